This design comes from an exercise in tuning for small area on the open sky130 flow, not from production work. In this exercise RTL edits were held to simulation tests only and were not proved equivalent to the original. Runs are listed by start time; runs that overlapped did not see each other's results, and the first one shown may already differ from the original design. Not every run is shown, and edits may drop behaviour that the tests do not exercise. The clock cells of runs 5 to 9 come from the design's own scripts or RTL, not from TritonCTS. No driver is modelled on the clock port, so clock power and skew are understated where the tree is cut down; a real chip needs a root buffer or a tree. Power and IR drop assume default switching activity.

==> design.v <==
module detect_module (
	input CLK,
	input rst,
	input Pin_In,
	output H2L_Sig,
	output L2H_Sig
);
parameter T100US = 13'd4_999;
reg [12:0]Count1;
reg isEn;
always @ ( posedge CLK )
	if( rst )
		isEn <= 1'b0;
	else
		isEn <= 1'b1;
reg H2L_F1;
reg H2L_F2;
reg L2H_F1;
reg L2H_F2;
always @ ( posedge CLK )
	if( rst ) begin
		H2L_F1 <= 1'b0;
		H2L_F2 <= 1'b0;
		L2H_F1 <= 1'b0;
		L2H_F2 <= 1'b0;
	end
	else begin
		H2L_F1 <= Pin_In;
		H2L_F2 <= H2L_F1;
		L2H_F1 <= Pin_In;
		L2H_F2 <= L2H_F1;
	end
assign H2L_Sig = isEn ? ( H2L_F2 & !H2L_F1 ) : 1'b0;
assign L2H_Sig = isEn ? ( !L2H_F2 & L2H_F1 ) : 1'b0;
endmodule
module delay_module(
	input CLK,
	input rst,
	input H2L_Sig,
	input L2H_Sig,
	output Pin_Out
);
parameter T1MS = 3'd5;
reg isCount;
reg [2:0]Count1;
always @ ( posedge CLK )
	if( rst )
		Count1 <= 3'd0;
	else if( isCount && Count1 == T1MS )
		Count1 <= 3'd0;
	else if( isCount )
		Count1 <= Count1 + 1'b1;
	else if( !isCount )
		Count1 <= 3'd0;
reg [3:0]Count_MS;
always @ ( posedge CLK )
	if( rst )
		Count_MS <= 4'd0;
	else if( isCount && Count1 == T1MS )
		Count_MS <= Count_MS + 1'b1;
	else if( !isCount )
		Count_MS <= 4'd0;
reg rPin_Out;
reg [1:0]i;
always @ ( posedge CLK )
	if( rst ) begin
		isCount <= 1'b0;
		rPin_Out <= 1'b0;
		i <= 2'd0;
	end
	else
	case ( i )
		2'd0 :
			if( H2L_Sig ) i <= 2'd1;
		else if( L2H_Sig ) i <= 2'd2;
		2'd1 :
			if( Count_MS == 4'd10 ) begin isCount <= 1'b0; rPin_Out <= 1'b1; i <= 2'd0; end
			else	isCount <= 1'b1;
		2'd2 :
			if( Count_MS == 4'd10 ) begin isCount <= 1'b0; rPin_Out <= 1'b0; i <= 2'd0; end
			else	isCount <= 1'b1;
		default: ;
	endcase
assign Pin_Out = rPin_Out;
endmodule
module debounce_module(
	input CLK,
	input rst,
	input Pin_In,
	output Pin_Out
);
wire H2L_Sig;
wire L2H_Sig;
detect_module U1
(
	.CLK( CLK ),
	.rst( rst ),
	.Pin_In( Pin_In ),    
	.H2L_Sig( H2L_Sig ),  
	.L2H_Sig( L2H_Sig )   
);
delay_module U2
(
	.CLK( CLK ),
	.rst( rst ),
	.H2L_Sig( H2L_Sig ),  
	.L2H_Sig( L2H_Sig ),  
	.Pin_Out( Pin_Out )   
);
endmodule
module debounce_module2(
	input clk_32_768K,
	input rst,
	input key,
	output reg key_out
);
reg state;
reg state_q;
reg[14:0] cnt;
always@(*)
begin
	if(key == 0)
		state = 1;  
	else if(cnt==15'd1_7000)
		state = 0;
	else
		state = state_q;
end
always@(posedge clk_32_768K)
begin
	if(rst)
		state_q <= 1'b0;
	else
		state_q <= state;
end
always@(posedge clk_32_768K)
begin
	if(rst)
		cnt<=15'd0;
	else if(state == 1)
		cnt<=cnt+1'b1;
	else
		cnt<=0;
end
always@(posedge clk_32_768K)
begin
	if(rst)
		key_out <=1'b0;
	else if(state == 1)
		key_out <=1'b1;
	else
		key_out <=1'b0;
end
endmodule
module Week (
	input wire [5:0] Day_Date,
	input wire [3:0] Mon_Date,
	input wire [6:0] Year_Date,
	output reg [2:0] Week,
	output reg [31:0] rDay_Date,
	output reg [31:0] rMon_Date,
	output reg [31:0] rYear_Date
);
always @(*) begin
	rDay_Date = Day_Date;
	rMon_Date = Mon_Date;
	rYear_Date = Year_Date+11'd2000;
	if((rMon_Date==4'd1)||(rMon_Date==4'd2)) begin
		rMon_Date = rMon_Date + 4'd12;
		rYear_Date = rYear_Date - 1'b1;
	end
	Week = (rDay_Date + rMon_Date*2 + (rMon_Date+1)*3/5 + rYear_Date 
		+ rYear_Date/4 - rYear_Date/100 + rYear_Date/400) % 7 + 1;
end	
endmodule
module TimeandDate (
	input wire clk_32_768K,  
	input wire rst,
	input wire Mode,
	input wire Button0,
	input wire Button1,
	input wire Button2,
	input wire Button3_Rise,
	output reg [1:0] Blink,
	output reg [5:0] Sec_Time,
	output reg [5:0] Min_Time,
	output reg [4:0] Hr_Time,
	output reg [5:0] Day_Date,
	output reg [3:0] Mon_Date,
	output reg [6:0] Year_Date,
	output reg Display
);
reg [12:0] Count_clk_8192Hz;
reg clk_8192HZ;
reg [2:0] Edit;
reg [1:0] Counter_T;
wire tick_2Hz = (Count_clk_8192Hz == 13'd8191) && !clk_8192HZ;
always @(posedge clk_32_768K) begin
	if (rst) begin
		Count_clk_8192Hz <= 13'd0;
		clk_8192HZ <= 1'b0;
	end
	else if (Count_clk_8192Hz ==  13'd8191) begin
		Count_clk_8192Hz <= 13'd0;
		clk_8192HZ <= ~ clk_8192HZ;
	end
	else begin
		Count_clk_8192Hz <= Count_clk_8192Hz + 1'b1;
	end
end
reg [1:0] ct;
reg [5:0] s;
reg [5:0] m;
reg [4:0] h;
reg [5:0] d;
reg [3:0] mo;
reg [6:0] y;
reg [5:0] ml;
always @(*) begin
	ct = Counter_T;
	s  = Sec_Time;
	m  = Min_Time;
	h  = Hr_Time;
	d  = Day_Date;
	mo = Mon_Date;
	y  = Year_Date;
	ml = 6'd31;
	ct = ct + 1'b1;
	if(ct == 2'd2) begin
		ct = 2'd0;
		s = s + 1'b1;
		if(s == 6'd60) begin
			s = 6'd0;
			m = m + 1'b1;
			if(m == 6'd60) begin
				m = 6'd0;
				h = h + 1'b1;
				if(h == 5'd24) begin
					h = 5'd0;
					d = d + 1'b1;
					case (mo)
						4'd2: ml = (y[1:0] == 2'd0) ? 6'd29 : 6'd28;
						4'd4, 4'd6, 4'd9, 4'd11: ml = 6'd30;
						default: ml = 6'd31;
					endcase
					if(d > ml) begin
						d = 6'd1;
						mo = mo + 1'b1;
						if(mo == 4'd13) begin
							mo = 4'd1;
							y = y + 1'b1;
							if(y == 7'd100) begin
								y = 7'd0;
							end
						end
					end
				end
			end
		end
	end
	if(Mode == 1'd1) begin
		case (Edit)
			3'd0: begin
				if(Button1 || Button2) 
					s = 6'd0; 
			end
			3'd1: begin 
				if(Button1) 
					m = m + 1'b1;
				if(Button2)
					m = 6'd0;
				if(m == 6'd60)
					m = 6'd0;
			end
			3'd2 : begin
				if(Button1) 
					h  = h + 1'b1;
				if(Button2)
					h  = 5'd0;
				if(h == 5'd24)
					h = 5'd0;
			end
			3'd3: begin
				if(Button1) begin
					d  = d + 1'b1;
					case (mo)
						4'd2: ml = (y[1:0] == 2'd0) ? 6'd29 : 6'd28;
						4'd4, 4'd6, 4'd9, 4'd11: ml = 6'd30;
						default: ml = 6'd31;
					endcase
					if(d > ml)
						d = 6'd1;
				end
				if(Button2)
					d = 6'd1;
			end
			3'd4: begin
				if(Button1) 
					mo  = mo + 1'b1;
				if(Button2)
					mo  = 4'd1;
				if(mo == 4'd13)
					mo = 4'd1;
			end
			3'd5: begin
				if(Button1) 
					y = y + 1'b1;
				if(Button2)
					y = y - 1'b1;
				if(y == 7'd100)
					y = 7'd0;
				if(y == 7'b111_1111)
					y = 7'd0;
			end
			default: ;
		endcase
	end
end
always @(posedge clk_32_768K) begin
	if (rst) begin
		Counter_T <= 2'd0;
		Sec_Time  <= 6'd0;
		Min_Time  <= 6'd0;
		Hr_Time   <= 5'd0;
		Day_Date  <= 6'd1;
		Mon_Date  <= 4'd1;
		Year_Date <= 7'd0;
	end
	else if (tick_2Hz) begin
		Counter_T <= ct;
		Sec_Time  <= s;
		Min_Time  <= m;
		Hr_Time   <= h;
		Day_Date  <= d;
		Mon_Date  <= mo;
		Year_Date <= y;
	end
end
always@(*)begin
	if(Mode == 1'd0) begin
		Blink = 2'b00;
		Display = 1'b0;
	end
	else begin
		case (Edit)
			3'd0: begin Blink = 2'b01; Display = 1'b0; end
			3'd1: begin Blink = 2'b10; Display = 1'b0; end
			3'd2 : begin Blink = 2'b11; Display = 1'b0; end
			3'd3: begin Blink = 2'b01; Display = 1'b1; end
			3'd4: begin Blink = 2'b10; Display = 1'b1; end
			3'd5:begin Blink = 2'b11; Display = 1'b1; end
			default : begin Blink = 2'b00; Display = 1'b0; end
		endcase
	end
end
always @(posedge clk_32_768K) begin
	if (rst)
		Edit <= 3'd0;
	else if(Button0) begin
		Edit <= 3'd0;
	end
	else if (Button3_Rise) begin
		if (Edit == 3'd5)
			Edit <=3'd0;
		else
			Edit <= Edit +1'b1;
	end
end
endmodule
module Watch_Control (
 	input wire clk_32_768K,     
	input wire rst,
	input wire Button0_IN,
	input wire Button1_IN,
	input wire Button2_IN,
	input wire Button3_IN,
	output wire [1:0] Blink,
	output wire [7:0] SecBuffer,
	output wire [7:0] MinBuffer,
	output wire [7:0] HrBuffer,
	output wire [3:0] Week
);
wire Button0;
wire Button1;
wire Button2;
wire Button3;
wire Button_SetTaD0;
wire Button_SetTaD1;
wire Button_SetTaD2;
wire Button_SetTaD3;
wire Button_DisplayDate;
wire [5:0] Sec_Time;
wire [5:0] Min_Time;
wire [4:0] Hr_Time;
wire [5:0] Day_Date;
wire [3:0] Mon_Date;
wire [6:0] Year_Date;
wire Display;
reg Mode;
reg StateTime;
reg StateSetTime;
reg BlinkSec;
reg BlinkMin;
reg BlinkHr;
reg Button0_d;
reg Button_SetTaD3_d;
debounce_module   debounce0 (clk_32_768K,rst,Button0_IN,Button0);
debounce_module2  debounce1 (clk_32_768K,rst,Button1_IN,Button1);
debounce_module2  debounce2 (clk_32_768K,rst,Button2_IN,Button2);
debounce_module   debounce3 (clk_32_768K,rst,Button3_IN,Button3);
always @(posedge clk_32_768K) begin
	if (rst) begin
		Button0_d <= 1'b0;
		Mode <= 1'd0;
	end
	else begin
		Button0_d <= Button0;
		if (Button0 && !Button0_d)
			Mode <= ~Mode;
	end
end
always @(*) begin
	case(Mode)
		1'd0: begin
			StateTime     = 1'b1;
			StateSetTime   = 1'b0;
		end
		default: begin
			StateTime     = 1'b0;
			StateSetTime   = 1'b1;
		end
	endcase
end
assign Button_SetTaD0 = StateSetTime & Button0;
assign Button_SetTaD1 = StateSetTime & Button1;
assign Button_SetTaD2 = StateSetTime & Button2;
assign Button_SetTaD3 = StateSetTime & Button3;
always @(posedge clk_32_768K) begin
	if (rst)
		Button_SetTaD3_d <= 1'b0;
	else
		Button_SetTaD3_d <= Button_SetTaD3;
end
assign Button_DisplayDate = StateTime & Button3;
assign SecBuffer=~Button_DisplayDate?(Display?Day_Date:Sec_Time):Day_Date;
assign MinBuffer=~Button_DisplayDate?(Display?Mon_Date:Min_Time):Mon_Date;
assign HrBuffer =~Button_DisplayDate?(Display?Year_Date:Hr_Time):Year_Date;
TimeandDate TaD0 (
	.clk_32_768K(clk_32_768K),
	.rst        (rst),
	.Mode       (Mode),
	.Button0    (Button_SetTaD0),
	.Button1    (Button_SetTaD1),
	.Button2    (Button_SetTaD2),
	.Button3_Rise (Button_SetTaD3 & ~Button_SetTaD3_d),
	.Blink      (Blink),
	.Sec_Time   (Sec_Time),
	.Min_Time   (Min_Time),
	.Hr_Time    (Hr_Time),
	.Day_Date   (Day_Date),
	.Mon_Date   (Mon_Date),
	.Year_Date  (Year_Date),
	.Display    (Display)
);
wire [2:0] Week3;
wire [31:0] rDay_unused;
wire [31:0] rMon_unused;
wire [31:0] rYear_unused;
Week wk0 (
	.Day_Date  (Day_Date),
	.Mon_Date  (Mon_Date),
	.Year_Date (Year_Date),
	.Week      (Week3),
	.rDay_Date (rDay_unused),
	.rMon_Date (rMon_unused),
	.rYear_Date(rYear_unused)
);
assign Week = {1'b0, Week3};
endmodule 
module number_mod_module (
	input CLK,
	input [23:0]Number_Data,
	output [3:0]Ten_Data0,
	output [3:0]One_Data0,
	output [3:0]Ten_Data1,
	output [3:0]One_Data1,
	output [3:0]Ten_Data2,
	output [3:0]One_Data2
);
reg [31:0]rTen0;
reg [31:0]rOne0;
reg [31:0]rTen1;
reg [31:0]rOne1;
reg [31:0]rTen2;
reg [31:0]rOne2;
always @ ( posedge CLK ) begin
	rTen0 <= Number_Data[7:0]   / 10;
	rOne0 <= Number_Data[7:0]   % 10;
	rTen1 <= Number_Data[15:8]  / 10;
	rOne1 <= Number_Data[15:8]  % 10;
	rTen2 <= Number_Data[23:16] / 10;
	rOne2 <= Number_Data[23:16] % 10;
end
assign Ten_Data0 = rTen0[3:0];
assign One_Data0 = rOne0[3:0];
assign Ten_Data1 = rTen1[3:0];
assign One_Data1 = rOne1[3:0];
assign Ten_Data2 = rTen2[3:0];
assign One_Data2 = rOne2[3:0];
endmodule
module smg_encoder_module (
	input CLK,
	input [3:0]Ten_Data,
	input [3:0]One_Data,
	output [7:0]Ten_SMG_Data,
	output [7:0]One_SMG_Data
);
parameter _0 = 8'b1100_0000, _1 = 8'b1111_1001, _2 = 8'b1010_0100,
	_3 = 8'b1011_0000, _4 = 8'b1001_1001, _5 = 8'b1001_0010,
		_6 = 8'b1000_0010, _7 = 8'b1111_1000, _8 = 8'b1000_0000,
			_9 = 8'b1001_0000;
reg [7:0]rTen_SMG_Data;
always @ ( posedge CLK )
	case( Ten_Data )
		4'd0 : rTen_SMG_Data <= _0;
		4'd1 : rTen_SMG_Data <= _1;
		4'd2 : rTen_SMG_Data <= _2;
		4'd3 : rTen_SMG_Data <= _3;
		4'd4 : rTen_SMG_Data <= _4;
		4'd5 : rTen_SMG_Data <= _5;
		4'd6 : rTen_SMG_Data <= _6;
		4'd7 : rTen_SMG_Data <= _7;
		4'd8 : rTen_SMG_Data <= _8;
		4'd9 : rTen_SMG_Data <= _9;
	endcase
	reg [7:0]rOne_SMG_Data;
always @ ( posedge CLK )
	case( One_Data )
		4'd0 : rOne_SMG_Data <= _0;
		4'd1 : rOne_SMG_Data <= _1;
		4'd2 : rOne_SMG_Data <= _2;
		4'd3 : rOne_SMG_Data <= _3;
		4'd4 : rOne_SMG_Data <= _4;
		4'd5 : rOne_SMG_Data <= _5;
		4'd6 : rOne_SMG_Data <= _6;
		4'd7 : rOne_SMG_Data <= _7;
		4'd8 : rOne_SMG_Data <= _8;
		4'd9 : rOne_SMG_Data <= _9;
	endcase
assign Ten_SMG_Data = rTen_SMG_Data;
assign One_SMG_Data = rOne_SMG_Data;
endmodule
module row_scan_module (
	input CLK,
	input rst,
	input [7:0]Ten_SMG_Data0,
	input [7:0]One_SMG_Data0,
	input [7:0]Ten_SMG_Data1,
	input [7:0]One_SMG_Data1,
	input [7:0]Ten_SMG_Data2,
	input [7:0]One_SMG_Data2,
	output [7:0]Row_Scan_Sig
);
parameter T10MS = 6'd54; 
reg [5:0]Count1;
always @ ( posedge CLK )
	if( rst )
		Count1 <= 6'd0;
	else if( Count1 == T10MS )
		Count1 <= 6'd0;
	else
		Count1 <= Count1 + 1'b1;
reg [2:0]t;
always @ ( posedge CLK )
	if( rst )
		t <= 3'd0;
	else if( t == 3'd6 )
		t <= 3'd0;
	else if( Count1 == T10MS )
		t <= t + 1'b1;
reg [7:0]rData;
always @ ( posedge CLK )
	if( rst )
		rData <= 8'b1111_1111;
	else if( Count1 == T10MS )
		case( t )
			3'd0 : rData <= Ten_SMG_Data0;
			3'd1 : rData <= One_SMG_Data0;
			3'd2 : rData <= Ten_SMG_Data1;
			3'd3 : rData <= One_SMG_Data1;
			3'd4 : rData <= Ten_SMG_Data2;
			3'd5 : rData <= One_SMG_Data2;
			default: ;
		endcase
assign Row_Scan_Sig = rData;
endmodule
module column_scan_module (
	input CLK,
	input rst,
	output [5:0]Column_Scan_Sig
);
parameter T10MS = 6'd54;
reg [5:0]Count1;
always @ ( posedge CLK )
	if( rst )
		Count1 <= 6'd0;
	else if( Count1 == T10MS )
		Count1 <= 6'd0;
	else
		Count1 <= Count1 + 1'b1;
reg [2:0]t;
always @ ( posedge CLK )
	if( rst )
		t <= 3'd0;
	else if( t == 3'd6 )
		t <= 3'd0;
	else if( Count1 == T10MS )
		t <= t + 1'b1;
reg [5:0]rColumn_Scan;
always @ ( posedge CLK )
	if( rst )
		rColumn_Scan <= 6'b111111;
	else if( Count1 == T10MS )
		case( t )
			3'd0 : rColumn_Scan <= 6'b111110;
			3'd1 : rColumn_Scan <= 6'b111101;
			3'd2 : rColumn_Scan <= 6'b111011;
			3'd3 : rColumn_Scan <= 6'b110111;
			3'd4 : rColumn_Scan <= 6'b101111;
			3'd5 : rColumn_Scan <= 6'b011111;
			default: ;
		endcase
assign Column_Scan_Sig = rColumn_Scan;
endmodule
module smg_scan_module (
	input CLK,
	input rst,
	input [7:0]Ten_SMG_Data0,
	input [7:0]One_SMG_Data0,
	input [7:0]Ten_SMG_Data1,
	input [7:0]One_SMG_Data1,
	input [7:0]Ten_SMG_Data2,
	input [7:0]One_SMG_Data2,
	output [7:0]Row_Scan_Sig,
	output [5:0]Column_Scan_Sig
);
row_scan_module U1
(
	.CLK( CLK ),
	.rst( rst ),
	.Ten_SMG_Data0( Ten_SMG_Data0),  
	.One_SMG_Data0( One_SMG_Data0),  
	.Ten_SMG_Data1( Ten_SMG_Data1),  
	.One_SMG_Data1( One_SMG_Data1),  
	.Ten_SMG_Data2( Ten_SMG_Data2),  
	.One_SMG_Data2( One_SMG_Data2),  
	.Row_Scan_Sig ( Row_Scan_Sig )   
);
column_scan_module U2
(
	.CLK( CLK ),
	.rst( rst ),
	.Column_Scan_Sig( Column_Scan_Sig )  
);
endmodule
module smg
(
	input CLK,
	input rst,
	input [1:0] Blink,
	input [23:0]Number_Data,
	output [7:0]Row_Scan_Sig,
	output [5:0]Column_Scan_Sig
);
wire [3:0]Ten_Data0;
wire [3:0]One_Data0;
wire [3:0]Ten_Data1;
wire [3:0]One_Data1;
wire [3:0]Ten_Data2;
wire [3:0]One_Data2;
wire [7:0] cRow_Scan_Sig;
number_mod_module U1
(
	.CLK( CLK ),
	.Number_Data(Number_Data),  
	.Ten_Data0(Ten_Data0),  
	.One_Data0(One_Data0),  
	.Ten_Data1(Ten_Data1),  
	.One_Data1(One_Data1),  
	.Ten_Data2(Ten_Data2),  
	.One_Data2(One_Data2)   
);
wire [7:0]Ten_SMG_Data0;
wire [7:0]One_SMG_Data0;
wire [7:0]Ten_SMG_Data1;
wire [7:0]One_SMG_Data1;
wire [7:0]Ten_SMG_Data2;
wire [7:0]One_SMG_Data2;
smg_encoder_module e0
(
	.CLK( CLK ),
	.Ten_Data( Ten_Data0),  
	.One_Data( One_Data0),  
	.Ten_SMG_Data( Ten_SMG_Data0),  
	.One_SMG_Data( One_SMG_Data0)   
);
smg_encoder_module e1
(
	.CLK( CLK ),
	.Ten_Data( Ten_Data1),  
	.One_Data( One_Data1),  
	.Ten_SMG_Data( Ten_SMG_Data1),  
	.One_SMG_Data( One_SMG_Data1)   
);
smg_encoder_module e2
(
	.CLK( CLK ),
	.Ten_Data( Ten_Data2),  
	.One_Data( One_Data2),  
	.Ten_SMG_Data( Ten_SMG_Data2),  
	.One_SMG_Data( One_SMG_Data2)   
);
smg_scan_module U3
(
	.CLK( CLK ),
	.rst( rst ),
	.Ten_SMG_Data0( Ten_SMG_Data0),  
	.One_SMG_Data0( One_SMG_Data0),  
	.Ten_SMG_Data1( Ten_SMG_Data1),  
	.One_SMG_Data1( One_SMG_Data1),  
	.Ten_SMG_Data2( Ten_SMG_Data2),  
	.One_SMG_Data2( One_SMG_Data2),  
	.Row_Scan_Sig( cRow_Scan_Sig),  
	.Column_Scan_Sig(Column_Scan_Sig)  
);
parameter T500MS = 14'd10800; 
reg [13:0]Count1;
reg rblink;
always @(posedge CLK) begin
	if(rst) begin
		Count1 <= 14'd0;
		rblink <= 1'b0;
	end
	else if(Blink) begin
		if( Count1 == T500MS ) begin
			Count1 <= 14'd0;
			rblink <= ~rblink;
		end
		else
			Count1 <= Count1 + 1'b1;
	end
end
reg [7:0] rRow_Scan_Sig;
always @(*) begin
	case (Blink)
		2'b01 : rRow_Scan_Sig = (rblink&&(~(Column_Scan_Sig[1]
	&&Column_Scan_Sig[0])))?8'b1111_1111:cRow_Scan_Sig;
		2'b10 : rRow_Scan_Sig = (rblink&&(~(Column_Scan_Sig[3]
	&&Column_Scan_Sig[2])))?8'b1111_1111:cRow_Scan_Sig;
		2'b11 : rRow_Scan_Sig = (rblink&&(~(Column_Scan_Sig[5]
	&&Column_Scan_Sig[4])))?8'b1111_1111:cRow_Scan_Sig;
		2'b00 : rRow_Scan_Sig = cRow_Scan_Sig;
	endcase
end
assign Row_Scan_Sig = rRow_Scan_Sig;
endmodule
module DigitalWatch (
	input clk,     
	input wire rst,  
	input wire Button0_IN,
	input wire Button1_IN,
	input wire Button2_IN,
	input wire Button3_IN,
	output wire [7:0]Row_Scan_Sig,
	output wire [5:0]Column_Scan_Sig,
	output [3:0] Week
);
	wire [7:0] SecBuffer;
	wire [7:0] MinBuffer;
	wire [7:0] HrBuffer;
	wire [1:0] Blink;
	wire clk_32_768K;
assign clk_32_768K = clk;
Watch_Control W0 (
	.clk_32_768K(clk_32_768K),
	.rst        (rst),
	.Button0_IN (Button0_IN),
	.Button1_IN (Button1_IN),
	.Button2_IN (Button2_IN),
	.Button3_IN (Button3_IN),
	.Blink      (Blink),
	.SecBuffer  (SecBuffer),
	.MinBuffer  (MinBuffer),
	.HrBuffer   (HrBuffer),
	.Week       (Week)
);
smg smg0 (
	.CLK            (clk_32_768K),
	.rst            (rst),
	.Blink          (Blink),
	.Number_Data    ({HrBuffer,MinBuffer,SecBuffer}),
	.Row_Scan_Sig   (Row_Scan_Sig),
	.Column_Scan_Sig(Column_Scan_Sig)
);
endmodule
==> run.sh <==
#!/bin/bash
# synth_recipe.tcl (not shown) runs the flow's synth.tcl, then flattens the netlist and writes it again
# the make line also repeats each setting of config.mk as NAME=value (left out here)
make -C /OpenROAD-flow-scripts/flow DESIGN_CONFIG=/design/flow/config.mk WORK_HOME=/design/flow/orfs CLKGATE_MAP_FILE= SYNTH_SCRIPT=/design/flow/synth_recipe.tcl finish
==> config.mk <==
export PLATFORM = sky130hd
export DESIGN_NAME = DigitalWatch
export DESIGN_NICKNAME = DigitalWatch
export VERILOG_FILES = /design/flow/design.v
export SDC_FILE = /design/flow/constraint.sdc
export NUM_CORES = 4
export LEC_CHECK = 0
export ABC_AREA = 1
export CAP_MARGIN = 20
export CORE_MARGIN = 2
export CORE_UTILIZATION = 40
export SLEW_MARGIN = 20
==> constraint.sdc <==
create_clock -name core_clock -period 40.0 [get_ports {clk}]
set_input_delay 8.0000 -clock core_clock [delete_from_list [all_inputs] [get_ports {clk}]]
set_output_delay 8.0000 -clock core_clock [all_outputs]
set_load 0.01 [all_outputs]
==> summary.md, run 1 <==
| Metric | Value |
|---|---|
| Status | no timing/DRC/antenna violations |
| Yosys cell types | 68 |
| Initial Util | 0.403 |
| Reg2reg end | W0.TaD0.Year_Date[6] |
| Post-layout util | 0.440 |
| # rows | 85 |
| CP Capture Type | output port |
| Vias | 19,100 |
| Number of routed nets with antenna violations | 0 |
| Clk sinks | 225 |
| Die height | 236 um |
| Number of vias per cell | between 4 and 5 |
| Starting DRT DRC Count | 920 |
| Wire length per cell | about 12 um |
| Worst Path Arrival | 23.67 ns |
| Hold/Removal Path Class | reg2reg |
| Total of max-cap violations | 0 |
| Worst Path Class, Setup | reg2out |
| Hold-fix buffer count after cts | 0 |
| Post-route design area | 0.0236 sq mm |
| Total CTS buffers | 24 |
| Area after DPL | 0.0227 sq mm |
| Reg2reg setup slack | 33.68 ns |
| Clk slew on worst S/H paths | 0.07 ns |
| Post-CTS sizing | 0 |
| Worst-Skew Late Latency | 0.55 ns |
| Most frequent CP cell | nand2_1 |
| Drt pass-1 iters | 6 |
| Port Buffer Count | 21 |
| Gpl congestion | 0.867 |
| Final wirelength | 47,800 um |
| Setup violations, final | 0 |
| Slew Limit Fails | 0 |
| Top FF cell, synth | dfxtp_1 |
| Max H-tree Level | 1 |
| Core Box Area | 0.0535 sq mm |
| Io pins | 24 |
| Syn_area_per_cell | 6.75 sq um |
| Total grt overflow | 0 |
| Final nets | roughly 3,500 |
| YS warnings | 11 |
| Crit-path slowest cell | o21ai_1 |
| Clock Skews | around 0.032 ns |
| Worst path required time | ~32 ns |
| Diode count | 0 |
| CTS tree | built |
| RSZ-0062 raised after global routing | no |
| Min-Delay Endpoint | W0.TaD0.Counter_T[1] |
| CP peak stage delay | approximately 0.55 ns |
| Slew @ Worst Pin | ~0.96 ns |
| Mapped Area | 0.0215 sq mm |
| Reg-to-Reg Start | W0.TaD0.Sec_Time[0] |
| Number of synthesized flops with an enable pin | 42 |
| R2R depth | 36 |
| Crit path launch type | flip-flop |
| Yosys reg bits | roughly 230 |
| Met2 WL post-DR | 21,400 um |
| Final-layout fill cell count | around 5,500 |
| Max FO, Critical Path | 10 |
| Die area | 0.0557 sq mm |
| Largest net degree at the start of global routing | 46 |
| Initial antenna violation count | 0 |
| WL met3 | 1530 um |
| FFs w/ async S/R, synth | 0 |
| Vias in the first global route | 17,700 |
| Highest clock rate | 31.6 MHz |
| Hold depth | 2 |
| Metal-1 WL | 24,300 um |
| Hpwl dp | 38,500 um |
| GRT Total Usage | 0.172 |
| Slew headroom | 0.359 |
| Die extent in x | 236 um |
| Max Buffers Root-to-Sink | 3 |
| Final hold vios | 0 |
| Final TNS setup | 0 ns |
| Share of cells above drive strength 1 | 0.0487 |
| Area growth syn-to-layout | 9.35% |
| Hold path startpoint | W0.TaD0.Counter_T[1] |
| Post-CTS Setup Inserts | 0 |
| Mapped Cells | 3,189 |
| Register area share after synthesis | 0.229 |
| DR top layer | met4 |
| Final period utilization | 0.792 |
| Final min period | approximately 32 ns |
| DR DRC count | 0 |
| First-pass GRT wire length | between 80,000 and 90,000 um |
| Root Driver | clkbuf_16 |
## cells in the mapped netlist, drive strengths merged, types with 2 or more instances
cell type / count / area [sq um]
conb: 2 / 7.51
nor3: 76 / 385
a221oi: 5 / 43.8
nand2: 728 / 2860
a21boi: 2 / 15.0
and2: 4 / 25.0
a31o: 3 / 26.3
ha: 197 / 2460
dfxtp: 183 / 3660
fa: 71 / 1420
xor2: 97 / 857
a22oi: 4 / 30.0
clkinv: 6 / 22.5
o21bai: 15 / 135
nor4: 19 / 119
a2111oi: 3 / 26.3
o221ai: 8 / 70.1
a21o: 6 / 45.0
o22ai: 4 / 25.0
edfxtp: 42 / 1260
and3: 3 / 18.8
o21a: 9 / 67.6
o21ai: 174 / 886
nand3b: 4 / 30.0
clkbuf: 23 / 86.3
inv: 640 / 2400
o211ai: 33 / 248
nor2: 333 / 1290
buf: 5 / 26.3
a31oi: 15 / 93.8
a21oi: 171 / 890
o311ai: 2 / 17.5
a211oi: 11 / 82.6
or2: 12 / 75.1
nand4: 60 / 419
nand3: 151 / 821
nor3b: 22 / 170
o2111ai: 2 / 17.5
xnor2: 34 / 298
## how the worst max path moves through the flow
| stage | start | to | slack, ns | cells after the start |
|---|---|---|---|---|
| finish | W0.TaD0.Mon_Date[0] | Week[2] | 8.33 | 171 |
| global route | W0.TaD0.Mon_Date[0] | Week[2] | 5.40 | 176 |
| CTS | W0.TaD0.Mon_Date[0] | Week[2] | 8.33 | 172 |
| detailed placement | W0.TaD0.Mon_Date[0] | Week[2] | 9.01 | 172 |
| global placement | W0.TaD0.Year_Date[5] | Week[2] | 9.24 | 177 |
| floorplan | W0.TaD0.Year_Date[5] | Week[2] | 12.74 | 170 |
## per-layer routing
layer,track usage,vias up
li1,-,10300
met1,0.246,8490
met2,0.286,257
met3,0.0172,38
met4,0.0237,0
met5,0,-
## registers in the layout, indices dropped and copies added, names as in the netlist, 5 cells and up
name                      cells
smg0.e2.rTen_SMG_Data         7
smg0.U3.U2.Count1             6
smg0.U3.U2.rColumn_Scan       6
W0.TaD0.Sec_Time              6
smg0.e2.rOne_SMG_Data         7
smg0.Count1                  14
W0.TaD0.Count_clk_8192Hz     13
smg0.e0.rTen_SMG_Data         7
W0.TaD0.Year_Date             7
smg0.U3.U1.rData              7
W0.TaD0.Day_Date              6
smg0.U3.U1.Count1             6
smg0.e1.rOne_SMG_Data         7
W0.TaD0.Hr_Time               5
smg0.e0.rOne_SMG_Data         7
smg0.e1.rTen_SMG_Data         7
W0.debounce2.cnt             15
W0.TaD0.Min_Time              6
W0.debounce1.cnt             15
## per-stage QoR
step / instances / hold slack, ns / setup slack (ns)
floorplan: 3244 / 0.409 / 12.74
global placement: 3937 / 0.424 / 9.24
detailed placement: 3937 / 0.427 / 9.01
CTS: 3981 / 0.437 / 8.33
global route: 3983 / 0.456 / 5.40
finish: 3983 / 0.431 / 8.33
## critical path, delay by kind of cell (launching register included)
family / cells / cell delay [ns]
flip-flops: 1 / 0.53
buffers and inverters: 26 / 3.33
adder cells (fa/ha/maj): 10 / 3.03
XOR/XNOR: 6 / 0.90
AND/OR/NAND/NOR: 105 / 11.13
AO/OA/AOI/OAI: 24 / 4.19
## cell usage in the layout (no fill, tap or decap), types with 9 or more instances in the layout
cell,count
a211oi_1,11
a21oi_1,164
a31oi_1,15
clkbuf_16,25
clkdlybuf4s50_1,20
conb_1,57
dfxtp_1,183
edfxtp_1,42
fa_1,71
ha_1,197
inv_1,629
inv_2,10
nand2_1,684
nand2_2,41
nand3_1,138
nand3_2,13
nand4_1,53
nor2_1,323
nor3_1,75
nor3b_1,21
nor4_1,17
o211ai_1,33
o21a_1,9
o21ai_0,153
o21ai_1,17
o21bai_1,11
or2_2,9
xnor2_1,34
xor2_1,96
## cell families after synthesis
group,count (synthesis),share of synthesized area
buffers and inverters,674,0.118
xor gates and xnor gates,131,0.0536
adders and majority gates,268,0.180
other,2,0.000349
and+or+nand+nor,1415,0.290
AOI/OAI and AO/OA,474,0.129
DFF,225,0.229
## layout make-up
cell class	instances	area, sq um	area share
flip-flops and latches	225	4920	0.209
clock buffers	34	679	0.0288
clock inverters	10	106	0.00452
repair buffers	27	251	0.0107
well taps	696	871	0.0370
multi-input cells	2345	14300	0.607
inverters	646	2430	0.103
Power of run 1 is left out: the tool's default activity adds up to more than one toggle a clock period on the data nets, which glitch-free logic cannot reach.
==> inputs of run 2 (changes only) <==
==> design.v (replaced) <==
module debounce_module (
	input clk,
	input rst,
	input pin,
	output reg out
);
reg f1, f2;
reg [5:0] k;
reg dir;
wire h2l = f2 & ~f1;
wire l2h = ~f2 & f1;
wire idle = (k == 6'd0);
wire fin = (k == 6'b110000);
always @(posedge clk) begin
	if (rst) begin
		f1 <= 1'b0;
		f2 <= 1'b0;
		out <= 1'b0;
	end
	else begin
		f1 <= pin;
		f2 <= f1;
		if (fin)
			out <= dir;
	end
	if (rst | fin)
		k <= 6'd0;
	else
		k <= {k[4:0], (k[5] ^ k[4]) | (idle & (h2l | l2h))};
	if (idle)
		dir <= h2l;
end
endmodule
module debounce_module2 (
	input clk,
	input rst,
	input key,
	output reg key_out
);
reg [14:0] cnt;
wire state = ~key | (key_out & (cnt != 15'b100000111111101));
always @(posedge clk) begin
	if (rst) begin
		key_out <= 1'b0;
		cnt <= 15'd0;
	end
	else begin
		key_out <= state;
		cnt <= state ? {cnt[13:0], cnt[14] ^ cnt[13] ^ (cnt[13:0] == 14'd0)} : 15'd0;
	end
end
endmodule
module week_calc (
	input [4:0] Day,
	input [3:0] Mon,
	input [6:0] Year,
	output [2:0] Week
);
reg [2:0] t2;
always @(*)
	case ({Mon, Year[1:0]})
		6'd0: t2 = 3'd0;
		6'd1: t2 = 3'd0;
		6'd2: t2 = 3'd0;
		6'd3: t2 = 3'd0;
		6'd4: t2 = 3'd5;
		6'd5: t2 = 3'd6;
		6'd6: t2 = 3'd6;
		6'd7: t2 = 3'd6;
		6'd8: t2 = 3'd1;
		6'd9: t2 = 3'd2;
		6'd10: t2 = 3'd2;
		6'd11: t2 = 3'd2;
		6'd12: t2 = 3'd2;
		6'd13: t2 = 3'd2;
		6'd14: t2 = 3'd2;
		6'd15: t2 = 3'd2;
		6'd16: t2 = 3'd5;
		6'd17: t2 = 3'd5;
		6'd18: t2 = 3'd5;
		6'd19: t2 = 3'd5;
		6'd20: t2 = 3'd0;
		6'd21: t2 = 3'd0;
		6'd22: t2 = 3'd0;
		6'd23: t2 = 3'd0;
		6'd24: t2 = 3'd3;
		6'd25: t2 = 3'd3;
		6'd26: t2 = 3'd3;
		6'd27: t2 = 3'd3;
		6'd28: t2 = 3'd5;
		6'd29: t2 = 3'd5;
		6'd30: t2 = 3'd5;
		6'd31: t2 = 3'd5;
		6'd32: t2 = 3'd1;
		6'd33: t2 = 3'd1;
		6'd34: t2 = 3'd1;
		6'd35: t2 = 3'd1;
		6'd36: t2 = 3'd4;
		6'd37: t2 = 3'd4;
		6'd38: t2 = 3'd4;
		6'd39: t2 = 3'd4;
		6'd40: t2 = 3'd6;
		6'd41: t2 = 3'd6;
		6'd42: t2 = 3'd6;
		6'd43: t2 = 3'd6;
		6'd44: t2 = 3'd2;
		6'd45: t2 = 3'd2;
		6'd46: t2 = 3'd2;
		6'd47: t2 = 3'd2;
		6'd48: t2 = 3'd4;
		6'd49: t2 = 3'd4;
		6'd50: t2 = 3'd4;
		6'd51: t2 = 3'd4;
		6'd52: t2 = 3'd0;
		6'd53: t2 = 3'd0;
		6'd54: t2 = 3'd0;
		6'd55: t2 = 3'd0;
		6'd56: t2 = 3'd0;
		6'd57: t2 = 3'd0;
		6'd58: t2 = 3'd0;
		6'd59: t2 = 3'd0;
		6'd60: t2 = 3'd0;
		6'd61: t2 = 3'd0;
		6'd62: t2 = 3'd0;
		6'd63: t2 = 3'd0;
		default: t2 = 3'd0;
	endcase
wire s0, k0;
assign {k0, s0} = Day[0] + Day[3] + Year[0];
wire s1, k1;
assign {k1, s1} = Year[2] + Year[3] + Year[5];
wire s2, k2;
assign {k2, s2} = Day[1] + Day[4] + Year[1];
wire s3, k3;
assign {k3, s3} = Year[3] + Year[4] + Year[6];
wire s4, k4;
assign {k4, s4} = Day[2] + Year[2] + Year[4];
wire s5, k5;
assign {k5, s5} = s0 + s1 + Year[6];
wire s6, k6;
assign {k6, s6} = k0 + k1 + s2;
wire s7, k7;
assign {k7, s7} = k2 + k3 + s4;
wire s8, k8;
assign {k8, s8} = s5 + t2[0] + k4;
wire s9, k9;
assign {k9, s9} = k5 + s6 + s3;
wire s10, k10;
assign {k10, s10} = k6 + s7 + Year[5];
wire s11, k11;
assign {k11, s11} = s8 + k7 + k10;
wire s12, k12;
assign {k12, s12} = k8 + s9 + t2[1];
wire s13, k13;
assign {k13, s13} = k9 + s10 + t2[2];
wire [3:0] u = {k12,k11,s11} + {s13,s12,k13};
wire [2:0] r = u[2:0] + u[3];
assign Week = (r == 3'd0) ? 3'd7 : r;
endmodule
module time_next (
	input tick,             
	input adv,              
	input Mode,
	input [2:0] Edit,
	input Button1,
	input Button2,
	input [5:0] Sec,
	input [5:0] Min,
	input [4:0] Hr,
	input [4:0] Day,
	input [3:0] Mon,
	input [6:0] Year,
	output [5:0] sec_n,
	output [5:0] min_n,
	output [4:0] hr_n,
	output [4:0] day_n,
	output [3:0] mon_n,
	output [6:0] year_n
);
wire setm = tick & Mode;
wire sel0 = setm & (Edit == 3'd0);
wire sel1 = setm & (Edit == 3'd1);
wire sel2 = setm & (Edit == 3'd2);
wire sel3 = setm & (Edit == 3'd3);
wire sel4 = setm & (Edit == 3'd4);
wire sel5 = setm & (Edit == 3'd5);
wire s59 = (Sec == 6'd59);
wire c_m = adv & s59;
assign sec_n = (sel0 & (Button1 | Button2)) ? 6'd0 :
                   adv ? (s59 ? 6'd0 : Sec + 1'b1) : Sec;
wire m59 = (Min == 6'd59);
wire c_h = c_m & m59;
wire [6:0] m_sum = Min + c_m + (sel1 & Button1);
assign min_n = (sel1 & Button2) ? 6'd0 :
                   (m_sum >= 7'd60) ? {5'd0, m_sum[0]} : m_sum[5:0];
wire h23 = (Hr == 5'd23);
wire c_d = c_h & h23;
wire [5:0] h_sum = Hr + c_h + (sel2 & Button1);
assign hr_n = (sel2 & Button2) ? 5'd0 :
                  (h_sum >= 6'd24) ? {4'd0, h_sum[0]} : h_sum[4:0];
reg [4:0] ml1;  
always @(*)
	case (Mon)
		4'd2: ml1 = (Year[1:0] == 2'd0) ? 5'd28 : 5'd27;
		4'd4, 4'd6, 4'd9, 4'd11: ml1 = 5'd29;
		default: ml1 = 5'd30;
	endcase
wire d_end  = (Day > ml1);        
wire d_end1 = (Day >= ml1);       
wire d_inc  = sel3 & Button1;
wire [1:0] d_n = c_d + d_inc;
wire [5:0] d_sum = Day + d_n;
wire c_mo = c_d & d_end;
assign day_n = (sel3 & Button2) ? 5'd1 :
                   (d_n != 2'd0 && d_end) ? {3'd0, d_n} :
                   (d_n == 2'd2 && d_end1) ? 5'd1 : d_sum[4:0];
wire mo12 = (Mon == 4'd12);
wire c_y = c_mo & mo12;
wire [4:0] mo_sum = Mon + c_mo + (sel4 & Button1);
assign mon_n = (sel4 & Button2) ? 4'd1 :
                   (mo_sum > 5'd12) ? mo_sum[3:0] - 4'd12 : mo_sum[3:0];
wire y99 = (Year == 7'd99);
wire y_up = sel5 & Button1 & ~Button2;
wire y_dn = sel5 & Button2 & ~Button1;
wire [6:0] y_delta = y_dn ? ((c_y & ~y99) ? 7'd0 : (c_y ? 7'd1 : 7'h7f)) : {5'd0, c_y & y_up, c_y ^ y_up};
wire [6:0] y_sum = Year + y_delta;
assign year_n = (y_sum == 7'h7f) ? 7'd0 :
                    (y_sum >= 7'd100) ? {6'd0, y_sum[0]} : y_sum;
endmodule
module DigitalWatch (
	input clk,     
	input wire rst,  
	input wire Button0_IN,
	input wire Button1_IN,
	input wire Button2_IN,
	input wire Button3_IN,
	output wire [7:0]Row_Scan_Sig,
	output wire [5:0]Column_Scan_Sig,
	output [3:0] Week
);
wire Button0, Button1, Button2, Button3;
debounce_module  db0 (.clk(clk), .rst(rst), .pin(Button0_IN), .out(Button0));
debounce_module  db3 (.clk(clk), .rst(rst), .pin(Button3_IN), .out(Button3));
debounce_module2 db1 (.clk(clk), .rst(rst), .key(Button1_IN), .key_out(Button1));
debounce_module2 db2 (.clk(clk), .rst(rst), .key(Button2_IN), .key_out(Button2));
reg Mode;
reg Button0_d;
reg SetB3_d;
reg [2:0] Edit;
wire SetB3 = Mode & Button3;
always @(posedge clk) begin
	if (rst) begin
		Button0_d <= 1'b0;
		Mode <= 1'b0;
		SetB3_d <= 1'b0;
		Edit <= 3'd0;
	end
	else begin
		Button0_d <= Button0;
		if (Button0 && !Button0_d)
			Mode <= ~Mode;
		SetB3_d <= SetB3;
		if (Mode & Button0)
			Edit <= 3'd0;
		else if (SetB3 & ~SetB3_d)
			Edit <= (Edit == 3'd5) ? 3'd0 : Edit + 1'b1;
	end
end
reg [14:0] Div;
wire tick = (Div[13:0] == 14'b11111110000000);
wire adv  = tick & Div[14];
always @(posedge clk) begin
	if (rst)
		Div <= 15'b000011100000001;
	else
		Div <= {Div[13:0], Div[14] ^ Div[13] ^ (Div[13:0] == 14'd0)};
end
reg [5:0] Sec;
reg [5:0] Min;
reg [4:0] Hr;
reg [4:0] Day;
reg [3:0] Mon;
reg [6:0] Year;
wire [5:0] sec_n;
wire [5:0] min_n;
wire [4:0] hr_n;
wire [4:0] day_n;
wire [3:0] mon_n;
wire [6:0] year_n;
time_next tn0 (
	.tick(tick), .adv(adv), .Mode(Mode), .Edit(Edit),
	.Button1(Button1), .Button2(Button2),
	.Sec(Sec), .Min(Min), .Hr(Hr), .Day(Day), .Mon(Mon), .Year(Year),
	.sec_n(sec_n), .min_n(min_n), .hr_n(hr_n), .day_n(day_n), .mon_n(mon_n), .year_n(year_n)
);
always @(posedge clk) begin
	if (rst) begin
		Sec  <= 6'd0;
		Min  <= 6'd0;
		Hr   <= 5'd0;
		Day  <= 5'd1;
		Mon  <= 4'd1;
		Year <= 7'd0;
	end
	else begin
		Sec  <= sec_n;
		Min  <= min_n;
		Hr   <= hr_n;
		Day  <= day_n;
		Mon  <= mon_n;
		Year <= year_n;
	end
end
wire [2:0] wd;
week_calc wk0 (.Day(Day), .Mon(Mon), .Year(Year), .Week(wd));
assign Week = {1'b0, wd};
wire ShowDate = Mode ? (Edit >= 3'd3) : Button3;
wire [1:0] Field = (Edit >= 3'd3) ? Edit - 3'd3 : Edit[1:0];
reg [13:0] BlinkCnt;
reg rblink;
wire bwrap = (BlinkCnt == 14'd10800);
always @(posedge clk) begin
	if (rst | (Mode & bwrap))
		BlinkCnt <= 14'd0;
	else
		BlinkCnt <= BlinkCnt + Mode;
	if (rst)
		rblink <= 1'b0;
	else if (Mode & bwrap)
		rblink <= ~rblink;
end
reg [5:0] Scan;
wire scan_take = (Scan == 6'b101001);
wire scan_show = (Scan == 6'b100111);
always @(posedge clk) begin
	if (rst)
		Scan <= 6'b000111;
	else
		Scan <= {Scan[4:3], Scan[2] & ~scan_show, Scan[1:0], Scan[5] ^ Scan[4]};
end
reg [2:0] Digit;     
reg [3:0] NextBCD;   
reg [3:0] ShowBCD;   
wire [2:0] NextDigit = (Digit[2] & Digit[0]) ? 3'd0 : Digit + 1'b1;
always @(posedge clk) begin
	if (rst)
		Digit <= 3'd7;
	else if (scan_show)
		Digit <= NextDigit;
end
reg [6:0] val;
always @(*) begin
	case ({ShowDate, NextDigit[2:1]})
		3'b000: val = {1'b0, Sec};
		3'b001: val = {1'b0, Min};
		3'b010: val = {2'b0, Hr};
		3'b100: val = {2'b0, Day};
		3'b101: val = {3'b0, Mon};
		3'b110: val = Year;
		default: val = 7'd0;
	endcase
end
wire [3:0] tens = val / 10;
wire [3:0] ones = val % 10;
always @(posedge clk) begin
	if (scan_take)
		NextBCD <= NextDigit[0] ? ones : tens;
	if (scan_show)
		ShowBCD <= NextBCD;
end
reg [6:0] seg;
always @(*) begin
	case (ShowBCD)
		4'd0: seg = 7'b100_0000;
		4'd1: seg = 7'b111_1001;
		4'd2: seg = 7'b010_0100;
		4'd3: seg = 7'b011_0000;
		4'd4: seg = 7'b001_1001;
		4'd5: seg = 7'b001_0010;
		4'd6: seg = 7'b000_0010;
		4'd7: seg = 7'b111_1000;
		4'd8: seg = 7'b000_0000;
		4'd9: seg = 7'b001_0000;
		default: seg = 7'b111_1111;
	endcase
end
wire blank = (Digit == 3'd7) | (rblink & Mode & (Digit[2:1] == Field));
assign Row_Scan_Sig = {1'b1, blank ? 7'h7f : seg};
assign Column_Scan_Sig = ~(6'b1 << Digit);
endmodule
==> run 2 against run 1 <==
Against the previous run:
- flip-flop and latch count down 80
- synthesized area down 62%
- synthesized cell count down 66%
- worst hold slack worse by 0.0081 ns
- sequential share of layout area up 11 points
- critical path type unchanged
- clock-buffer cell count down 13
- clock skew down 0.022 ns
- highest routed layer unchanged
- critical endpoint is now Week[0]
- wire length down 67%
- via count down 66%
- critical path depth down 156
- non-clock buffer count down 4
==> summary.md, run 2 <==
| Metric | Value |
|---|---|
| Crit path launch type | flip-flop (unchanged) |
| Post-CTS Setup Inserts | 0 (unchanged) |
| Clk pwr share | 0.485 |
| FFs w/ async S/R, synth | 0 (unchanged) |
| Clk sinks | 145 (was 225) |
| Final TNS setup | 0 ns (unchanged) |
| Most frequent cells in the layout | 209 x inv_1, 147 x nand2_1, 143 x nor2_1 (was 684 x nand2_1, 629 x inv_1, 323 x nor2_1) |
| Final min period | 12.74 ns (was 31.67 ns) |
| Syn_area_per_cell | 7.71 sq um (was 6.75 sq um) |
| Setup violations, final | 0 (unchanged) |
| Initial antenna violation count | 0 (unchanged) |
| Total CTS buffers | 17 (was 24) |
| Die extent in x | 148 um (was 236 um) |
| Int Pwr | 0.000242 W |
| Max IR drop VDD | around 0.028 mV |
| Worst Path Class, Setup | reg2out (unchanged) |
| # rows | 52 (was 85) |
| Share of cells above drive strength 1 | 0.0835 (was 0.0487) |
| Yosys reg bits | 145 (was 225) |
| Max Buffers Root-to-Sink | 2 (was 3) |
| Total grt overflow | 0 (unchanged) |
| RSZ-0062 raised after global routing | no (unchanged) |
| Total of max-cap violations | 0 (unchanged) |
| Most frequent cell after synthesis | inv_1 (was nand2_1) |
| Max FO, Critical Path | 7 (was 10) |
| Core Box Area | 0.0202 sq mm (was 0.0535 sq mm) |
| Gpl congestion | 0.843 (was 0.867) |
| CTS tree | built (unchanged) |
| Slew Limit Fails | 0 (unchanged) |
| Final wirelength | 15,500 um (was 47,800 um) |
| Flop pwr share | 0.482 |
| Starting DRT DRC Count | 293 (was 920) |
| Yosys cell types | 54 (was 68) |
| YS warnings | 5 (was 11) |
| Largest net degree at the start of global routing | 31 (was 46) |
| Max H-tree Level | 4 (was 1) |
| Clk slew on worst S/H paths | 0.06 ns (was 0.07 ns) |
| Hold/Removal Path Class | reg2reg (unchanged) |
| Diode count | 0 (unchanged) |
| Worst path required time | 32.00 ns (about the same) |
| PD cells | 33.5 mW/mm^2 |
| Root Driver | clkbuf_16 (unchanged) |
| Hold-fix buffer count after cts | 0 (unchanged) |
| Mapped Area | 0.00826 sq mm (was 0.0215 sq mm) |
| Vias in the first global route | 6,215 (was 17,700) |
| Initial Util | 0.408 (was 0.403) |
| Top FF cell, synth | dfxtp_1 (unchanged) |
| R2R depth | 31 (was 36) |
| Leakage | 4.16 nW |
| Hold depth | 2 (unchanged) |
| Slew @ Worst Pin | 0.966 ns (was 0.958 ns) |
| DR DRC count | 0 (unchanged) |
| Highest clock rate | 78.5 MHz (was 31.6 MHz) |
| First-pass GRT wire length | 27,600 um (was 82,300 um) |
| Synth area leader | dfxtp_1 (unchanged) |
| Combinational power share | 0.033 |
| Ranking of synthesized cells by area | dfxtp_1 33%, inv_1 9.5%, ha_1 8.8% (was dfxtp_1 17%, nand2_1 12%, ha_1 11%) |
| Final hold vios | 0 (unchanged) |
| Biggest regs | Div: 15 flops, db1.cnt: 15 flops, db2.cnt: 15 flops (was W0.debounce1.cnt: 15 flops, W0.debounce2.cnt: 15 flops, smg0.Count1: 14 flops) |
| Number of routed nets with antenna violations | 0 (unchanged) |
| Port Buffer Count | 21 (unchanged) |
| Final nets | 1,185 (was 3,543) |
| Die area | 0.0218 sq mm (was 0.0557 sq mm) |
| Area of the multi-input gates | 0.00437 sq mm (was 0.0143 sq mm) |
| Net Switching | 0.0000698 W |
| Vias | 6,477 (was 19,100) |
| Drt pass-1 iters | 5 (was 6) |
| Register area share after synthesis | 0.364 (was 0.229) |
| Top post-synthesis cells by count | 209 x inv_1, 147 x nand2_1, 143 x nor2_1 (was 684 x nand2_1, 629 x inv_1, 323 x nor2_1) |
| Switching Share | 0.224 |
| Io pins | 24 (unchanged) |
| Worst-Skew Late Latency | 0.42 ns (was 0.55 ns) |
| GRT Total Usage | 0.151 (was 0.172) |
| Number of synthesized flops with an enable pin | 10 (was 42) |
| Wire length per cell | 11.2 um (was 12.0 um) |
| Final period utilization | 0.318 (was 0.792) |
| Mapped Cells | 1,071 (was 3,189) |
| Slew headroom | 0.354 (was 0.359) |
| Status | no timing/DRC/antenna violations (unchanged) |
| Most common cell after layout, fill and taps aside | inv_1 (was nand2_1) |
| Clock Skews | 0.00963 ns (was 0.0319 ns) |
| Post-CTS sizing | 0 (unchanged) |
| CP Capture Type | output port (unchanged) |
| Die height | 148 um (was 236 um) |
| Post-synth top area share | 0.327 (was 0.170) |
| Worst Path Arrival | 4.74 ns (was 23.67 ns) |
| Number of vias per cell | 4.68 (was 4.80) |
| Post-layout util | 0.460 (was 0.440) |
| Hpwl dp | 11,900 um (was 38,500 um) |
| Final-layout fill cell count | 1,984 (was 5,535) |
| Register area | 0.00300 sq mm (was 0.00492 sq mm) |
| Area growth syn-to-layout | 12.8% (was 9.35%) |
==> run 2: changes by cell type after synthesis, moves of 74 or more <==
cell     before  now
ha_1        197   58
inv_1       629  209
a21oi_1     164   35
nor2_1      323  143
o21ai_0     154   42
nand2_1     684  147
nand3_1     138   64
==> run 2: worst max-delay path, cell delays in order (launching register included) <==
cell	delay [ns]
dfxtp_1	0.40
fa_1	0.56
inv_1	0.05
fa_1	0.53
inv_1	0.05
fa_1	0.49
fa_1	0.41
ha_1	0.35
a21oi_1	0.15
nand2_1	0.06
ha_1	0.19
ha_1	0.18
xor2_1	0.19
nand3_1	0.11
nand2_1	0.07
clkdlybuf4s50_1	0.52
==> run 2: power by group through the flow <==
stage | Sequential [W] | Combinational (W) | Clock [W]
floorplan | 0.000153 | 0.00000755 | 0
global placement | 0.000153 | 0.0000103 | 0
detailed placement | 0.000153 | 0.0000103 | 0
CTS | 0.000150 | 0.0000104 | 0.000155
global route | 0.000150 | 0.0000119 | 0.000161
finish | 0.000150 | 0.0000103 | 0.000151
==> run 2: kinds of logic (layout without fill, tap and decap cells) <==
family                   Yosys count  after routing  share of synthesized area
XOR/XNOR                          28             28                     0.0297
adder cells (fa/ha/maj)           78             78                      0.136
AO/OA/AOI/OAI                    111            111                     0.0818
AND/OR/NAND/NOR                  478            478                      0.280
other                              2              2                   0.000910
flip-flops                       145            145                      0.364
buffers and inverters            229            272                      0.107
==> run 2: area by class of cell <==
type | instances | area share
multi-input cells | 697 | 0.469
clock inverters | 11 | 0.0109
clock buffers | 21 | 0.0496
flip-flops and latches | 145 | 0.322
well taps | 270 | 0.0363
inverters | 217 | 0.0880
repair buffers | 23 | 0.0242
==> run 2: per-stage QoR <==
stage	area, sq um	setup WS, ns	hold slack [ns]	std cells	power (W)
2_1_floorplan	8260	28.30	0.403	1071	0.000160
3_5_place_dp	8750	27.68	0.415	1352	0.000164
3_3_place_gp	8750	27.72	0.414	1352	0.000164
5_1_grt	9310	26.97	0.450	1384	0.000323
6_report	9310	27.26	0.423	1384	0.000312
4_1_cts	9310	27.23	0.426	1384	0.000316
==> run 2: worst paths after layout <==
check              start  endpoint  slack, ns
setup / recovery  Day[2]   Week[0]      27.26
hold / removal    Div[5]    Div[6]       0.42
hold reg to reg   Div[5]    Div[6]       0.42
setup reg to reg  Div[1]   Year[1]      34.72
==> run 2: per-layer routing <==
metal  vias to the layer above  wire length [um]  global-route usage
met5                         -                 0                   0
met4                         0               172              0.0471
met3                        15               334              0.0259
met2                        54              7190               0.253
met1                      2942              7840               0.201
li1                       3466                 -                   -
==> inputs of run 3 (changes only) <==
==> flow/run.sh (new file) <==
#!/bin/bash
# Layout flow: the standard flow (standard.sh) with
#  - synth_area.tcl: the standard synthesis, but ABC maps for area (area.abc)
#    and adders are not extracted into adder cells;
#  - a clock tree of clkbuf_8 buffers without dummy loads;
#  - buf_1 cells as the port buffers.
# The make run's full output goes to standard.log in the work folder; the
# tools' own logs stay under orfs/logs.
set -euo pipefail
W=$PWD
CTS="-sink_clustering_enable -sink_clustering_size 50 -sink_clustering_max_diameter 500 -sink_clustering_levels 1 -dont_use_dummy_load -buf_list {sky130_fd_sc_hd__clkbuf_8}"
bash standard.sh SYNTH_SCRIPT="$W/flow/synth_area.tcl" CTS_ARGS="$CTS" \
  BUFFER_PORTS_ARGS="-buffer_cell sky130_fd_sc_hd__buf_1" finish > "$W/standard.log" 2>&1
==> flow/area.abc (new file) <==
strash
&get -n
&deepsyn -I 4 -J 50
&put
dch -f
amap
topo
==> flow/synth_area.tcl (new file) <==
# Area-oriented synthesis: the standard ORFS synthesis (synth_recipe.tcl's
# steps, without Yosys's fsm and share passes), except that full/half adders
# are left to ABC instead of being extracted into adder cells, and ABC maps
# with the area-recovery script in area.abc.
set ::area_abc [file join [file dirname [file normalize [info script]]] area.abc]
proc synth {args} { yosys synth -nofsm -noshare {*}$args }
proc extract_fa {args} { }
proc abc {args} {
  set i [lsearch -exact $args -script]
  if { $i >= 0 } {
    set args [lreplace $args [expr {$i + 1}] [expr {$i + 1}] $::area_abc]
  }
  yosys abc {*}$args
}
source $::env(SCRIPTS_DIR)/synth.tcl
# left out here: clear keep_hierarchy, flatten, clean up, hide names made inside functions, write 1_2_yosys.v
==> standard.sh (new file) <==
#!/bin/bash
# synth_recipe.tcl (not shown) runs the flow's synth.tcl, then flattens the netlist and writes it again
# the make line also repeats each setting of config.mk as NAME=value (left out here)
make -C /OpenROAD-flow-scripts/flow DESIGN_CONFIG=/design/flow/config.mk WORK_HOME=/design/flow/orfs CLKGATE_MAP_FILE= SYNTH_SCRIPT=/design/flow/synth_recipe.tcl "${@:-finish}"
--- a/config.mk
+++ b/config.mk
@@ -9,4 +9,5 @@
 export CAP_MARGIN = 20
 export CORE_MARGIN = 2
-export CORE_UTILIZATION = 40
+export CORE_UTILIZATION = 75
+export PLACE_DENSITY = 0.85
 export SLEW_MARGIN = 20
removed: run.sh
==> run 3 against run 2 <==
Against the previous run:
- final area decreased by 26%
- still clean
- utilization up 38 points
- critical path depth grew 10
- sequential share of layout area is 11 points higher
- flip-flop and latch count did not move
- combinational power down 9%
- final cell count is 29% lower
- largest power group is now registers
- worst hold slack about the same
==> summary.md, run 3 <==
| Metric | Value |
|---|---|
| R2R depth | 29 (was 31) |
| Reg2reg end | Year[6] (was Year[1]) |
| PD cells | 35.4 mW/mm^2 (was 33.5 mW/mm^2) |
| Vias | 6,140 (was 6,477) |
| Synth area leader | dfxtp_1 (unchanged) |
| Final hold vios | 0 (unchanged) |
| Die height | 96.7 um (was 148 um) |
| Wire length per cell | 15.3 um (was 11.2 um) |
| Setup violations, final | 0 (unchanged) |
| Top post-synthesis cells by count | 160 x nor2_1, 135 x dfxtp_1, 111 x clkinv_1 (was 209 x inv_1, 147 x nand2_1, 143 x nor2_1) |
| Mapped Cells | 839 (was 1,071) |
| Share of cells above drive strength 1 | 0.0250 (was 0.0835) |
| Tot Pwr | 0.000245 W (was 0.000312 W) |
| Largest net degree at the start of global routing | 28 (was 31) |
| Most common cell after layout, fill and taps aside | nor2_1 (was inv_1) |
| RSZ-0062 raised after global routing | no (unchanged) |
| Most frequent cells in the layout | 160 x nor2_1, 135 x dfxtp_1, 111 x clkinv_1 (was 209 x inv_1, 147 x nand2_1, 143 x nor2_1) |
| Hold depth | 2 (unchanged) |
| CP Capture Type | output port (unchanged) |
| Io pins | 24 (unchanged) |
| Initial antenna violation count | 0 (unchanged) |
| Biggest regs | Div: 15 flops, db1.cnt: 15 flops, db2.cnt: 15 flops (unchanged) |
| Number of synthesized flops with an enable pin | 10 (unchanged) |
| Worst-Skew Late Latency | 0.46 ns (was 0.42 ns) |
| Post-CTS Setup Inserts | 0 (unchanged) |
| Status | no timing/DRC/antenna violations (unchanged) |
| Syn_area_per_cell | 7.69 sq um (was 7.71 sq um) |
| Crit path launch type | flip-flop (unchanged) |
| Worst Path Class, Setup | reg2out (unchanged) |
| Reg2reg setup slack | 32.98 ns (was 34.72 ns) |
| Max FO, Critical Path | 7 (unchanged) |
| # rows | 33 (was 52) |
| Hold path startpoint | Div[4] (was Div[5]) |
| Worst Path Arrival | 4.50 ns (was 4.74 ns) |
| Mapped Area | 0.00645 sq mm (was 0.00826 sq mm) |
| Yosys cell types | 42 (was 54) |
| Levels on crit path | 25 (was 15) |
| Reg-to-Reg Start | Div[0] (was Div[1]) |
| Highest clock rate | 80.0 MHz (was 78.5 MHz) |
| Final min period | 12.50 ns (was 12.74 ns) |
| Hold/Removal Path Class | reg2reg (unchanged) |
| Final TNS setup | 0 ns (unchanged) |
| Final nets | 888 (was 1,185) |
| Die extent in x | 96.7 um (was 148 um) |
| Initial Util | 0.781 (was 0.408) |
| Clk sinks | 145 (unchanged) |
| Final period utilization | 0.312 (was 0.318) |
| Drt pass-1 iters | 6 (was 5) |
| Hpwl dp | 10,700 um (was 11,900 um) |
| Worst path bufs/invs | 2 (was 3) |
| CTS tree | built (unchanged) |
| Total of max-cap violations | 0 (unchanged) |
| Max H-tree Level | 4 (unchanged) |
| Area growth syn-to-layout | 7.26% (was 12.8%) |
| Most frequent CP cell | nand2_1 (was fa_1) |
| Starting DRT DRC Count | 478 (was 293) |
| Final-layout fill cell count | 525 (was 1,984) |
| Max IR drop VDD | 0.0432 mV (was 0.0277 mV) |
| Critical path's top delay family | compound AO/OA/AOI/OAI gates (was adder cells) |
| Hold-fix buffer count after cts | 0 (unchanged) |
| Post-CTS sizing | 0 (unchanged) |
| Top FF cell, synth | dfxtp_1 (unchanged) |
| Total CTS buffers | 17 (unchanged) |
| Yosys reg bits | 145 (unchanged) |
| Slew Limit Fails | 0 (unchanged) |
| Root Driver | clkbuf_8 (was clkbuf_16) |
| Number of vias per cell | 6.23 (was 4.68) |
| DR DRC count | 0 (unchanged) |
| First-pass GRT wire length | 25,600 um (was 27,600 um) |
| Min-Delay Endpoint | Div[5] (was Div[6]) |
| Clock Skews | 0.0341 ns (was 0.00963 ns) |
| Slew headroom | 0.347 (was 0.354) |
| YS warnings | 5 (unchanged) |
| Crit-path slowest cell | dfxtp_1 (was fa_1) |
| Slew @ Worst Pin | 0.955 ns (was 0.966 ns) |
| Total grt overflow | 0 (unchanged) |
| Vias in the first global route | 5,793 (was 6,215) |
| Leakage | 2.40 nW (was 4.16 nW) |
| Die area | 0.00936 sq mm (was 0.0218 sq mm) |
| Most frequent cell after synthesis | nor2_1 (was inv_1) |
| Gpl congestion | 0.985 (was 0.843) |
| Core Box Area | 0.00826 sq mm (was 0.0202 sq mm) |
| Number of routed nets with antenna violations | 0 (unchanged) |
| Clk slew on worst S/H paths | 0.09 ns (was 0.06 ns) |
| Max Buffers Root-to-Sink | 2 (unchanged) |
| Ranking of synthesized cells by area | dfxtp_1 42%, nor2_1 9.3%, clkinv_1 6.5% (was dfxtp_1 33%, inv_1 9.5%, ha_1 8.8%) |
| FFs w/ async S/R, synth | 0 (unchanged) |
| Port Buffer Count | 21 (unchanged) |
| Area of the multi-input gates | 0.00302 sq mm (was 0.00437 sq mm) |
| GRT Total Usage | 0.328 (was 0.151) |
| Register area share after synthesis | 0.466 (was 0.364) |
| Register area | 0.00300 sq mm (unchanged) |
| Final wirelength | 15,100 um (was 15,500 um) |
| Worst path required time | 32.00 ns (about the same) |
| Post-synth top area share | 0.419 (was 0.327) |
| CP peak stage delay | 0.44 ns (was 0.56 ns) |
| CP startpoint | Year[5] (was Day[2]) |
| Diode count | 0 (unchanged) |
-- run 3: logic make-up (layout without fill, tap and decap cells) --
family / Yosys count / count (layout) / synth area share
AOI/OAI and AO/OA: 208 / 208 / 0.199
xor gates and xnor gates: 1 / 1 / 0.00136
buffers and inverters: 113 / 154 / 0.0669
DFF: 145 / 145 / 0.466
other: 2 / 2 / 0.00116
and+or+nand+nor: 370 / 370 / 0.266
-- run 3: layout make-up --
cell class                 count  share of cell area
sequential                   145               0.434
multi-input combinational    581               0.436
tap                          105              0.0190
timing repair buffer          26              0.0168
inverter                     111              0.0602
clock buffer                  17              0.0338
-- run 3: where the power goes --
part / leakage [nW] / switching, W / internal (W)
registers: 1.19 / 0.00000155 / 0.000148
logic: 1.09 / 0.00000627 / 0.00000310
clock network: 0.122 / 0.0000478 / 0.0000375
total: 2.40 / 0.0000556 / 0.000189
-- run 3: layer usage --
| metal | wire, um | global-route usage | up-vias | part of all wire |
|---|---|---|---|---|
| li1 | - | - | 2978 | - |
| met2 | 7600 | 0.589 | 254 | 0.50 |
| met4 | 493 | 0.118 | 0 | 0.033 |
| met3 | 923 | 0.0737 | 57 | 0.061 |
| met5 | 0 | 0 | - | 0 |
| met1 | 6070 | 0.384 | 2851 | 0.40 |
-- run 3: tightest hold or removal path, delay by kind of cell, from the launching register on --
| family | cells | cell delay [ns] |
|---|---|---|
| buffers and inverters | 1 | 0.06 |
| flip-flops | 1 | 0.31 |
| AND/OR/NAND/NOR | 1 | 0.04 |
-- run 3: how the worst max path moves through the flow --
stage	slack, ns	end
3_3_place_gp	28.42	Week[1]
6_report	27.50	Week[0]
4_1_cts	27.68	Week[0]
2_1_floorplan	28.71	Week[0]
3_5_place_dp	28.12	Week[0]
5_1_grt	26.91	Week[0]
-- run 3: stage by stage --
step	hold slack, ns	util	instances	setup slack (ns)	cell area, sq um
after floorplan	0.401	-	839	28.71	6450
after global placement	0.407	0.809	968	28.42	6680
after detailed placement	0.417	0.809	968	28.12	6680
after CTS	0.426	0.838	985	27.68	6920
after global routing	0.439	0.838	985	26.91	6920
final	0.423	0.838	985	27.50	6920
==> inputs of run 4 (changes only) <==
--- a/design.v
+++ b/design.v
@@ -57,4 +57,5 @@
 	output [2:0] Week
 );
+wire [6:0] ny = ~Year;
 reg [2:0] t2;
 always @(*)
@@ -64,52 +65,52 @@
 		6'd2: t2 = 3'd0;
 		6'd3: t2 = 3'd0;
-		6'd4: t2 = 3'd5;
-		6'd5: t2 = 3'd6;
-		6'd6: t2 = 3'd6;
-		6'd7: t2 = 3'd6;
-		6'd8: t2 = 3'd1;
-		6'd9: t2 = 3'd2;
-		6'd10: t2 = 3'd2;
-		6'd11: t2 = 3'd2;
-		6'd12: t2 = 3'd2;
-		6'd13: t2 = 3'd2;
-		6'd14: t2 = 3'd2;
-		6'd15: t2 = 3'd2;
-		6'd16: t2 = 3'd5;
-		6'd17: t2 = 3'd5;
-		6'd18: t2 = 3'd5;
-		6'd19: t2 = 3'd5;
-		6'd20: t2 = 3'd0;
-		6'd21: t2 = 3'd0;
-		6'd22: t2 = 3'd0;
-		6'd23: t2 = 3'd0;
-		6'd24: t2 = 3'd3;
-		6'd25: t2 = 3'd3;
-		6'd26: t2 = 3'd3;
-		6'd27: t2 = 3'd3;
-		6'd28: t2 = 3'd5;
-		6'd29: t2 = 3'd5;
-		6'd30: t2 = 3'd5;
-		6'd31: t2 = 3'd5;
-		6'd32: t2 = 3'd1;
-		6'd33: t2 = 3'd1;
-		6'd34: t2 = 3'd1;
-		6'd35: t2 = 3'd1;
-		6'd36: t2 = 3'd4;
-		6'd37: t2 = 3'd4;
-		6'd38: t2 = 3'd4;
-		6'd39: t2 = 3'd4;
-		6'd40: t2 = 3'd6;
-		6'd41: t2 = 3'd6;
-		6'd42: t2 = 3'd6;
-		6'd43: t2 = 3'd6;
-		6'd44: t2 = 3'd2;
-		6'd45: t2 = 3'd2;
-		6'd46: t2 = 3'd2;
-		6'd47: t2 = 3'd2;
-		6'd48: t2 = 3'd4;
-		6'd49: t2 = 3'd4;
-		6'd50: t2 = 3'd4;
-		6'd51: t2 = 3'd4;
+		6'd4: t2 = 3'd6;
+		6'd5: t2 = 3'd0;
+		6'd6: t2 = 3'd0;
+		6'd7: t2 = 3'd0;
+		6'd8: t2 = 3'd2;
+		6'd9: t2 = 3'd3;
+		6'd10: t2 = 3'd3;
+		6'd11: t2 = 3'd3;
+		6'd12: t2 = 3'd3;
+		6'd13: t2 = 3'd3;
+		6'd14: t2 = 3'd3;
+		6'd15: t2 = 3'd3;
+		6'd16: t2 = 3'd6;
+		6'd17: t2 = 3'd6;
+		6'd18: t2 = 3'd6;
+		6'd19: t2 = 3'd6;
+		6'd20: t2 = 3'd1;
+		6'd21: t2 = 3'd1;
+		6'd22: t2 = 3'd1;
+		6'd23: t2 = 3'd1;
+		6'd24: t2 = 3'd4;
+		6'd25: t2 = 3'd4;
+		6'd26: t2 = 3'd4;
+		6'd27: t2 = 3'd4;
+		6'd28: t2 = 3'd6;
+		6'd29: t2 = 3'd6;
+		6'd30: t2 = 3'd6;
+		6'd31: t2 = 3'd6;
+		6'd32: t2 = 3'd2;
+		6'd33: t2 = 3'd2;
+		6'd34: t2 = 3'd2;
+		6'd35: t2 = 3'd2;
+		6'd36: t2 = 3'd5;
+		6'd37: t2 = 3'd5;
+		6'd38: t2 = 3'd5;
+		6'd39: t2 = 3'd5;
+		6'd40: t2 = 3'd0;
+		6'd41: t2 = 3'd0;
+		6'd42: t2 = 3'd0;
+		6'd43: t2 = 3'd0;
+		6'd44: t2 = 3'd3;
+		6'd45: t2 = 3'd3;
+		6'd46: t2 = 3'd3;
+		6'd47: t2 = 3'd3;
+		6'd48: t2 = 3'd5;
+		6'd49: t2 = 3'd5;
+		6'd50: t2 = 3'd5;
+		6'd51: t2 = 3'd5;
 		6'd52: t2 = 3'd0;
 		6'd53: t2 = 3'd0;
@@ -129,32 +130,92 @@
 assign {k0, s0} = Day[0] + Day[3] + Year[0];
 wire s1, k1;
-assign {k1, s1} = Year[2] + Year[3] + Year[5];
+assign {k1, s1} = Day[1] + Day[4] + Year[1];
 wire s2, k2;
-assign {k2, s2} = Day[1] + Day[4] + Year[1];
+assign {k2, s2} = ny[2] + ny[5] + t2[1];
 wire s3, k3;
-assign {k3, s3} = Year[3] + Year[4] + Year[6];
+assign {k3, s3} = Day[2] + ny[3] + ny[6];
 wire s4, k4;
-assign {k4, s4} = Day[2] + Year[2] + Year[4];
+assign {k4, s4} = s0 + ny[4] + t2[0];
 wire s5, k5;
-assign {k5, s5} = s0 + s1 + Year[6];
+assign {k5, s5} = k0 + s1 + s2;
 wire s6, k6;
-assign {k6, s6} = k0 + k1 + s2;
+assign {k6, s6} = k1 + k2 + s3;
 wire s7, k7;
-assign {k7, s7} = k2 + k3 + s4;
+assign {k7, s7} = s4 + k3 + k6;
 wire s8, k8;
-assign {k8, s8} = s5 + t2[0] + k4;
+assign {k8, s8} = k5 + s6 + t2[2];
 wire s9, k9;
-assign {k9, s9} = k5 + s6 + s3;
-wire s10, k10;
-assign {k10, s10} = k6 + s7 + Year[5];
-wire s11, k11;
-assign {k11, s11} = s8 + k7 + k10;
-wire s12, k12;
-assign {k12, s12} = k8 + s9 + t2[1];
-wire s13, k13;
-assign {k13, s13} = k9 + s10 + t2[2];
-wire [3:0] u = {k12,k11,s11} + {s13,s12,k13};
-wire [2:0] r = u[2:0] + u[3];
-assign Week = (r == 3'd0) ? 3'd7 : r;
+assign {k9, s9} = k7 + k4 + s5;
+wire [2:0] ra = {k9,s9,s7};
+wire [2:0] rb = {s8,1'b0,k8};
+reg [2:0] w;
+always @(*)
+	case ({ra, rb})
+		6'd0: w = 3'd7;
+		6'd1: w = 3'd1;
+		6'd2: w = 3'd2;
+		6'd3: w = 3'd3;
+		6'd4: w = 3'd4;
+		6'd5: w = 3'd5;
+		6'd6: w = 3'd6;
+		6'd7: w = 3'd7;
+		6'd8: w = 3'd1;
+		6'd9: w = 3'd2;
+		6'd10: w = 3'd3;
+		6'd11: w = 3'd4;
+		6'd12: w = 3'd5;
+		6'd13: w = 3'd6;
+		6'd14: w = 3'd7;
+		6'd15: w = 3'd1;
+		6'd16: w = 3'd2;
+		6'd17: w = 3'd3;
+		6'd18: w = 3'd4;
+		6'd19: w = 3'd5;
+		6'd20: w = 3'd6;
+		6'd21: w = 3'd7;
+		6'd22: w = 3'd1;
+		6'd23: w = 3'd2;
+		6'd24: w = 3'd3;
+		6'd25: w = 3'd4;
+		6'd26: w = 3'd5;
+		6'd27: w = 3'd6;
+		6'd28: w = 3'd7;
+		6'd29: w = 3'd1;
+		6'd30: w = 3'd2;
+		6'd31: w = 3'd3;
+		6'd32: w = 3'd4;
+		6'd33: w = 3'd5;
+		6'd34: w = 3'd6;
+		6'd35: w = 3'd7;
+		6'd36: w = 3'd1;
+		6'd37: w = 3'd2;
+		6'd38: w = 3'd3;
+		6'd39: w = 3'd4;
+		6'd40: w = 3'd5;
+		6'd41: w = 3'd6;
+		6'd42: w = 3'd7;
+		6'd43: w = 3'd1;
+		6'd44: w = 3'd2;
+		6'd45: w = 3'd3;
+		6'd46: w = 3'd4;
+		6'd47: w = 3'd5;
+		6'd48: w = 3'd6;
+		6'd49: w = 3'd7;
+		6'd50: w = 3'd1;
+		6'd51: w = 3'd2;
+		6'd52: w = 3'd3;
+		6'd53: w = 3'd4;
+		6'd54: w = 3'd5;
+		6'd55: w = 3'd6;
+		6'd56: w = 3'd7;
+		6'd57: w = 3'd1;
+		6'd58: w = 3'd2;
+		6'd59: w = 3'd3;
+		6'd60: w = 3'd4;
+		6'd61: w = 3'd5;
+		6'd62: w = 3'd6;
+		6'd63: w = 3'd7;
+	endcase
+assign Week = w;
 endmodule
 module time_next (
@@ -244,27 +305,27 @@
 debounce_module2 db1 (.clk(clk), .rst(rst), .key(Button1_IN), .key_out(Button1));
 debounce_module2 db2 (.clk(clk), .rst(rst), .key(Button2_IN), .key_out(Button2));
-reg Mode;
+reg [2:0] Sel;
 reg Button0_d;
 reg SetB3_d;
-reg [2:0] Edit;
+wire Mode = (Sel[1:0] != 2'b11);
 wire SetB3 = Mode & Button3;
 always @(posedge clk) begin
 	if (rst) begin
 		Button0_d <= 1'b0;
-		Mode <= 1'b0;
 		SetB3_d <= 1'b0;
-		Edit <= 3'd0;
+		Sel <= 3'b011;
 	end
 	else begin
 		Button0_d <= Button0;
-		if (Button0 && !Button0_d)
-			Mode <= ~Mode;
 		SetB3_d <= SetB3;
-		if (Mode & Button0)
-			Edit <= 3'd0;
+		if (Button0 && !Button0_d)
+			Sel <= Mode ? 3'b011 : 3'b000;
+		else if (Mode & Button0)
+			Sel <= 3'b000;
 		else if (SetB3 & ~SetB3_d)
-			Edit <= (Edit == 3'd5) ? 3'd0 : Edit + 1'b1;
+			Sel <= (Sel[1:0] == 2'd2) ? {~Sel[2], 2'd0} : {Sel[2], Sel[1:0] + 2'd1};
 	end
 end
+wire [2:0] Edit = Sel[2] ? {1'b0, Sel[1:0]} + 3'd3 : {1'b0, Sel[1:0]};
 reg [14:0] Div;
 wire tick = (Div[13:0] == 14'b11111110000000);
@@ -315,6 +376,6 @@
 week_calc wk0 (.Day(Day), .Mon(Mon), .Year(Year), .Week(wd));
 assign Week = {1'b0, wd};
-wire ShowDate = Mode ? (Edit >= 3'd3) : Button3;
-wire [1:0] Field = (Edit >= 3'd3) ? Edit - 3'd3 : Edit[1:0];
+wire ShowDate = Mode ? Sel[2] : Button3;
+wire [1:0] Field = Sel[1:0];
 reg [13:0] BlinkCnt;
 reg rblink;
==> run 4 against run 3 <==
Against the previous run:
- die area shrank 2.1%
- critical path type unchanged
- highest routed layer unchanged
- via count shrank 4.8%
- final area shrank 2.2%
- wire length shrank 6.3%
- largest power group unchanged
==> summary.md, run 4 <==
| Metric | Value |
|---|---|
| Clk pwr share | 0.340 (was 0.349) |
| Post-CTS sizing | 0 (unchanged) |
| Final hold vios | 0 (unchanged) |
| Max Buffers Root-to-Sink | 2 (unchanged) |
| Final-layout fill cell count | 538 (was 525) |
| Share of cells above drive strength 1 | 0.0244 (was 0.0250) |
| Clk slew on worst S/H paths | 0.09 ns (about the same) |
| Most frequent cell after synthesis | nor2_1 (unchanged) |
| Initial Util | 0.772 (was 0.781) |
| Switching Share | 0.219 (was 0.227) |
| Die area | 0.00916 sq mm (was 0.00936 sq mm) |
| Area growth syn-to-layout | 7.28% (was 7.26%) |
| Root Driver | clkbuf_8 (unchanged) |
| Yosys cell types | 43 (was 42) |
| Hold/Removal Path Class | reg2reg (unchanged) |
| Hold depth | 2 (unchanged) |
| CTS tree | built (unchanged) |
| Max H-tree Level | 4 (unchanged) |
| Register area share after synthesis | 0.473 (was 0.466) |
| Ranking of synthesized cells by area | dfxtp_1 43%, nor2_1 9.7%, clkinv_1 6.8% (was dfxtp_1 42%, nor2_1 9.3%, clkinv_1 6.5%) |
| Io pins | 24 (unchanged) |
| Worst-Skew Late Latency | 0.45 ns (was 0.46 ns) |
| Crit path launch type | flip-flop (unchanged) |
| Final wirelength | 14,100 um (was 15,100 um) |
| PD cells | 35.6 mW/mm^2 (was 35.4 mW/mm^2) |
| CP startpoint | Mon[2] (was Year[5]) |
| Post-CTS Setup Inserts | 0 (unchanged) |
| Synth Area in Compound Gates | 0.182 (was 0.199) |
| Total CTS buffers | 17 (unchanged) |
| Synth Area in Adders | 0 (unchanged) |
| Fraction of synthesized cell area in xor and xnor cells | 0 (was 0.00136) |
| YS warnings | 5 (unchanged) |
| Worst Setup EP | Week[0] (unchanged) |
| Reg2reg end | Year[5] (was Year[6]) |
| Wire length per cell | 14.6 um (was 15.3 um) |
| Largest net degree at the start of global routing | 41 (was 28) |
| Hpwl dp | 10,200 um (was 10,700 um) |
| DR DRC count | 0 (unchanged) |
| Slew headroom | 0.439 (was 0.347) |
| Post-synthesis simple-gate area fraction | 0.274 (was 0.266) |
| Max IR drop VDD | 0.0283 mV (was 0.0432 mV) |
| Combinational power share | 0.040 (was 0.038) |
| Total grt overflow | 0 (unchanged) |
| Vias | 5,848 (was 6,140) |
| Initial antenna violation count | 0 (unchanged) |
| Worst path required time | 32.00 ns (about the same) |
| Number of routed nets with antenna violations | 0 (unchanged) |
| Int Pwr | 0.000188 W (was 0.000189 W) |
| Core Box Area | 0.00818 sq mm (was 0.00826 sq mm) |
| GRT Total Usage | 0.324 (was 0.328) |
| Biggest regs | Div: 15 flops, db1.cnt: 15 flops, db2.cnt: 15 flops (unchanged) |
| Final TNS setup | 0 ns (unchanged) |
| Clock Skews | 0.0352 ns (was 0.0341 ns) |
| Setup violations, final | 0 (unchanged) |
| Largest family of logic cells by synthesized area | simple AND/OR/NAND/NOR gates (unchanged) |
| Mapped Cells | 822 (was 839) |
| Synth area leader | dfxtp_1 (unchanged) |
| Vias in the first global route | 5,356 (was 5,793) |
| Final nets | 870 (was 888) |
| RSZ-0062 raised after global routing | no (unchanged) |
| Leakage | 2.28 nW (was 2.40 nW) |
| Slew Limit Fails | 0 (unchanged) |
| Worst Path Arrival | 3.99 ns (was 4.50 ns) |
| FFs w/ async S/R, synth | 0 (unchanged) |
| Final hold slack | 0.401 ns (was 0.423 ns) |
| Status | no timing/DRC/antenna violations (unchanged) |
| Top post-synthesis cells by count | 163 x nor2_1, 134 x dfxtp_1, 114 x clkinv_1 (was 160 x nor2_1, 135 x dfxtp_1, 111 x clkinv_1) |
| First-pass GRT wire length | 23,100 um (was 25,600 um) |
| Worst Path Class, Setup | reg2out (unchanged) |
| Port Buffer Count | 21 (unchanged) |
| Clk sinks | 144 (was 145) |
| Die extent in x | 95.7 um (was 96.7 um) |
| Drt pass-1 iters | 5 (was 6) |
| Net Switching | 0.0000527 W (was 0.0000556 W) |
| Reg-to-Reg Start | Div[5] (was Div[0]) |
| Top FF cell, synth | dfxtp_1 (unchanged) |
| Highest clock rate | 83.4 MHz (was 80.0 MHz) |
| Total of max-cap violations | 0 (unchanged) |
| Yosys reg bits | 144 (was 145) |
| Mux contribution to synthesized area | 0 (unchanged) |
| Reg2reg setup slack | 34.34 ns (was 32.98 ns) |
| Die height | 95.7 um (was 96.7 um) |
| Diode count | 0 (unchanged) |
| Slew @ Worst Pin | 0.831 ns (was 0.955 ns) |
| Number of vias per cell | 6.05 (was 6.23) |
| Final min period | 11.99 ns (was 12.50 ns) |
| Hold-fix buffer count after cts | 0 (unchanged) |
| Max FO, Critical Path | 5 (was 7) |
| Most frequent cells in the layout | 163 x nor2_1, 134 x dfxtp_1, 114 x clkinv_1 (was 160 x nor2_1, 135 x dfxtp_1, 111 x clkinv_1) |
| Final period utilization | 0.300 (was 0.312) |
| Gpl congestion | 0.948 (was 0.985) |
| Number of synthesized flops with an enable pin | 10 (unchanged) |
| Starting DRT DRC Count | 374 (was 478) |
| Mapped Area | 0.00631 sq mm (was 0.00645 sq mm) |
| # rows | 33 (unchanged) |
| Post-synth top area share | 0.425 (was 0.419) |
| R2R depth | 26 (was 29) |
| Syn_area_per_cell | 7.68 sq um (was 7.69 sq um) |
| Most common cell after layout, fill and taps aside | nor2_1 (unchanged) |
| CP Capture Type | output port (unchanged) |
| Flop pwr share | 0.620 (was 0.613) |
run 4: cells by family after synthesis:
family / after synthesis
simple gates: 379
compound gates: 181
flops: 144
buf+inv: 116
other cells: 2
run 4: per-layer routing:
metal,share of wire,global-route usage,wire [um],vias up
met2,0.49,0.558,6950,247
met1,0.42,0.390,5920,2671
met5,0,0,0,-
met3,0.067,0.0720,945,42
li1,-,-,-,2888
met4,0.022,0.139,318,0
run 4: cell type report:
class,count,area (sq um),area share
clock buffer,17,234,0.0346
inverter,114,428,0.0632
multi-input combinational,562,2880,0.426
sequential,144,2980,0.441
tap,105,131,0.0194
timing repair buffer,25,109,0.0161
run 4: how the worst min path moves through the flow:
stage          startpoint     endpoint  slack [ns]
6_report           Div[6]       Div[7]        0.40
5_1_grt            Div[6]       Div[7]        0.42
4_1_cts            Div[6]       Div[7]        0.40
3_5_place_dp       Div[5]       Div[6]        0.42
3_3_place_gp   db2.cnt[9]  db2.cnt[10]        0.41
2_1_floorplan      Div[5]       Div[6]        0.40
run 4: worst max-delay path, stage by stage, from the launching register on:
cell and delay [ns]:
dfxtp_1 0.35, nor2_1 0.22, clkinv_1 0.15, nor3_1 0.26, nor2_1 0.07, o31ai_1 0.09
nand2_1 0.11, o21ai_0 0.11, nand2_1 0.10, o21ai_0 0.12, nand2_1 0.11, o21a_1 0.16
o21ai_0 0.26, nor2_1 0.11, a21oi_1 0.25, nor2_1 0.09, a21oi_1 0.23, nand2_1 0.11
o22ai_1 0.22, clkinv_1 0.09, o221ai_1 0.17, buf_1 0.17
run 4: power groups by stage:
stage / Sequential [W] / Combinational, W / Clock, W
detailed placement: 0.000152 / 0.00000937 / 0
global placement: 0.000152 / 0.00000867 / 0
floorplan: 0.000152 / 0.00000647 / 0
global route: 0.000150 / 0.0000107 / 0.0000886
CTS: 0.000149 / 0.00000951 / 0.0000823
finish: 0.000149 / 0.00000967 / 0.0000820
run 4: through the flow:
stage                util  instances  setup slack (ns)  cell area, sq um  total power (W)
floorplan               -        822             29.16              6310         0.000158
global placement    0.799        950             28.91              6540         0.000161
detailed placement  0.799        950             28.58              6540         0.000162
CTS                 0.828        967             28.14              6770         0.000241
global route        0.828        967             27.53              6770         0.000249
finish              0.828        967             28.01              6770         0.000241
==> inputs of run 5 (changes only) <==
--- a/design.v
+++ b/design.v
@@ -6,5 +6,7 @@
 );
 reg f1, f2;
-reg [5:0] k;
+localparam [5:0] K_POL = 6'b101010;  
+reg [5:0] ks;
+wire [5:0] k = ks ^ K_POL;
 reg dir;
 wire h2l = f2 & ~f1;
@@ -25,7 +27,7 @@
 	end
 	if (rst | fin)
-		k <= 6'd0;
+		ks <= K_POL;
 	else
-		k <= {k[4:0], (k[5] ^ k[4]) | (idle & (h2l | l2h))};
+		ks <= {k[4:0], (k[5] ^ k[4]) | (idle & (h2l | l2h))} ^ K_POL;
 	if (idle)
 		dir <= h2l;
@@ -38,15 +40,12 @@
 	output reg key_out
 );
-reg [14:0] cnt;
+localparam [14:0] CNT_POL = 15'b010101010101010;
+reg [14:0] cs;
+wire [14:0] cnt = cs ^ CNT_POL;
 wire state = ~key | (key_out & (cnt != 15'b100000111111101));
+wire run = state & ~rst;
 always @(posedge clk) begin
-	if (rst) begin
-		key_out <= 1'b0;
-		cnt <= 15'd0;
-	end
-	else begin
-		key_out <= state;
-		cnt <= state ? {cnt[13:0], cnt[14] ^ cnt[13] ^ (cnt[13:0] == 14'd0)} : 15'd0;
-	end
+	key_out <= run;
+	cs <= (run ? {cnt[13:0], cnt[14] ^ cnt[13] ^ (cnt[13:0] == 14'd0)} : 15'd0) ^ CNT_POL;
 end
 endmodule
@@ -328,19 +327,27 @@
 end
 wire [2:0] Edit = Sel[2] ? {1'b0, Sel[1:0]} + 3'd3 : {1'b0, Sel[1:0]};
-reg [14:0] Div;
+localparam [14:0] DIV_POL = 15'b010101010101010;
+reg [14:0] DivS;
+wire [14:0] Div = DivS ^ DIV_POL;
 wire tick = (Div[13:0] == 14'b11111110000000);
 wire adv  = tick & Div[14];
 always @(posedge clk) begin
 	if (rst)
-		Div <= 15'b000011100000001;
+		DivS <= 15'b000011100000001 ^ DIV_POL;
 	else
-		Div <= {Div[13:0], Div[14] ^ Div[13] ^ (Div[13:0] == 14'd0)};
+		DivS <= {Div[13:0], Div[14] ^ Div[13] ^ (Div[13:0] == 14'd0)} ^ DIV_POL;
 end
-reg [5:0] Sec;
-reg [5:0] Min;
-reg [4:0] Hr;
-reg [4:0] Day;
-reg [3:0] Mon;
-reg [6:0] Year;
+reg [5:0] SecN;
+reg [5:0] MinN;
+reg [4:0] HrN;
+reg [4:0] DayN;
+reg [3:0] MonN;
+reg [6:0] YearN;
+wire [5:0] Sec = ~SecN;
+wire [5:0] Min = ~MinN;
+wire [4:0] Hr = ~HrN;
+wire [4:0] Day = ~DayN;
+wire [3:0] Mon = ~MonN;
+wire [6:0] Year = ~YearN;
 wire [5:0] sec_n;
 wire [5:0] min_n;
@@ -357,18 +364,18 @@
 always @(posedge clk) begin
 	if (rst) begin
-		Sec  <= 6'd0;
-		Min  <= 6'd0;
-		Hr   <= 5'd0;
-		Day  <= 5'd1;
-		Mon  <= 4'd1;
-		Year <= 7'd0;
+		SecN  <= ~6'd0;
+		MinN  <= ~6'd0;
+		HrN   <= ~5'd0;
+		DayN  <= ~5'd1;
+		MonN  <= ~4'd1;
+		YearN <= ~7'd0;
 	end
 	else begin
-		Sec  <= sec_n;
-		Min  <= min_n;
-		Hr   <= hr_n;
-		Day  <= day_n;
-		Mon  <= mon_n;
-		Year <= year_n;
+		SecN  <= ~sec_n;
+		MinN  <= ~min_n;
+		HrN   <= ~hr_n;
+		DayN  <= ~day_n;
+		MonN  <= ~mon_n;
+		YearN <= ~year_n;
 	end
 end
@@ -391,12 +398,14 @@
 		rblink <= ~rblink;
 end
-reg [5:0] Scan;
+localparam [5:0] SCAN_POL = 6'b101010;  
+reg [5:0] ScanS;
+wire [5:0] Scan = ScanS ^ SCAN_POL;
 wire scan_take = (Scan == 6'b101001);
 wire scan_show = (Scan == 6'b100111);
 always @(posedge clk) begin
 	if (rst)
-		Scan <= 6'b000111;
+		ScanS <= 6'b000111 ^ SCAN_POL;
 	else
-		Scan <= {Scan[4:3], Scan[2] & ~scan_show, Scan[1:0], Scan[5] ^ Scan[4]};
+		ScanS <= {Scan[4:3], Scan[2] & ~scan_show, Scan[1:0], Scan[5] ^ Scan[4]} ^ SCAN_POL;
 end
 reg [2:0] Digit;     
==> flow/run.sh (replaced) <==
#!/bin/bash
# Layout flow: the standard flow (standard.sh) with
#  - synth_area.tcl: the standard synthesis, but ABC maps for area (area.abc)
#    and adders are not extracted into adder cells;
#  - pre_cts.tcl: a two-level clock tree (1 + 6 buffers) in place of
#    TritonCTS's H-tree;
#  - buf_1 cells as the port buffers.
# The make run's full output goes to standard.log in the work folder; the
# tools' own logs stay under orfs/logs.
set -euo pipefail
W=$PWD
bash standard.sh SYNTH_SCRIPT="$W/flow/synth_area.tcl" PRE_CTS_TCL="$W/flow/pre_cts.tcl" \
  BUFFER_PORTS_ARGS="-buffer_cell sky130_fd_sc_hd__buf_1" finish > "$W/standard.log" 2>&1
==> flow/pre_cts.tcl (new file) <==
# Clock distribution (PRE_CTS_TCL hook of ORFS's cts.tcl): the flip-flops
# are split by position into 6 groups of equal size (recursive halving along
# the longer side); each group is driven by one clkbuf_16 placed at its
# centre, and the clock port drives one clkbuf_8 that drives those six.
# This replaces TritonCTS's H-tree, which for this small design builds 17
# buffers. Every flip-flop is two buffers from the clock port.
set ngrp 6
set bufm sky130_fd_sc_hd__clkbuf_16
set rootm sky130_fd_sc_hd__clkbuf_8
set block [ord::get_db_block]
set clknet [$block findNet clk]
set pts {}
foreach it [$clknet getITerms] {
  if { [$it isInputSignal] } {
    set b [[$it getInst] getBBox]
    lappend pts [list $it [expr {([$b xMin] + [$b xMax]) / 2}] [expr {([$b yMin] + [$b yMax]) / 2}]]
  }
}
proc split_groups {pts n} {
  if {$n <= 1} { return [list $pts] }
  set xs [lmap p $pts {lindex $p 1}]
  set ys [lmap p $pts {lindex $p 2}]
  set w [expr {[tcl::mathfunc::max {*}$xs] - [tcl::mathfunc::min {*}$xs]}]
  set h [expr {[tcl::mathfunc::max {*}$ys] - [tcl::mathfunc::min {*}$ys]}]
  set idx [expr {$w >= $h ? 1 : 2}]
  set s [lsort -integer -index $idx $pts]
  set n1 [expr {$n / 2}]
  set cut [expr {int(round([llength $s] * double($n1) / $n))}]
  return [concat [split_groups [lrange $s 0 [expr {$cut - 1}]] $n1] \
                 [split_groups [lrange $s $cut end] [expr {$n - $n1}]]]
}
set master [[ord::get_db] findMaster $bufm]
# the port drives one root buffer, at the centre of all flip-flops, that
# drives the groups' buffers
set rm [[ord::get_db] findMaster $rootm]
set root [odb::dbInst_create $block $rm "clkbuf_root"]
set srcnet [odb::dbNet_create $block "clknet_root"]
$srcnet setSigType CLOCK
[$root findITerm A] connect $clknet
[$root findITerm X] connect $srcnet
set sx 0; set sy 0
foreach p $pts { incr sx [lindex $p 1]; incr sy [lindex $p 2] }
$root setLocation [expr {$sx / [llength $pts]}] [expr {$sy / [llength $pts]}]
$root setPlacementStatus PLACED
set k 0
set sizes {}
foreach g [split_groups $pts $ngrp] {
  set inst [odb::dbInst_create $block $master "clkbuf_grp_$k"]
  set net [odb::dbNet_create $block "clknet_grp_$k"]
  $net setSigType CLOCK
  [$inst findITerm A] connect $srcnet
  [$inst findITerm X] connect $net
  set sx 0; set sy 0
  foreach p $g {
    set it [lindex $p 0]
    $it disconnect
    $it connect $net
    incr sx [lindex $p 1]; incr sy [lindex $p 2]
  }
  set m [llength $g]
  set x [expr {$sx / $m - [$master getWidth] / 2}]
  set y [expr {$sy / $m - [$master getHeight] / 2}]
  $inst setLocation $x $y
  $inst setPlacementStatus PLACED
  lappend sizes $m
  incr k
}
puts "pre_cts: [llength $pts] clock sinks in $k groups of $sizes, each driven by $bufm"
# The groups' buffers are the whole clock tree: clock_tree_synthesis, which
# cts.tcl calls next, only marks the clocks propagated.
rename clock_tree_synthesis ""
proc clock_tree_synthesis {args} {
  puts "clock_tree_synthesis: clock buffers already placed by pre_cts.tcl"
  set_propagated_clock [all_clocks]
}
==> run 5 against run 4 <==
Against the previous run:
- still clean
- combinational power shrank 14%
- final area decreased by 3.5%
- die area shrank 2.3%
- via count is 2.5% lower
- clock power is 15% lower
- worst hold slack lost 0.018 ns
- critical path depth decreased by 3
- first-iteration DRC count shrank 15%
- wire length shrank 2.8%
- sequential power is essentially flat
- register-to-register slack got worse by 0.35 ns
==> summary.md, run 5 <==
| Metric | Value |
|---|---|
| # rows | 33 (unchanged) |
| Number of vias per cell | 6.21 (was 6.05) |
| Final wirelength | 13,800 um (was 14,100 um) |
| Hold-fix buffer count after cts | 0 (unchanged) |
| Initial Util | 0.761 (was 0.772) |
| Slew @ Worst Pin | 1.01 ns (was 0.831 ns) |
| Ranking of synthesized cells by area | dfxtp_1 44%, nor2_1 9.3%, nand2_1 5.5% (was dfxtp_1 43%, nor2_1 9.7%, clkinv_1 6.8%) |
| Syn_area_per_cell | 7.84 sq um (was 7.68 sq um) |
| Drt pass-1 iters | 7 (was 5) |
| Vias | 5,703 (was 5,848) |
| Biggest regs | DivS: 15 flops, db1.cs: 15 flops, db2.cs: 15 flops (was Div: 15 flops, db1.cnt: 15 flops, db2.cnt: 15 flops) |
| Leakage | 2.30 nW (was 2.28 nW) |
| Highest clock rate | 83.0 MHz (was 83.4 MHz) |
| Gpl congestion | 0.941 (was 0.948) |
| Worst Path Arrival | 4.04 ns (was 3.99 ns) |
| Status | no timing/DRC/antenna violations (unchanged) |
| Starting DRT DRC Count | 317 (was 374) |
| Post-CTS sizing | 0 (unchanged) |
| Area after DPL | 0.00637 sq mm (was 0.00654 sq mm) |
| Total grt overflow | 0 (unchanged) |
| Synth area leader | dfxtp_1 (unchanged) |
| Setup violations, final | 0 (unchanged) |
| Largest net degree at the start of global routing | 26 (was 41) |
| Area growth syn-to-layout | 6.08% (was 7.28%) |
| Final min period | 12.04 ns (was 11.99 ns) |
| Crit path launch type | flip-flop (unchanged) |
| Final-layout fill cell count | 553 (was 538) |
| Hpwl dp | 10,100 um (was 10,200 um) |
| Die height | 94.6 um (was 95.7 um) |
| Post-route design area | 0.00653 sq mm (was 0.00677 sq mm) |
| Worst-Skew Late Latency | 0.40 ns (was 0.45 ns) |
| First-pass GRT wire length | 22,600 um (was 23,100 um) |
| Register area | 0.00298 sq mm (unchanged) |
| CP Capture Type | output port (unchanged) |
| Max FO, Critical Path | 8 (was 5) |
| Clk slew on worst S/H paths | 0.10 ns (was 0.09 ns) |
| Hold path startpoint | db1.cs[10] (was Div[6]) |
| Slew Limit Fails | 0 (unchanged) |
| Worst Path Class, Setup | reg2out (unchanged) |
| Number of synthesized flops with an enable pin | 10 (unchanged) |
| Register area share after synthesis | 0.485 (was 0.473) |
| Die extent in x | 94.6 um (was 95.7 um) |
| Top FF cell, synth | dfxtp_1 (unchanged) |
| Worst slack, placed | 28.62 ns (was 28.58 ns) |
| Post-synth top area share | 0.436 (was 0.425) |
| Hold/Removal Path Class | reg2reg (unchanged) |
| Yosys reg bits | 144 (unchanged) |
| Post-layout util | 0.807 (was 0.828) |
| RSZ-0062 raised after global routing | no (unchanged) |
| CP startpoint | MonN[1] (was Mon[2]) |
| DR DRC count | 0 (unchanged) |
| Port Buffer Count | 21 (unchanged) |
| Slew headroom | 0.320 (was 0.439) |
| Max IR drop VDD | 0.0505 mV (was 0.0283 mV) |
| Area of the multi-input gates | 0.00286 sq mm (was 0.00288 sq mm) |
| Mapped Area | 0.00616 sq mm (was 0.00631 sq mm) |
| Most frequent cell after synthesis | nor2_1 (unchanged) |
| GRT Total Usage | 0.306 (was 0.324) |
| Reg-to-Reg Start | DivS[6] (was Div[5]) |
| YS warnings | 5 (unchanged) |
| Top post-synthesis cells by count | 152 x nor2_1, 134 x dfxtp_1, 91 x nand2_1 (was 163 x nor2_1, 134 x dfxtp_1, 114 x clkinv_1) |
| Worst path required time | 32.00 ns (about the same) |
| Wire length per cell | 15.0 um (was 14.6 um) |
| Io pins | 24 (unchanged) |
| Die area | 0.00895 sq mm (was 0.00916 sq mm) |
| Total of max-cap violations | 0 (unchanged) |
| Worst setup margin | 27.96 ns (was 28.01 ns) |
| Most common cell after layout, fill and taps aside | nor2_1 (unchanged) |
| Final nets | 821 (was 870) |
| PD cells | 34.8 mW/mm^2 (was 35.6 mW/mm^2) |
| Post-CTS Setup Inserts | 0 (unchanged) |
| Final TNS setup | 0 ns (unchanged) |
| Number of routed nets with antenna violations | 0 (unchanged) |
| Mapped Cells | 785 (was 822) |
| Diode count | 0 (unchanged) |
| Yosys cell types | 46 (was 43) |
| Final period utilization | 0.301 (was 0.300) |
| Vias in the first global route | 5,235 (was 5,356) |
| Initial antenna violation count | 0 (unchanged) |
| Final hold vios | 0 (unchanged) |
| Share of cells above drive strength 1 | 0.0111 (was 0.0244) |
| FFs w/ async S/R, synth | 0 (unchanged) |
| Core Box Area | 0.00809 sq mm (was 0.00818 sq mm) |
| Most frequent cells in the layout | 152 x nor2_1, 134 x dfxtp_1, 91 x nand2_1 (was 163 x nor2_1, 134 x dfxtp_1, 114 x clkinv_1) |
| Clock Skews | 0.0149 ns (was 0.0352 ns) |
## run 5: changes by cell type after synthesis, moves of 5 or more
cell / change
nand2_1: +26
a211oi_1: -6
clkinv_1: -34
nand3_1: -5
nand4b_1: +5
nor2b_1: -15
nand4_1: -9
a2111oi_0: -6
nor2_1: -11
## run 5: power breakdown
group | internal [W] | switching (W)
sequential | 0.000147 | 0.00000167
combinational | 0.00000275 | 0.00000560
clock | 0.0000292 | 0.0000403
## run 5: worst paths after layout
check	cells after the start	to	slack, ns
setup / recovery	18	Week[2]	27.96
hold / removal	1	db1.cs[11]	0.38
setup reg to reg	28	YearN[4]	33.99
hold reg to reg	1	db1.cs[11]	0.38
## run 5: area by class of cell
cell class / count / share of cell area
sequential: 144 / 0.457
multi-input combinational: 559 / 0.438
inverter: 80 / 0.0460
buffer: 7 / 0.0251
tap: 105 / 0.0201
timing repair buffer: 23 / 0.0144
## run 5: metrics by stage
step,std cells,power (W),hold slack (ns)
3_5_place_dp,911,0.000161,0.372
4_1_cts,918,0.000228,0.393
2_1_floorplan,785,0.000158,0.358
6_report,918,0.000227,0.383
5_1_grt,918,0.000234,0.394
3_3_place_gp,911,0.000160,0.362
## run 5: critical path, cell delays in order, from the launching register on
cell	delay, ns
dfxtp_1	0.40
clkinv_1	0.21
nor2_1	0.24
clkinv_1	0.15
nor3_1	0.31
a21oi_1	0.07
o32a_1	0.20
a21oi_1	0.30
nor2_1	0.11
a21oi_1	0.19
nor2_1	0.10
a21o_1	0.19
nor2_1	0.18
nor2_1	0.11
nor2_1	0.24
o21ai_0	0.16
nor2b_1	0.18
o22a_1	0.15
buf_1	0.14
## run 5: per-layer routing
| metal | global-route usage | share of wire |
|---|---|---|
| met5 | 0 | 0 |
| met4 | 0.0857 | 0.033 |
| met3 | 0.0247 | 0.059 |
| met2 | 0.555 | 0.50 |
| met1 | 0.393 | 0.41 |
## run 5: logic make-up (layout without fill, tap and decap cells)
group | Yosys count | in the layout | synth area share
compound gates | 179 | 179 | 0.183
xor+xnor | 1 | 1 | 0.00142
buf+inv | 82 | 110 | 0.0512
flops | 144 | 144 | 0.485
other cells | 2 | 2 | 0.00122
simple gates | 377 | 377 | 0.278
==> inputs of run 6 (changes only) <==
--- a/flow/run.sh
+++ b/flow/run.sh
@@ -1,5 +1,6 @@
 #!/bin/bash
 # Layout flow: the standard flow (standard.sh) with
-#  - synth_area.tcl: the standard synthesis, but ABC maps for area (area.abc)
+#  - synth_area.tcl: the standard synthesis, but ABC maps for area (the best
+#    of a few area scripts)
 #    and adders are not extracted into adder cells;
 #  - pre_cts.tcl: a two-level clock tree (1 + 6 buffers) in place of
==> flow/synth_area.tcl (replaced) <==
# Area-oriented synthesis: the standard ORFS synthesis (synth_recipe.tcl's
# steps, without Yosys's fsm and share passes), except that
#  - full/half adders are left to ABC instead of being extracted into adder
#    cells, and
#  - ABC maps with area-recovery scripts: each script below is run on the
#    same netlist and the smallest result (by liberty cell area) is kept.
# Only the combinational mapping differs; the flip-flops are mapped before
# ABC exactly as in the standard synthesis.
set ::area_scripts {
  "strash; &get -n; &deepsyn -I 4 -J 50; &put; dch -f; amap; topo"
  "strash; &get -n; &deepsyn -I 4 -J 50; &put; dch -f; amap; topo; strash; dch -f; amap; topo"
  "strash; &get -n; &deepsyn -I 4 -J 50 -S 3; &put; dch -f; amap; topo; strash; dch -f; amap; topo"
  "strash; &get -n; &deepsyn -I 4 -J 50 -S 5; &put; dch -f; amap; topo; strash; dch -f; amap; topo"
  "strash; dc2; dch -f; amap; topo; strash; dch -f; amap; topo"
}
proc synth {args} { yosys synth -nofsm -noshare {*}$args }
proc extract_fa {args} { }
proc abc {args} {
  global lib_args
  set i [lsearch -exact $args -script]
  yosys design -save area_pre_abc
  set best_area 1e30
  set n 0
  foreach s $::area_scripts {
    set f [file join $::env(OBJECTS_DIR) "area_$n.abc"]
    set fh [open $f w]
    puts $fh [join [split $s ";"] "\n"]
    close $fh
    yosys design -load area_pre_abc
    yosys abc {*}[lreplace $args [expr {$i + 1}] [expr {$i + 1}] $f]
    set st [tee -q -s result.string stat {*}$lib_args]
    regexp {Chip area for module[^:]*:\s*([0-9.]+)} $st -> area
    puts "area script $n: $area"
    if { $area < $best_area } {
      set best_area $area
      set best $n
      yosys design -save area_best
    }
    incr n
  }
  yosys design -load area_best
  puts "area scripts: kept script $best ($best_area)"
}
source $::env(SCRIPTS_DIR)/synth.tcl
# left out here: clear keep_hierarchy, flatten, clean up, hide names made inside functions, write 1_2_yosys.v
removed: flow/area.abc
==> run 6 against run 5 <==
Against the previous run:
- still clean
- worst setup slack better by 0.29 ns
- wire length is 3.6% higher
- global-route usage is 1.4 points higher
- clock skew is 0.0016 ns higher
- sequential share of layout area is 0.22 points higher
- critical endpoint unchanged
- largest power group unchanged
- highest routed layer unchanged
==> summary.md, run 6 <==
| Metric | Value |
|---|---|
| Status | no timing/DRC/antenna violations (unchanged) |
| Clk slew on worst S/H paths | 0.10 ns (about the same) |
| Final hold vios | 0 (unchanged) |
| PD cells | 35.2 mW/mm^2 (was 34.8 mW/mm^2) |
| Final min period | 11.75 ns (was 12.04 ns) |
| Most frequent CP cell | nor2_1 (unchanged) |
| Top post-synthesis cells by count | 154 x nor2_1, 134 x dfxtp_1, 87 x nand2_1 (was 152 x nor2_1, 134 x dfxtp_1, 91 x nand2_1) |
| Number of routed nets with antenna violations | 0 (unchanged) |
| Drt pass-1 iters | 8 (was 7) |
| Worst path bufs/invs | 2 (was 3) |
| Die extent in x | 94.4 um (was 94.6 um) |
| Slew Limit Fails | 0 (unchanged) |
| Most frequent cells in the layout | 154 x nor2_1, 134 x dfxtp_1, 87 x nand2_1 (was 152 x nor2_1, 134 x dfxtp_1, 91 x nand2_1) |
| Critical path cell sequence | clkinv_1 > nor2_1 > nor3_1 > nor2_1 > nor2_1 > a31oi_1 > nor2_1 > a21oi_1 > nor2_1 > a21oi_1 > nor2_1 > a21o_1 > nor2_1 > nor2_1 > nor2_1 > o21a_1 > and2_0 > o22a_1 > buf_1 (was clkinv_1 > nor2_1 > clkinv_1 > nor3_1 > a21oi_1 > o32a_1 > a21oi_1 > nor2_1 > a21oi_1 > nor2_1 > a21o_1 > nor2_1 > nor2_1 > nor2_1 > o21ai_0 > nor2b_1 > o22a_1 > buf_1) |
| Number of synthesized flops with an enable pin | 10 (unchanged) |
| Crit-path slowest cell | dfxtp_1 (unchanged) |
| Port Buffer Count | 21 (unchanged) |
| Initial antenna violation count | 0 (unchanged) |
| Worst Path Arrival | 3.75 ns (was 4.04 ns) |
| Reg2reg setup slack | 33.51 ns (was 33.99 ns) |
| Largest net degree at the start of global routing | 31 (was 26) |
| Int Pwr | 0.000179 W (about the same) |
| Setup violations, final | 0 (unchanged) |
| Critical path's top delay family | simple AND/OR/NAND/NOR gates (unchanged) |
| Gpl congestion | 0.966 (was 0.941) |
| Switching Share | 0.215 (was 0.209) |
| Final wirelength | 14,200 um (was 13,800 um) |
| Combinational power share | 0.038 (was 0.037) |
| Die height | 94.4 um (was 94.6 um) |
| # rows | 32 (was 33) |
| Syn_area_per_cell | 7.84 sq um (about the same) |
| Total grt overflow | 0 (unchanged) |
| Slew headroom | 0.328 (was 0.320) |
| Mapped Area | 0.00613 sq mm (was 0.00616 sq mm) |
| Worst path required time | 32.00 ns (about the same) |
| Wire length per cell | 15.6 um (was 15.0 um) |
| YS warnings | 5 (unchanged) |
| Post-CTS Setup Inserts | 0 (unchanged) |
| CP peak stage delay | 0.43 ns (was 0.40 ns) |
| Area growth syn-to-layout | 6.04% (was 6.08%) |
| Starting DRT DRC Count | 441 (was 317) |
| Mapped Cells | 782 (was 785) |
| Register area share after synthesis | 0.487 (was 0.485) |
| Clock Skews | 0.0165 ns (was 0.0149 ns) |
| Final nets | 818 (was 821) |
| Number of vias per cell | 6.36 (was 6.21) |
| Slew @ Worst Pin | 0.997 ns (was 1.01 ns) |
| Final TNS setup | 0 ns (unchanged) |
| Flop pwr share | 0.652 (was 0.657) |
| Post-CTS sizing | 0 (unchanged) |
| Core Box Area | 0.00781 sq mm (was 0.00809 sq mm) |
| Die area | 0.00891 sq mm (was 0.00895 sq mm) |
| Synth area leader | dfxtp_1 (unchanged) |
| Final hold slack | 0.392 ns (was 0.383 ns) |
| Share of cells above drive strength 1 | 0.0111 (about the same) |
| Max FO, Critical Path | 7 (was 8) |
| Highest clock rate | 85.1 MHz (was 83.0 MHz) |
| Area after DPL | 0.00633 sq mm (was 0.00637 sq mm) |
| Hold-fix buffer count after cts | 0 (unchanged) |
| Vias in the first global route | 5,301 (was 5,235) |
| Clk pwr share | 0.311 (was 0.306) |
| Initial Util | 0.785 (was 0.761) |
| First-pass GRT wire length | 23,400 um (was 22,600 um) |
| Most common cell after layout, fill and taps aside | nor2_1 (unchanged) |
| CP Capture Type | output port (unchanged) |
| Worst-Skew Late Latency | 0.40 ns (about the same) |
| Post-route design area | 0.00650 sq mm (was 0.00653 sq mm) |
| Max IR drop VDD | 0.0591 mV (was 0.0505 mV) |
| Yosys reg bits | 144 (unchanged) |
| Hold/Removal Path Class | reg2reg (unchanged) |
| Diode count | 0 (unchanged) |
| Most frequent cell after synthesis | nor2_1 (unchanged) |
| Total of max-cap violations | 0 (unchanged) |
| Post-synth top area share | 0.438 (was 0.436) |
| Io pins | 24 (unchanged) |
| Worst Path Class, Setup | reg2out (unchanged) |
| Final-layout fill cell count | 496 (was 553) |
| Final period utilization | 0.294 (was 0.301) |
| DR DRC count | 0 (unchanged) |
| Crit path launch type | flip-flop (unchanged) |
| Top FF cell, synth | dfxtp_1 (unchanged) |
| RSZ-0062 raised after global routing | no (unchanged) |
| Hpwl dp | 10,300 um (was 10,100 um) |
| Ranking of synthesized cells by area | dfxtp_1 44%, nor2_1 9.4%, nand2_1 5.3% (was dfxtp_1 44%, nor2_1 9.3%, nand2_1 5.5%) |
| Tot Pwr | 0.000228 W (was 0.000227 W) |
| Net Switching | 0.0000492 W (was 0.0000475 W) |
| Vias | 5,804 (was 5,703) |
| Yosys cell types | 49 (was 46) |
| FFs w/ async S/R, synth | 0 (unchanged) |
| Biggest regs | DivS: 15 flops, db1.cs: 15 flops, db2.cs: 15 flops (unchanged) |
| Post-layout util | 0.832 (was 0.807) |
| Leakage | 2.27 nW (was 2.30 nW) |
| GRT Total Usage | 0.320 (was 0.306) |
run 6: power groups by stage:
stage,registers (W),clock network [W],logic (W)
floorplan,0.000152,0,0.00000584
detailed placement,0.000152,0,0.00000819
CTS,0.000149,0.0000710,0.00000844
finish,0.000149,0.0000710,0.00000865
global placement,0.000152,0,0.00000759
global route,0.000149,0.0000765,0.00000950
run 6: metrics by stage:
step / setup slack (ns) / std cells
floorplan: 29.32 / 782
finish: 28.25 / 912
CTS: 28.33 / 912
detailed placement: 28.79 / 905
global placement: 28.94 / 905
global route: 27.66 / 912
run 6: cells by family after synthesis:
| group | Yosys count | synth area share |
|---|---|---|
| buf+inv | 78 | 0.0490 |
| flops | 144 | 0.487 |
| other cells | 2 | 0.00123 |
| simple gates | 376 | 0.278 |
| compound gates | 182 | 0.185 |
run 6: final timing paths:
kind | start | to | cells after the start
min reg2reg | db2.cs[10] | db2.cs[11] | 1
max reg2reg | DivS[0] | YearN[4] | 25
max | MonN[3] | Week[2] | 19
min | db2.cs[10] | db2.cs[11] | 1
run 6: layer usage:
metal / track usage / up-vias / part of all wire
li1: - / 2795 / -
met1: 0.410 / 2700 / 0.41
met2: 0.583 / 270 / 0.49
met3: 0.0311 / 39 / 0.076
met4: 0.0761 / 0 / 0.021
met5: 0 / - / 0
run 6: layout make-up:
class	count	area [sq um]	area share
inverters	76	285	0.0439
well taps	102	128	0.0196
repair buffers	23	93.8	0.0144
plain buffers	7	164	0.0252
flip-flops and latches	144	2980	0.459
multi-input cells	560	2850	0.438
==> inputs of run 7 (changes only) <==
--- a/flow/pre_cts.tcl
+++ b/flow/pre_cts.tcl
@@ -2,10 +2,10 @@
 # are split by position into 6 groups of equal size (recursive halving along
 # the longer side); each group is driven by one clkbuf_16 placed at its
-# centre, and the clock port drives one clkbuf_8 that drives those six.
+# centre, and the clock port drives one clkbuf_4 that drives those six.
 # This replaces TritonCTS's H-tree, which for this small design builds 17
 # buffers. Every flip-flop is two buffers from the clock port.
 set ngrp 6
 set bufm sky130_fd_sc_hd__clkbuf_16
-set rootm sky130_fd_sc_hd__clkbuf_8
+set rootm sky130_fd_sc_hd__clkbuf_4
 set block [ord::get_db_block]
 set clknet [$block findNet clk]
--- a/flow/synth_area.tcl
+++ b/flow/synth_area.tcl
@@ -13,4 +13,5 @@
   "strash; &get -n; &deepsyn -I 4 -J 50 -S 5; &put; dch -f; amap; topo; strash; dch -f; amap; topo"
   "strash; dc2; dch -f; amap; topo; strash; dch -f; amap; topo"
+  "strash; &get -n; &deepsyn -I 4 -J 50; &put; resub -K 8; dch -f; amap; topo; strash; dch -f; amap; topo"
 }
 proc synth {args} { yosys synth -nofsm -noshare {*}$args }
==> run 7 against run 6 <==
Against the previous run:
- final cell count is 0.44% lower
- critical path type unchanged
- maximum frequency fell by 1.3%
- critical endpoint unchanged
- clock skew shrank 0.0026 ns
- total power shrank 0.43%
- clock power is 2% lower
- global-route usage grew 0.53 points
- highest routed layer unchanged
- worst hold slack better by 0.0010 ns
- flip-flop and latch count stayed put
==> summary.md, run 7 <==
| Metric | Value |
|---|---|
| Die area | 0.00890 sq mm (was 0.00891 sq mm) |
| Yosys cell types | 49 (unchanged) |
| YS warnings | 5 (unchanged) |
| First-pass GRT wire length | 23,800 um (was 23,400 um) |
| Critical path cell sequence | clkinv_1 > nor2_1 > nor3_1 > nor2_1 > nor2_1 > a31oi_1 > nor2_1 > a21oi_1 > nor2_1 > a21oi_1 > nor2_1 > a21o_1 > nor2_1 > nor2_1 > nor2_1 > o21a_1 > and2_0 > o22a_1 > buf_1 (unchanged) |
| Worst-Skew Late Latency | 0.49 ns (was 0.40 ns) |
| FFs w/ async S/R, synth | 0 (unchanged) |
| # rows | 32 (unchanged) |
| Most frequent CP cell | nor2_1 (unchanged) |
| Mapped Cells | 778 (was 782) |
| Leakage | 2.29 nW (was 2.27 nW) |
| Biggest regs | DivS: 15 flops, db1.cs: 15 flops, db2.cs: 15 flops (unchanged) |
| CP peak stage delay | 0.49 ns (was 0.43 ns) |
| Post-CTS Setup Inserts | 0 (unchanged) |
| Final wirelength | 14,400 um (was 14,200 um) |
| Hpwl dp | 10,500 um (was 10,300 um) |
| Share of cells above drive strength 1 | 0.0112 (was 0.0111) |
| Slew Limit Fails | 0 (unchanged) |
| Clock Skews | 0.0139 ns (was 0.0165 ns) |
| Wire length per cell | 15.8 um (was 15.6 um) |
| Io pins | 24 (unchanged) |
| Starting DRT DRC Count | 392 (was 441) |
| Vias in the first global route | 5,319 (was 5,301) |
| Final TNS setup | 0 ns (unchanged) |
| Crit-path slowest cell | dfxtp_1 (unchanged) |
| Slew headroom | 0.278 (was 0.328) |
| Total of max-cap violations | 0 (unchanged) |
| Final nets | 814 (was 818) |
| Drt pass-1 iters | 5 (was 8) |
| Vias | 5,687 (was 5,804) |
| Hold-fix buffer count after cts | 0 (unchanged) |
| Number of synthesized flops with an enable pin | 10 (unchanged) |
| Final hold vios | 0 (unchanged) |
| Final-layout fill cell count | 510 (was 496) |
| RSZ-0062 raised after global routing | no (unchanged) |
| Synth area leader | dfxtp_1 (unchanged) |
| Top FF cell, synth | dfxtp_1 (unchanged) |
| Slew @ Worst Pin | 1.07 ns (was 0.997 ns) |
| Clk slew on worst S/H paths | 0.10 ns (about the same) |
| Total grt overflow | 0 (unchanged) |
| Most frequent cells in the layout | 150 x nor2_1, 134 x dfxtp_1, 90 x nand2_1 (was 154 x nor2_1, 134 x dfxtp_1, 87 x nand2_1) |
| Mapped Area | 0.00612 sq mm (was 0.00613 sq mm) |
| Gpl congestion | 0.960 (was 0.966) |
| CP Capture Type | output port (unchanged) |
| Worst Path Arrival | 3.90 ns (was 3.75 ns) |
| Max FO, Critical Path | 8 (was 7) |
| Worst path required time | 32.00 ns (about the same) |
| Most frequent cell after synthesis | nor2_1 (unchanged) |
| Tot Pwr | 0.000227 W (was 0.000228 W) |
| PD cells | 35.1 mW/mm^2 (was 35.2 mW/mm^2) |
| Crit path launch type | flip-flop (unchanged) |
| Register area share after synthesis | 0.488 (was 0.487) |
| Hold/Removal Path Class | reg2reg (unchanged) |
| Area of the multi-input gates | 0.00285 sq mm (about the same) |
| Initial Util | 0.784 (was 0.785) |
| Syn_area_per_cell | 7.86 sq um (was 7.84 sq um) |
| Top post-synthesis cells by count | 150 x nor2_1, 134 x dfxtp_1, 90 x nand2_1 (was 154 x nor2_1, 134 x dfxtp_1, 87 x nand2_1) |
| Yosys reg bits | 144 (unchanged) |
| Final period utilization | 0.298 (was 0.294) |
| Post-synth top area share | 0.438 (about the same) |
| Max IR drop VDD | 0.0568 mV (was 0.0591 mV) |
| Die height | 94.3 um (was 94.4 um) |
| Highest clock rate | 84.0 MHz (was 85.1 MHz) |
| Port Buffer Count | 21 (unchanged) |
| GRT Total Usage | 0.325 (was 0.320) |
| Worst Path Class, Setup | reg2out (unchanged) |
| Diode count | 0 (unchanged) |
| Largest net degree at the start of global routing | 26 (was 31) |
| Status | no timing/DRC/antenna violations (unchanged) |
| Register area | 0.00298 sq mm (unchanged) |
| Ranking of synthesized cells by area | dfxtp_1 44%, nor2_1 9.2%, nand2_1 5.5% (was dfxtp_1 44%, nor2_1 9.4%, nand2_1 5.3%) |
| Core Box Area | 0.00781 sq mm (unchanged) |
| Die extent in x | 94.3 um (was 94.4 um) |
| Initial antenna violation count | 0 (unchanged) |
| Final min period | 11.90 ns (was 11.75 ns) |
| Most common cell after layout, fill and taps aside | nor2_1 (unchanged) |
| Post-layout util | 0.830 (was 0.832) |
| DR DRC count | 0 (unchanged) |
| Area growth syn-to-layout | 5.95% (was 6.04%) |
| Number of vias per cell | 6.26 (was 6.36) |
| Post-CTS sizing | 0 (unchanged) |
| Number of routed nets with antenna violations | 0 (unchanged) |
| Setup violations, final | 0 (unchanged) |
-- run 7: report_power, final --
group          switching [W]  leakage, nW  internal, W
Sequential        0.00000164         1.19     0.000147
Clock              0.0000417       0.0785    0.0000277
Combinational     0.00000597         1.03   0.00000293
-- run 7: worst paths after layout --
kind | cells after the start | start | to | slack [ns]
worst max register to register | 25 | DivS[0] | YearN[1] | 33.94
worst min-delay path | 1 | db1.cs[12] | db1.cs[13] | 0.39
worst min register to register | 1 | db1.cs[12] | db1.cs[13] | 0.39
worst max-delay path | 19 | MonN[3] | Week[2] | 28.10
-- run 7: layout make-up --
cell class	count	share of cell area
inverters	73	0.0423
plain buffers	7	0.0243
well taps	102	0.0197
flip-flops and latches	144	0.460
repair buffers	23	0.0145
multi-input cells	559	0.439
-- run 7: metal layers --
metal | up-vias | GRT usage | wire, um
met5 | - | 0 | 0
met4 | 0 | 0.0966 | 357
met3 | 42 | 0.0289 | 901
met2 | 231 | 0.589 | 7200
met1 | 2637 | 0.414 | 5900
li1 | 2777 | - | -
-- run 7: logic make-up after synthesis --
group / Yosys count / share of synthesized area
AOI/OAI and AO/OA: 179 / 0.183
other: 2 / 0.00123
and+or+nand+nor: 378 / 0.281
buffers and inverters: 75 / 0.0472
DFF: 144 / 0.488
-- run 7: through the flow --
step | instance area [sq um] | setup slack, ns | std cells | hold WS (ns)
2_1_floorplan | 6120 | 29.31 | 778 | 0.358
3_3_place_gp | 6320 | 28.93 | 901 | 0.362
3_5_place_dp | 6320 | 28.74 | 901 | 0.373
4_1_cts | 6480 | 28.18 | 908 | 0.389
5_1_grt | 6480 | 27.78 | 908 | 0.396
6_report | 6480 | 28.10 | 908 | 0.393
-- run 7: worst max-delay path, delay by kind of cell (launching register included) --
family | cells | cell delay (ns)
simple gates | 11 | 1.43
buf+inv | 2 | 0.36
flops | 1 | 0.49
compound gates | 6 | 1.14
==> inputs of run 8 (changes only) <==
--- a/design.v
+++ b/design.v
@@ -43,9 +43,10 @@
 reg [14:0] cs;
 wire [14:0] cnt = cs ^ CNT_POL;
-wire state = ~key | (key_out & (cnt != 15'b100000111111101));
+wire z = (cnt[13:0] == 14'd0);
+wire state = ~key | (key_out & ~(z & ~cnt[14]));
 wire run = state & ~rst;
 always @(posedge clk) begin
 	key_out <= run;
-	cs <= (run ? {cnt[13:0], cnt[14] ^ cnt[13] ^ (cnt[13:0] == 14'd0)} : 15'd0) ^ CNT_POL;
+	cs <= (run ? {cnt[13:0], cnt[14] ^ cnt[13] ^ z} : 15'b100010001111101) ^ CNT_POL;
 end
 endmodule
@@ -330,11 +331,12 @@
 reg [14:0] DivS;
 wire [14:0] Div = DivS ^ DIV_POL;
-wire tick = (Div[13:0] == 14'b11111110000000);
-wire adv  = tick & Div[14];
+wire div_z = (Div[13:7] == 7'd0) & (Div[5:0] == 6'd0);
+wire tick = Div[14] & div_z;
+wire adv  = tick & ~Div[6];
 always @(posedge clk) begin
 	if (rst)
-		DivS <= 15'b000011100000001 ^ DIV_POL;
+		DivS <= 15'b000000010001001 ^ DIV_POL;
 	else
-		DivS <= {Div[13:0], Div[14] ^ Div[13] ^ (Div[13:0] == 14'd0)} ^ DIV_POL;
+		DivS <= {Div[13:0], Div[14] ^ Div[13] ^ (div_z & ~Div[6])} ^ DIV_POL;
 end
 reg [5:0] SecN;
==> run 8 against run 7 <==
Against the previous run:
- sequential power hardly changed
- critical path type unchanged
- still clean on timing, DRC and antenna
- utilization is 0.080 points lower
- worst setup slack got worse by 0.025 ns
- global-route usage increased by 0.65 points
- synthesized area fell by 0.10%
- wire length grew 1.7%
==> summary.md, run 8 <==
| Metric | Value |
|---|---|
| Most frequent cells in the layout | 138 x nor2_1, 134 x dfxtp_1, 85 x clkinv_1 (was 150 x nor2_1, 134 x dfxtp_1, 90 x nand2_1) |
| Hold/Removal Path Class | reg2reg (unchanged) |
| Synth area leader | dfxtp_1 (unchanged) |
| # rows | 32 (unchanged) |
| Post-CTS sizing | 0 (unchanged) |
| Register area share after synthesis | 0.488 (about the same) |
| Total grt overflow | 0 (unchanged) |
| Post-layout util | 0.829 (was 0.830) |
| RSZ-0062 raised after global routing | no (unchanged) |
| Port Buffer Count | 21 (unchanged) |
| Slew Limit Fails | 0 (unchanged) |
| Initial Util | 0.783 (was 0.784) |
| Yosys cell types | 44 (was 49) |
| Worst Path Arrival | 3.93 ns (was 3.90 ns) |
| Tot Pwr | 0.000229 W (was 0.000227 W) |
| Number of synthesized flops with an enable pin | 10 (unchanged) |
| Biggest regs | DivS: 15 flops, db1.cs: 15 flops, db2.cs: 15 flops (unchanged) |
| Starting DRT DRC Count | 455 (was 392) |
| CP Capture Type | output port (unchanged) |
| Mapped Area | 0.00611 sq mm (was 0.00612 sq mm) |
| DR DRC count | 0 (unchanged) |
| Highest clock rate | 83.8 MHz (was 84.0 MHz) |
| Total of max-cap violations | 0 (unchanged) |
| Clk slew on worst S/H paths | 0.10 ns (about the same) |
| Yosys reg bits | 144 (unchanged) |
| Initial antenna violation count | 0 (unchanged) |
| Final period utilization | 0.298 (about the same) |
| Slew headroom | 0.373 (was 0.278) |
| Status | no timing/DRC/antenna violations (unchanged) |
| Worst Path Class, Setup | reg2out (unchanged) |
| Slew @ Worst Pin | 0.927 ns (was 1.07 ns) |
| Mapped Cells | 777 (was 778) |
| Worst path bufs/invs | 4 (was 2) |
| Final TNS setup | 0 ns (unchanged) |
| Final hold vios | 0 (unchanged) |
| YS warnings | 5 (unchanged) |
| Worst path required time | 32.00 ns (about the same) |
| Hpwl dp | 10,400 um (was 10,500 um) |
| Number of vias per cell | 6.31 (was 6.26) |
| Top FF cell, synth | dfxtp_1 (unchanged) |
| PD cells | 35.3 mW/mm^2 (was 35.1 mW/mm^2) |
| CP peak stage delay | 0.59 ns (was 0.49 ns) |
| Critical path cell sequence | clkinv_1 > nor2_1 > clkinv_1 > nand2_1 > a22oi_1 > o21ai_0 > o31a_1 > o22ai_1 > o21ai_0 > o22ai_1 > nor2_1 > clkinv_1 > and3_1 > or2_0 > o21ai_0 > buf_1 (was clkinv_1 > nor2_1 > nor3_1 > nor2_1 > nor2_1 > a31oi_1 > nor2_1 > a21oi_1 > nor2_1 > a21oi_1 > nor2_1 > a21o_1 > nor2_1 > nor2_1 > nor2_1 > o21a_1 > and2_0 > o22a_1 > buf_1) |
| Largest net degree at the start of global routing | 31 (was 26) |
| Wire length per cell | 16.1 um (was 15.8 um) |
| Max FO, Critical Path | 11 (was 8) |
| Core Box Area | 0.00781 sq mm (unchanged) |
| Die area | 0.00889 sq mm (was 0.00890 sq mm) |
| Critical path's top delay family | compound AO/OA/AOI/OAI gates (was simple AND/OR/NAND/NOR gates) |
| Area growth syn-to-layout | 5.96% (was 5.95%) |
| Hold-fix buffer count after cts | 0 (unchanged) |
| Die extent in x | 94.3 um (about the same) |
| Final nets | 813 (was 814) |
| Vias in the first global route | 5,404 (was 5,319) |
| Clock Skews | 0.0124 ns (was 0.0139 ns) |
| GRT Total Usage | 0.332 (was 0.325) |
| Drt pass-1 iters | 5 (unchanged) |
| Worst-Skew Late Latency | 0.50 ns (was 0.49 ns) |
| Die height | 94.3 um (about the same) |
| Crit-path slowest cell | dfxtp_1 (unchanged) |
| Diode count | 0 (unchanged) |
| Number of routed nets with antenna violations | 0 (unchanged) |
| Gpl congestion | 0.958 (was 0.960) |
| Syn_area_per_cell | 7.87 sq um (was 7.86 sq um) |
| Post-synth top area share | 0.439 (was 0.438) |
| First-pass GRT wire length | 24,100 um (was 23,800 um) |
| Top post-synthesis cells by count | 138 x nor2_1, 134 x dfxtp_1, 85 x clkinv_1 (was 150 x nor2_1, 134 x dfxtp_1, 90 x nand2_1) |
| Final wirelength | 14,600 um (was 14,400 um) |
| Leakage | 2.23 nW (was 2.29 nW) |
| Most common cell after layout, fill and taps aside | nor2_1 (unchanged) |
| Max IR drop VDD | 0.0510 mV (was 0.0568 mV) |
| Share of cells above drive strength 1 | 0.0112 (about the same) |
| Io pins | 24 (unchanged) |
| Crit path launch type | flip-flop (unchanged) |
| Ranking of synthesized cells by area | dfxtp_1 44%, nor2_1 8.5%, clkinv_1 5.2% (was dfxtp_1 44%, nor2_1 9.2%, nand2_1 5.5%) |
| Final min period | 11.93 ns (was 11.90 ns) |
| Most frequent cell after synthesis | nor2_1 (unchanged) |
| Post-CTS Setup Inserts | 0 (unchanged) |
| Vias | 5,723 (was 5,687) |
| FFs w/ async S/R, synth | 0 (unchanged) |
| Setup violations, final | 0 (unchanged) |
-- run 8: changes by cell type in the layout (fill, tap and decap cells not counted), moves of 8 or more --
cell      previous run  this run
clkinv_1            73        85
nor2_1             150       138
nand2_1             90        79
or2_0               20        30
o21ai_0             51        60
o211ai_1             1         9
-- run 8: cell type report --
| type | count | area [sq um] |
|---|---|---|
| well taps | 102 | 128 |
| fillers | 503 | 1330 |
| inverters | 85 | 319 |
| plain buffers | 7 | 158 |
| multi-input cells | 546 | 2800 |
| repair buffers | 23 | 93.8 |
| flip-flops and latches | 144 | 2980 |
-- run 8: power breakdown --
group / total [W] / internal, W / switching [W]
Clock: 0.0000692 / 0.0000277 / 0.0000415
Sequential: 0.000151 / 0.000149 / 0.00000222
Combinational: 0.00000887 / 0.00000271 / 0.00000616
Total: 0.000229 / 0.000179 / 0.0000499
-- run 8: kinds of logic after synthesis --
logic type	synth area share
buffers and inverters	0.0547
and+or+nand+nor	0.269
AOI/OAI and AO/OA	0.187
other	0.00123
DFF	0.488
-- run 8: path summary, 6_finish.rpt --
check | start | to | slack (ns) | cells past startpoint
worst max-delay path | MonN[1] | Week[1] | 28.07 | 16
worst min-delay path | db1.cs[1] | db1.cs[2] | 0.38 | 1
worst max register to register | DivS[11] | YearN[1] | 32.41 | 30
worst min register to register | db1.cs[1] | db1.cs[2] | 0.38 | 1
-- run 8: metal layers --
metal / part of all wire / GRT usage / up-vias
met5: 0 / 0 / -
met4: 0.026 / 0.0797 / 0
met3: 0.065 / 0.0209 / 44
met2: 0.51 / 0.625 / 259
met1: 0.40 / 0.412 / 2660
li1: - / - / 2760
-- run 8: worst reg2reg max path, delay by kind of cell (launching register included) --
family	cells	cell delay, ns
compound gates	8	1.69
buf+inv	2	0.36
flops	1	0.36
simple gates	20	5.14
-- run 8: metrics by stage --
| step | instances | area, sq um | setup slack [ns] | hold slack (ns) |
|---|---|---|---|---|
| 2_1_floorplan | 777 | 6110 | 29.18 | 0.352 |
| 3_3_place_gp | 900 | 6320 | 28.95 | 0.359 |
| 3_5_place_dp | 900 | 6320 | 28.67 | 0.364 |
| 4_1_cts | 907 | 6480 | 28.12 | 0.389 |
| 5_1_grt | 907 | 6480 | 27.58 | 0.402 |
| 6_report | 907 | 6480 | 28.07 | 0.384 |
==> inputs of run 9 (changes only) <==
--- a/design.v
+++ b/design.v
@@ -389,8 +389,8 @@
 reg [13:0] BlinkCnt;
 reg rblink;
-wire bwrap = (BlinkCnt == 14'd10800);
+wire bwrap = &BlinkCnt;
 always @(posedge clk) begin
 	if (rst | (Mode & bwrap))
-		BlinkCnt <= 14'd0;
+		BlinkCnt <= 14'd5583;
 	else
 		BlinkCnt <= BlinkCnt + Mode;
==> run 9 against run 8 <==
Against the previous run:
- final cell count decreased by 1.2%
- sequential power about the same
- worst hold slack gained 0.0027 ns
- synthesized area down 0.39%
- highest routed layer unchanged
==> summary.md, run 9 <==
| Metric | Value |
|---|---|
| Die area | 0.00885 sq mm (was 0.00889 sq mm) |
| FFs w/ async S/R, synth | 0 (unchanged) |
| Largest net degree at the start of global routing | 33 (was 31) |
| Flop pwr share | 0.657 (was 0.659) |
| Io pins | 24 (unchanged) |
| Worst slack, placed | 28.24 ns (was 28.67 ns) |
| Highest clock rate | 80.5 MHz (was 83.8 MHz) |
| Yosys reg bits | 144 (unchanged) |
| Slew @ Worst Pin | 0.941 ns (was 0.927 ns) |
| Syn_area_per_cell | 7.96 sq um (was 7.87 sq um) |
| # rows | 32 (unchanged) |
| Worst setup margin | 27.57 ns (was 28.07 ns) |
| Port Buffer Count | 21 (unchanged) |
| Switching Share | 0.221 (was 0.218) |
| CP peak stage delay | 0.50 ns (was 0.59 ns) |
| Worst path required time | 32.00 ns (about the same) |
| Worst path bufs/invs | 4 (unchanged) |
| Number of vias per cell | 6.36 (was 6.31) |
| Most frequent CP cell | nor2_1 |
| Vias | 5,702 (was 5,723) |
| DR DRC count | 0 (unchanged) |
| Diode count | 0 (unchanged) |
| Gpl congestion | 0.877 (was 0.958) |
| Post-Place Cells | 889 (was 900) |
| CP Capture Type | output port (unchanged) |
| Core Box Area | 0.00781 sq mm (unchanged) |
| Levels on crit path | 21 (was 16) |
| Final wirelength | 14,700 um (was 14,600 um) |
| Wire length per cell | 16.4 um (was 16.1 um) |
| Int Pwr | 0.000179 W (about the same) |
| Initial antenna violation count | 0 (unchanged) |
| Clk slew on worst S/H paths | 0.10 ns (about the same) |
| Reg2reg setup slack | 32.77 ns (was 32.41 ns) |
| Max FO, Critical Path | 7 (was 11) |
| Area growth syn-to-layout | 6.10% (was 5.96%) |
| Mapped Area | 0.00609 sq mm (was 0.00611 sq mm) |
| Reg-to-Reg Start | DivS[0] (was DivS[11]) |
| Synth area leader | dfxtp_1 (unchanged) |
| YS warnings | 5 (unchanged) |
| Post-CTS Setup Inserts | 0 (unchanged) |
| Most frequent cell after synthesis | dfxtp_1 (was nor2_1) |
| Mapped Cells | 765 (was 777) |
| Drt pass-1 iters | 5 (unchanged) |
| Worst Setup EP | Week[0] (was Week[1]) |
| Post-layout util | 0.827 (was 0.829) |
| Die extent in x | 94.1 um (was 94.3 um) |
| Yosys cell types | 47 (was 44) |
| Worst Path Arrival | 4.43 ns (was 3.93 ns) |
| Combinational power share | 0.038 (was 0.039) |
| Ranking of synthesized cells by area | dfxtp_1 44%, nor2_1 7.3%, nand2_1 5.6% (was dfxtp_1 44%, nor2_1 8.5%, clkinv_1 5.2%) |
| Reg2reg end | YearN[1] (unchanged) |
| Final hold vios | 0 (unchanged) |
| Share of cells above drive strength 1 | 0.0126 (was 0.0112) |
| Post-synth top area share | 0.441 (was 0.439) |
| PD cells | 35.6 mW/mm^2 (was 35.3 mW/mm^2) |
| Die height | 94.1 um (was 94.3 um) |
| R2R depth | 29 (was 30) |
| Max IR drop VDD | 0.0500 mV (was 0.0510 mV) |
| Status | no timing/DRC/antenna violations (unchanged) |
| Slew headroom | 0.369 (was 0.373) |
| Total grt overflow | 0 (unchanged) |
| Hold/Removal Path Class | reg2reg (unchanged) |
| Initial Util | 0.780 (was 0.783) |
| Most frequent cells in the layout | 134 x dfxtp_1, 119 x nor2_1, 91 x nand2_1 (was 138 x nor2_1, 134 x dfxtp_1, 85 x clkinv_1) |
| Slew Limit Fails | 0 (unchanged) |
| Starting DRT DRC Count | 368 (was 455) |
| Register area share after synthesis | 0.490 (was 0.488) |
| Number of synthesized flops with an enable pin | 10 (unchanged) |
| Crit path launch type | flip-flop (unchanged) |
| Clock Skews | 0.0120 ns (was 0.0124 ns) |
| Final nets | 802 (was 813) |
| Top FF cell, synth | dfxtp_1 (unchanged) |
| First-pass GRT wire length | 24,700 um (was 24,100 um) |
| Leakage | 2.33 nW (was 2.23 nW) |
| Final std cells w/o fill | 896 (was 907) |
| Final period utilization | 0.311 (was 0.298) |
| Worst-Skew Late Latency | 0.52 ns (was 0.50 ns) |
| Critical path's top delay family | compound AO/OA/AOI/OAI gates (unchanged) |
| Crit-path slowest cell | dfxtp_1 (unchanged) |
| Vias in the first global route | 5,524 (was 5,404) |
| Final min period | 12.43 ns (was 11.93 ns) |
| GRT Total Usage | 0.340 (was 0.332) |
| Critical path cell sequence | clkinv_1 > o21ai_0 > o21ai_0 > a211oi_1 > nor2_1 > a21oi_1 > nand2_1 > o21a_1 > nand2_1 > o21ai_0 > nor2_1 > clkinv_1 > nor2_1 > clkinv_1 > nand2_1 > o21ai_0 > o21a_1 > nor2_1 > nor2_1 > a21oi_1 > buf_1 (was clkinv_1 > nor2_1 > clkinv_1 > nand2_1 > a22oi_1 > o21ai_0 > o31a_1 > o22ai_1 > o21ai_0 > o22ai_1 > nor2_1 > clkinv_1 > and3_1 > or2_0 > o21ai_0 > buf_1) |
| Clk pwr share | 0.305 (was 0.302) |
| Total of max-cap violations | 0 (unchanged) |
| Hold-fix buffer count after cts | 0 (unchanged) |
| Worst Path Class, Setup | reg2out (unchanged) |
| Hpwl dp | 10,200 um (was 10,400 um) |
| Net Switching | 0.0000508 W (was 0.0000499 W) |
| Number of routed nets with antenna violations | 0 (unchanged) |
| Top post-synthesis cells by count | 134 x dfxtp_1, 119 x nor2_1, 91 x nand2_1 (was 138 x nor2_1, 134 x dfxtp_1, 85 x clkinv_1) |
| Most common cell after layout, fill and taps aside | dfxtp_1 (was nor2_1) |
| Biggest regs | DivS: 15 flops, db1.cs: 15 flops, db2.cs: 15 flops (unchanged) |
| Setup violations, final | 0 (unchanged) |
| Post-CTS sizing | 0 (unchanged) |
| RSZ-0062 raised after global routing | no (unchanged) |
| CP startpoint | YearN[1] (was MonN[1]) |
| Final TNS setup | 0 ns (unchanged) |
## run 9: cell families after synthesis
family	after synthesis	synth area share
DFF	144	0.490
xor gates and xnor gates	1	0.00144
and+or+nand+nor	330	0.247
AOI/OAI and AO/OA	199	0.204
other	2	0.00123
buffers and inverters	89	0.0561
## run 9: routing by layer
metal | global-route usage | part of all wire | routed length [um]
met4 | 0.112 | 0.027 | 392
met1 | 0.415 | 0.40 | 5880
met3 | 0.0313 | 0.067 | 983
met2 | 0.628 | 0.51 | 7440
met5 | 0 | 0 | 0
## run 9: area by class of cell
class	instances	area [sq um]
plain buffers	7	158
fillers	494	1350
inverters	87	327
multi-input cells	532	2760
flip-flops and latches	144	2980
well taps	102	128
repair buffers	24	101
## run 9: through the flow
stage | total power [W] | cell area, sq um | hold slack (ns)
2_1_floorplan | 0.000159 | 6090 | 0.352
3_3_place_gp | 0.000162 | 6300 | 0.361
3_5_place_dp | 0.000162 | 6300 | 0.367
4_1_cts | 0.000229 | 6460 | 0.385
5_1_grt | 0.000235 | 6460 | 0.402
6_report | 0.000230 | 6460 | 0.387
## run 9: worst min path at each step
stage	from	end	slack, ns	depth (start not counted)
after global routing	db2.cs[8]	db2.cs[9]	0.40	1
after CTS	db2.cs[12]	db2.cs[13]	0.38	1
after detailed placement	db1.cs[8]	db1.cs[9]	0.37	1
after floorplan	db1.cs[12]	db1.cs[13]	0.35	1
final	db2.cs[12]	db2.cs[13]	0.39	1
after global placement	db2.cs[8]	db2.cs[9]	0.36	1
## run 9: power groups by stage
| stage | clock network, W | logic [W] | registers [W] |
|---|---|---|---|
| after floorplan | 0 | 0.00000580 | 0.000153 |
| after global placement | 0 | 0.00000773 | 0.000154 |
| after detailed placement | 0 | 0.00000830 | 0.000154 |
| after CTS | 0.0000695 | 0.00000863 | 0.000151 |
| after global routing | 0.0000742 | 0.00000979 | 0.000151 |
| final | 0.0000700 | 0.00000879 | 0.000151 |

[port drivers added, routing unchanged]
The results above use ideal ports. As a check the final layouts listed here were re-extracted and re-timed, cells and wires unchanged.
Step 1: set_driving_cell puts a clkbuf_16 on clk and a buf_2 on each other input, an assumption about the parent block.
Step 2 times the ports against the registers' clock, not the clock port: input delays grow and output delays shrink by t, the midpoint of the rising clock arrivals with the driver on.
Slacks: ideal ports / drivers / drivers and shift; pairs: ideal ports / drivers.
run | t (ns) | setup slack, ns | worst register clock-pin slew, ns
run 1 | 0.583 | 8.334 / 8.280 / 8.863 | 0.07 / 0.07
run 2 | 0.454 | 27.261 / 27.219 / 27.673 | 0.06 / 0.06
run 3 | 0.474 | 27.505 / 27.468 / 27.942 | 0.10 / 0.10
run 4 | 0.469 | 28.015 / 27.980 / 28.449 | 0.09 / 0.09
run 5 | 0.418 | 27.958 / 27.929 / 28.347 | 0.10 / 0.10
run 6 | 0.421 | 28.250 / 28.219 / 28.641 | 0.10 / 0.10
run 7 | 0.514 | 28.099 / 28.070 / 28.583 | 0.10 / 0.10
run 8 | 0.521 | 28.074 / 28.042 / 28.563 | 0.10 / 0.10
run 9 | 0.539 | 27.571 / 27.542 / 28.081 | 0.10 / 0.10
After both steps every run listed still meets setup and hold.
